This is an optimization exercise on Yosys and OpenROAD, whose aim is a short achievable clock period and few clock cycles, not a production implementation.
RTL that was checked went through simulation tests only; none was proved equivalent to the original.
The runs stand in the order in which they began. Some may have run side by side, so a run need not build on the results above it, and the first need not be the original design.
The series may have gaps, and a smaller design here may also do less where the tests do not look.
Only the layout flow was run in runs 1 to 6 and 8; the RTL was not checked for function there.
Power and IR drop assume default switching activity.

`config.mk`:
```
export PLATFORM = sky130hd
export DESIGN_NAME = cache
export DESIGN_NICKNAME = cache
export VERILOG_FILES = /design/flow/design.v
export SDC_FILE = /design/flow/constraint.sdc
export NUM_CORES = 4
export LEC_CHECK = 0
export CAP_MARGIN = 20
export CORE_MARGIN = 2
export CORE_UTILIZATION = 40
export SLEW_MARGIN = 20
```
`run.sh`:
```
#!/bin/bash
# synth_recipe.tcl (not shown) runs the flow's synth.tcl, then flattens the netlist and writes it again
# the make line also repeats each setting of config.mk as NAME=value (left out here)
make -C /OpenROAD-flow-scripts/flow DESIGN_CONFIG=/design/flow/config.mk WORK_HOME=/design/flow/orfs CLKGATE_MAP_FILE= SYNTH_SCRIPT=/design/flow/synth_recipe.tcl finish
```
`constraint.sdc`:
```
create_clock -name core_clock -period 5.0 [get_ports {clk}]
set_input_delay 1.0000 -clock core_clock [delete_from_list [all_inputs] [get_ports {clk}]]
set_output_delay 1.0000 -clock core_clock [all_outputs]
set_load 0.01 [all_outputs]
```
`design.v`:
```
module cache(PRead_request, PWrite_request, PWrite_data, PAddress, clk, rst, MRead_data, MRead_ready, MWrite_done,
             MRead_request, MWrite_request, MWrite_data, MAddress, PRead_ready, PWrite_done, PRead_data);
input PRead_request;
input PWrite_request;
input [7:0] PWrite_data;
input [7:0] PAddress;
output PRead_ready;
output PWrite_done;
output [7:0] PRead_data;
output MRead_request;
output MWrite_request;
output [7:0] MWrite_data;
output [7:0] MAddress;
input MRead_ready;
input MWrite_done;
input [31:0] MRead_data;
input clk;
input rst;
reg [31:0] blocks [7:0];
reg [2:0]  cache_tags [7:0];
reg [7:0]  valid;
wire [2:0] p_tag           = PAddress[7:5];
wire [2:0] p_block_select  = PAddress[4:2];
wire [1:0] p_byte_in_block = PAddress[1:0];
wire cache_hit = valid[p_block_select] & (cache_tags[p_block_select] == p_tag);
wire fill = PRead_request & MRead_ready;
wire write_hit = PWrite_request & cache_hit;
always @(posedge clk) begin
    if (rst)
        valid <= 8'h00;
    else if (fill)
        valid[p_block_select] <= 1'b1;
end
always @(posedge clk) begin
    if (fill) begin
        blocks[p_block_select]     <= MRead_data;
        cache_tags[p_block_select] <= p_tag;
    end else if (write_hit) begin
        case (p_byte_in_block)
            2'd0: blocks[p_block_select][7:0]   <= PWrite_data;
            2'd1: blocks[p_block_select][15:8]  <= PWrite_data;
            2'd2: blocks[p_block_select][23:16] <= PWrite_data;
            2'd3: blocks[p_block_select][31:24] <= PWrite_data;
        endcase
    end
end
wire [31:0] line = blocks[p_block_select];
wire [7:0] cache_byte = (p_byte_in_block == 2'd0) ? line[7:0] :
                        (p_byte_in_block == 2'd1) ? line[15:8] :
                        (p_byte_in_block == 2'd2) ? line[23:16] : line[31:24];
wire [7:0] mem_byte   = (p_byte_in_block == 2'd0) ? MRead_data[7:0] :
                        (p_byte_in_block == 2'd1) ? MRead_data[15:8] :
                        (p_byte_in_block == 2'd2) ? MRead_data[23:16] : MRead_data[31:24];
assign PRead_ready    = PRead_request & (cache_hit | MRead_ready);
assign PRead_data     = MRead_ready ? mem_byte : cache_byte;
assign PWrite_done    = MWrite_done;
assign MRead_request  = PRead_request & ~cache_hit;
assign MWrite_request = PWrite_request;
assign MWrite_data    = PWrite_data;
assign MAddress       = {PAddress[7:2], PRead_request ? 2'b00 : p_byte_in_block};
endmodule
```
==> key figures, run 1 <==
Finish
  – Proportion of layout cells with a drive suffix above 1: 0.202
  – Diodes inserted: 0
  – Fin area: 14500 sq um
  – Post-layout nets: 931
  – Util after Layout: 0.489
  – Leading cell type in the layout, fill and taps excluded: edfxtp_1
  – Highest-count cells in the layout ignoring fill and taps: 280 x edfxtp_1, 76 x clkdlybuf4s50_1, 70 x nor2_1
  – Synth-to-layout area growth: 20.6%

Synthesis
  – Cell variety after synth: 51
  – #FFs+latches synth: 288
  – Post-synth EDFFs: 280
  – Top FF cell, synth: edfxtp_1
  – Share of the synthesized area in the top cell type: 0.700
  – Synth async-reset ratio: 0
  – Syn Area/Cell: 16.0 sq um
  – Syn_nets: 809
  – Ys Warns: 1
  – Synth Cell Area: 12000 sq um
  – Sequential-to-total area share from yosys stat: 0.713
  – Post-Syn Instances: 752
  – Synth top area cells: edfxtp_1 70%, a22oi_1 4.0%, mux4_2 3.0%
  – Yosys top cell by area: edfxtp_1

Route
  – DR vias: 7406
  – Drt drc: 0
  – WL final: 32.7 mm
  – Pre-antenna DRT Iters: 5
  – Iter 0 DRT Violations: 846
  – Routed Antenna Nets: 0
  – Vias per inst: 5.78
  – Routed WL per cell: 25.6 microns

Worst setup path
  – CP max FO: 8
  – CP bufs+invs: 3
  – CP peak stage delay: 0.78 ns
  – FF-to-FF setup slack: 2.16 ns
  – Worst path most repeated cell: clkdlybuf4s50_1
  – WP data arrival: 3.85 ns
  – Critical Path Slowest Stage Cell: clkdlybuf4s50_1
  – Critical path type: in -> out
  – Worst setup SP type: primary input
  – CP delay by family, top: buffers and inverters
  – Critical path cell sequence: clkdlybuf4s50_1, or2_2, a221oi_1, o21ai_0, nand2_1, o41ai_1, buf_4, clkdlybuf4s50_1
  – Critical Path Sink Type: primary output
  – Crit path required time: 4.00 ns

GRT
  – First-pass GRT wire length: 48.1 mm
  – GRT Total Usage: 0.211
  – Global route total overflow: 0
  – Vias in the first global route: 7434
  – Initial antenna violation count: 0
  – Largest net degree at the start of global routing: 27

CTS
  – Hold-fix buffers, CTS: 0
  – Cts repair resizes: 0
  – Setup Fix Bufs, Post-CTS: 0
  – CTS Root Cell: clkbuf_16
  – CTS tree: done
  – Cts bufs inserted: 30
  – H-tree levels: 1
  – Clock latency (worst-skew pair): 0.57 ns
  – Worst-path clk slew: 0.06 ns
  – Clock Sinks: 288
  – Clk buf depth: 3

Placement
  – DP HPWL: 22.1 mm
  – DP Worst Slack: 0.198 ns
  – IO buf count: 79
  – Placed inst area: 13600 sq um
  – Gpl congestion: 0.846

Timing
  – Tmin final: 4.85 ns
  – RSZ-0062 raised after global routing: false
  – Setup WS post-layout: 0.145 ns
  – Fin Clk Skew: 0.0118 ns
  – Slew Limit Headroom: 0.573
  – Final Cycle Share: 0.971
  – Min Hold Slack: 0.473 ns
  – Setup_tns: 0 ns
  – Max Slew Vio Count: 0
  – Achievable clock frequency: 206 MHz
  – Setup violators final: 0
  – Final Hold Violating Endpoints: 0
  – Least-Margin Pin Slew: 0.639 ns

Pwr
  – LEAKAGE: 4.76 nW
  – Power Density: 364 nW/um^2
  – Max VDD drop: 258 uV

Die
  – Initial core utilization: 0.405
  – Die width: 177 microns
  – Io pins: 82
  – Die Span Y: 177 microns
  – Row count: 63
  – Core Area: 29600 sq um
  – Die Area: 31400 sq um

Worst hold path
  – Worst min-delay path category: reg -> reg

Outcome
  – Status: timing/DRC/antenna clean

Run
  – Max-Cap Viols: 0
synthesized netlist by cell type (5+ instances only):
library cell and count:
edfxtp_1 280, a21oi_1 22, nand4_1 10, dfxtp_1 8, mux2_4 8, buf_4 18, a22oi_1 64, nor2_1 71
mux2_2 27, o21ai_0 14, nand2_1 23, nor2b_1 5, buf_2 13, mux2i_1 27, nand3_1 9, a22o_1 12
mux4_2 16, a31oi_1 15, clkbuf_1 25, a221oi_1 19
path summary, 6_finish.rpt:
path,depth (start not counted),end,startpoint
setup / recovery,8,PRead_data[6],PAddress[0]
hold / removal,2,valid[2],valid[2]
setup reg to reg,6,blocks[3][22],cache_tags[3][0]
hold reg to reg,2,valid[2],valid[2]
final cells by class:
type | count | area (sq um)
Clock buffer | 33 | 762
Clock inverter | 16 | 164
Fill cell | 2562 | 15200
Inverter | 4 | 15.0
Multi-Input combinational cell | 398 | 3110
Sequential cell | 288 | 8570
Tap cell | 390 | 488
Timing Repair Buffer | 152 | 1370
registers in the layout (all words and copies together) (netlist names):
signal,count
valid,8
blocks,256
cache_tags,24
cells by family (layout without fill, tap and decap cells):
logic type / after synthesis / in the layout / synth area share
flops: 288 / 288 / 0.713
xor+xnor: 4 / 4 / 0.00292
mux: 78 / 78 / 0.0878
simple gates: 145 / 145 / 0.0577
buf+inv: 66 / 205 / 0.0296
compound gates: 168 / 168 / 0.105
fa+ha+maj: 3 / 3 / 0.00313
through the flow:
| step | power (mW) | instances |
|---|---|---|
| final | 5.26 | 1281 |
| after global routing | 5.41 | 1281 |
| after CTS | 5.29 | 1281 |
| after detailed placement | 3.18 | 1232 |
| after global placement | 3.18 | 1232 |
| after floorplan | 2.98 | 752 |
power breakdown:
part	internal [mW]	switching, mW	leakage [nW]	total (mW)
clock	1.24	0.893	0.450	2.13
combinational	0.181	0.244	1.72	0.425
sequential	2.70	0.0115	2.59	2.71
total	4.12	1.15	4.76	5.26
per-layer routing:
metal,GRT usage,share of wire,vias to the layer above
met4,0.0707,0.037,0
met3,0.0286,0.077,77
li1,-,-,3249
met2,0.338,0.46,366
met5,0,0,-
met1,0.299,0.43,3714
worst min-delay path: stages (launching register included):
cell and delay (ns):
dfxtp_1 0.33, a31oi_1 0.04, nor2_1 0.07
==> run 2, diff against run 1 <==
==> design.v (replaced) <==
module cache(PRead_request, PWrite_request, PWrite_data, PAddress, clk, rst, MRead_data, MRead_ready, MWrite_done,
             MRead_request, MWrite_request, MWrite_data, MAddress, PRead_ready, PWrite_done, PRead_data);
input PRead_request;
input PWrite_request;
input [7:0] PWrite_data;
input [7:0] PAddress;
output PRead_ready;
output PWrite_done;
output [7:0] PRead_data;
output MRead_request;
output MWrite_request;
output [7:0] MWrite_data;
output [7:0] MAddress;
input MRead_ready;
input MWrite_done;
input [31:0] MRead_data;
input clk;
input rst;
reg [31:0] blocks [7:0];
reg [2:0]  cache_tags [7:0];
reg [7:0]  valid;
reg hit_state;
reg miss_state;
reg [7:0] hit_byte;      
reg [1:0] offset;        
reg write_hit;           
wire [2:0] p_tag           = PAddress[7:5];
wire [2:0] p_block_select  = PAddress[4:2];
wire [1:0] p_byte_in_block = PAddress[1:0];
wire cache_hit = valid[p_block_select] & (cache_tags[p_block_select] == p_tag);
wire lookup    = ~hit_state & ~miss_state;
wire fill      = miss_state & MRead_ready;
wire update    = write_hit & MWrite_done;
wire [31:0] line = blocks[p_block_select];
wire [7:0] cache_byte = (p_byte_in_block == 2'd0) ? line[7:0] :
                        (p_byte_in_block == 2'd1) ? line[15:8] :
                        (p_byte_in_block == 2'd2) ? line[23:16] : line[31:24];
always @(posedge clk) begin
    if (rst) begin
        valid      <= 8'h00;
        hit_state  <= 1'b0;
        miss_state <= 1'b0;
    end else begin
        if (fill)
            valid[p_block_select] <= 1'b1;
        hit_state  <= lookup & PRead_request & cache_hit;
        miss_state <= lookup ? (PRead_request & ~cache_hit) : (miss_state & ~MRead_ready);
    end
end
always @(posedge clk) begin
    hit_byte  <= cache_byte;
    offset    <= p_byte_in_block;
    write_hit <= PWrite_request & cache_hit;
end
always @(posedge clk) begin
    if (fill) begin
        blocks[p_block_select]     <= MRead_data;
        cache_tags[p_block_select] <= p_tag;
    end else if (update) begin
        case (p_byte_in_block)
            2'd0: blocks[p_block_select][7:0]   <= PWrite_data;
            2'd1: blocks[p_block_select][15:8]  <= PWrite_data;
            2'd2: blocks[p_block_select][23:16] <= PWrite_data;
            2'd3: blocks[p_block_select][31:24] <= PWrite_data;
        endcase
    end
end
wire [7:0] mem_byte = (offset == 2'd0) ? MRead_data[7:0] :
                      (offset == 2'd1) ? MRead_data[15:8] :
                      (offset == 2'd2) ? MRead_data[23:16] : MRead_data[31:24];
assign PRead_ready    = hit_state | fill;
assign PRead_data     = miss_state ? mem_byte : hit_byte;
assign PWrite_done    = MWrite_done;
assign MRead_request  = miss_state;
assign MWrite_request = PWrite_request;
assign MWrite_data    = PWrite_data;
assign MAddress       = {PAddress[7:2], miss_state ? 2'b00 : p_byte_in_block};
endmodule
--- a/config.mk
+++ b/config.mk
@@ -5,7 +5,9 @@
 export SDC_FILE = /design/flow/constraint.sdc
 export NUM_CORES = 4
 export LEC_CHECK = 0
+export ABC_CLOCK_PERIOD_IN_PS = 2200
 export CAP_MARGIN = 20
 export CORE_MARGIN = 2
 export CORE_UTILIZATION = 40
+export SETUP_SLACK_MARGIN = 2.7
 export SLEW_MARGIN = 20
==> key figures, run 2 <==
CTS
  – Clock latency (worst-skew pair): 0.58 ns (about the same)
  – Clock Sinks: 301 (+4.5%)
  – Hold-fix buffers, CTS: 0 (unchanged)
  – Clk buf depth: 3 (unchanged)
  – CTS Root Cell: clkbuf_16
  – CTS tree: done
  – Worst-path clk slew: 0.06 ns (about the same)
  – H-tree levels: 1 (unchanged)
  – Cts bufs inserted: 31 (+3.3%)

Worst setup path
  – CP bufs+invs: 1 (-2)
  – Critical path type: reg -> out
  – WP data arrival: 2.09 ns (-1.76 ns)
  – Crit path required time: 4.00 ns (about the same)
  – CP delay by family, top: multiplexers
  – Worst setup SP type: flop
  – CP peak stage delay: 0.58 ns (-0.20 ns)
  – CP max FO: 8 (unchanged)
  – Critical Path Slowest Stage Cell: mux4_2
  – Critical Path Sink Type: primary output
  – Critical path cell sequence: mux4_2, mux2_4, buf_6

Pwr
  – Max VDD drop: 280 uV (+8.2%)
  – P_sw: 1.30 mW (+13%)
  – Combinational power share: 0.099 (+0.018)
  – Sequential Power Share: 0.501 (-0.013)
  – Power, Total: 5.57 mW (+5.8%)
  – Power Density: 355 nW/um^2 (-2.4%)
  – LEAKAGE: 5.30 nW (+11%)
  – Cell-internal power: 4.27 mW (+3.8%)
  – Power share of the clock group: 0.400 (-0.005)
  – Sw frac: 0.233 (+0.0148)

Finish
  – Largest registers: blocks x256, cache_tags x24
  – Highest-count cells in the layout ignoring fill and taps: 280 x edfxtp_1, 45 x mux2i_1, 40 x nor2_4
  – Synth-to-layout area growth: 23.4%
  – Util after Layout: 0.499 (+0.0101)
  – Sequential cell area: 8840 sq um (+3.1%)
  – Flip-flop count of the largest register after layout: 256 (unchanged)
  – Fillers: 2611 (+1.9%)
  – Leading cell type in the layout, fill and taps excluded: edfxtp_1
  – Reg with most FFs: blocks
  – Diodes inserted: 0 (unchanged)
  – Post-layout nets: 958 (+2.9%)
  – Multi-input gate area: 4090 sq um (+32%)
  – Proportion of layout cells with a drive suffix above 1: 0.370 (+0.168)

Placement
  – IO buf count: 81 (+2.5%)
  – Gpl congestion: 0.844 (-0.26%)
  – DP Worst Slack: 1.21 ns (+1.01 ns)
  – DP HPWL: 24.7 mm (+12%)

Route
  – Iter 0 DRT Violations: 862 (+1.9%)
  – Vias per inst: 5.95 (+3.0%)
  – DR vias: 7905 (+6.7%)
  – Drt drc: 0 (unchanged)
  – WL final: 38.4 mm (+17%)
  – Pre-antenna DRT Iters: 5 (unchanged)
  – Routed WL per cell: 28.9 microns (+13%)
  – Routed Antenna Nets: 0 (unchanged)

Synthesis
  – Ys Warns: 1 (unchanged)
  – Top-count cell post-synth: edfxtp_1
  – Top FF cell, synth: edfxtp_1
  – Cell variety after synth: 59 (+16%)
  – Sequential-to-total area share from yosys stat: 0.694 (-0.0195)
  – Post-Syn Instances: 799 (+6.3%)
  – Syn Area/Cell: 15.9 sq um (-0.29%)
  – Synth top cells by count: 280 x edfxtp_1, 76 x nor2_1, 66 x mux2_2, 45 x mux2i_1, 29 x nand2_1
  – Post-synth EDFFs: 280 (unchanged)
  – Synth Cell Area: 12700 sq um (+5.9%)
  – Yosys top cell by area: edfxtp_1
  – Share of the synthesized area in the top cell type: 0.661 (-0.0392)
  – Synth async-reset ratio: 0 (unchanged)
  – Syn_nets: 856 (+5.8%)
  – #FFs+latches synth: 301 (+4.5%)
  – Synth top area cells: edfxtp_1 66%, mux2_2 5.8%, mux2i_1 3.5%

GRT
  – Largest net degree at the start of global routing: 26 (-3.7%)
  – First-pass GRT wire length: 55.0 mm (+14%)
  – Global route total overflow: 0 (unchanged)
  – Initial antenna violation count: 0 (unchanged)
  – Vias in the first global route: 7845 (+5.5%)
  – GRT Total Usage: 0.232 (+0.0205)

Timing
  – Max Slew Vio Count: 0 (unchanged)
  – Least-Margin Pin Slew: 0.689 ns (+0.0502 ns)
  – Final Hold Violating Endpoints: 0 (unchanged)
  – Setup WS post-layout: 1.91 ns (+1.77 ns)
  – Tmin final: 3.09 ns (-1.77 ns)
  – Slew Limit Headroom: 0.538 (-0.0342)
  – Setup violators final: 0 (unchanged)
  – Fin Clk Skew: 0.0157 ns (+0.00393 ns)
  – RSZ-0062 raised after global routing: true
  – Final Cycle Share: 0.618 (-0.353)
  – Setup_tns: 0 ns (unchanged)
  – Achievable clock frequency: 324 MHz (+57%)

Run
  – Max-Cap Viols: 0 (unchanged)

Die
  – Initial core utilization: 0.404 (-0.000970)
  – Die width: 182 microns (+2.9%)
  – Die Area: 33200 sq um (+5.8%)
  – Io pins: 82 (unchanged)
  – Die Span Y: 182 microns (+2.9%)
  – Row count: 65 (+3.2%)
  – Core Area: 31500 sq um (+6.2%)

Worst hold path
  – Worst min-delay path category: reg -> reg

Outcome
  – Status: timing/DRC/antenna clean
-- run 2: cell count changes in the layout (fill, tap and decap cells not counted), sizes merged, moves of 7 or more --
cell | before | now
clkdlybuf4s50 | 76 | 2
buf | 76 | 121
a22oi | 64 | 20
mux2 | 35 | 66
mux2i | 27 | 45
clkbuf | 33 | 48
dfxtp | 8 | 21
nand4 | 11 | 0
a31oi | 18 | 9
a221o | 3 | 11
o22ai | 1 | 9
a22o | 12 | 5
o221ai | 0 | 7
-- run 2: worst reg2reg max path: cells and delay by family (launching register included) --
kind                   cells  cell delay [ns]
buffers and inverters      5             0.81
flip-flops                 1             0.32
multiplexers               1             0.44
AND/OR/NAND/NOR            3             0.48
-- run 2: layer usage --
metal,up-vias,track usage,part of all wire
met5,-,0,0
met4,0,0.0842,0.038
li1,3385,-,-
met2,399,0.372,0.47
met1,4040,0.318,0.42
met3,81,0.0419,0.077
-- run 2: area by class of cell --
| type | count | area share |
|---|---|---|
| Clock buffer | 47 | 0.0558 |
| Multi-Input combinational cell | 432 | 0.261 |
| Sequential cell | 301 | 0.563 |
| Clock inverter | 11 | 0.00590 |
| Tap cell | 402 | 0.0320 |
| Inverter | 8 | 0.00438 |
| Timing Repair Buffer | 127 | 0.0782 |
-- run 2: power by group through the flow --
| stage | registers [mW] | logic (mW) | clock network, mW |
|---|---|---|---|
| 5_1_grt | 2.79 | 0.577 | 2.34 |
| 3_3_place_gp | 2.85 | 0.495 | 0 |
| 2_1_floorplan | 2.84 | 0.304 | 0 |
| 3_5_place_dp | 2.85 | 0.498 | 0 |
| 4_1_cts | 2.79 | 0.534 | 2.23 |
| 6_report | 2.79 | 0.552 | 2.23 |
-- run 2: logic make-up after synthesis --
group           synth area share
flops                      0.694
fa+ha+maj                0.00295
buf+inv                   0.0331
mux                        0.128
compound gates            0.0874
xor+xnor                0.000689
simple gates              0.0535
-- run 2: metrics by stage --
stage               cells  cell area (sq um)  hold slack (ns)
finish               1328              15700            0.471
global route         1328              15700            0.487
detailed placement   1243              14300            0.456
floorplan             799              13400            0.429
CTS                  1323              15600            0.471
global placement     1243              14300            0.444
-- run 2: repair_timing --
action                     CTS  global route
buffers inserted            19             5
pin swaps                    4             3
gates cloned                 3             0
setup endpoints to repair  583            61
resized for setup          385            25
-- run 2: path summary, 6_finish.rpt --
| kind | endpoint | depth (start not counted) | startpoint | slack, ns |
|---|---|---|---|---|
| max | PRead_data[2] | 3 | offset[0] | 1.91 |
| min | valid[2] | 2 | valid[2] | 0.47 |
| max reg2reg | blocks[3][23] | 9 | miss_state | 2.67 |
| min reg2reg | valid[2] | 2 | valid[2] | 0.47 |
==> run 3, diff against run 2 <==
==> design.v (replaced) <==
module cache(PRead_request, PWrite_request, PWrite_data, PAddress, clk, rst, MRead_data, MRead_ready, MWrite_done,
             MRead_request, MWrite_request, MWrite_data, MAddress, PRead_ready, PWrite_done, PRead_data);
input PRead_request;
input PWrite_request;
input [7:0] PWrite_data;
input [7:0] PAddress;
output PRead_ready;
output PWrite_done;
output [7:0] PRead_data;
output MRead_request;
output MWrite_request;
output [7:0] MWrite_data;
output [7:0] MAddress;
input MRead_ready;
input MWrite_done;
input [31:0] MRead_data;
input clk;
input rst;
reg [31:0] blocks [7:0];
reg [2:0]  cache_tags [7:0];
reg [7:0]  valid;
wire [2:0] p_tag           = PAddress[7:5];
wire [2:0] p_block_select  = PAddress[4:2];
wire [1:0] p_byte_in_block = PAddress[1:0];
wire cache_hit = valid[p_block_select] & (cache_tags[p_block_select] == p_tag);
wire fill = PRead_request & MRead_ready;
wire write_hit = PWrite_request & cache_hit;
always @(posedge clk) begin
    if (rst)
        valid <= 8'h00;
    else if (fill)
        valid[p_block_select] <= 1'b1;
end
always @(posedge clk) begin
    if (fill) begin
        blocks[p_block_select]     <= MRead_data;
        cache_tags[p_block_select] <= p_tag;
    end else if (write_hit) begin
        case (p_byte_in_block)
            2'd0: blocks[p_block_select][7:0]   <= PWrite_data;
            2'd1: blocks[p_block_select][15:8]  <= PWrite_data;
            2'd2: blocks[p_block_select][23:16] <= PWrite_data;
            2'd3: blocks[p_block_select][31:24] <= PWrite_data;
        endcase
    end
end
wire [31:0] line = blocks[p_block_select];
wire [7:0] cache_byte = (p_byte_in_block == 2'd0) ? line[7:0] :
                        (p_byte_in_block == 2'd1) ? line[15:8] :
                        (p_byte_in_block == 2'd2) ? line[23:16] : line[31:24];
wire [7:0] mem_byte   = (p_byte_in_block == 2'd0) ? MRead_data[7:0] :
                        (p_byte_in_block == 2'd1) ? MRead_data[15:8] :
                        (p_byte_in_block == 2'd2) ? MRead_data[23:16] : MRead_data[31:24];
assign PRead_ready    = PRead_request & (cache_hit | MRead_ready);
assign PRead_data     = MRead_ready ? mem_byte : cache_byte;
assign PWrite_done    = MWrite_done;
assign MRead_request  = PRead_request & ~cache_hit;
assign MWrite_request = PWrite_request;
assign MWrite_data    = PWrite_data;
assign MAddress       = {PAddress[7:2], PRead_request ? 2'b00 : p_byte_in_block};
endmodule
--- a/config.mk
+++ b/config.mk
@@ -5,9 +5,9 @@
 export SDC_FILE = /design/flow/constraint.sdc
 export NUM_CORES = 4
 export LEC_CHECK = 0
-export ABC_CLOCK_PERIOD_IN_PS = 2200
+export ABC_CLOCK_PERIOD_IN_PS = 3000
 export CAP_MARGIN = 20
 export CORE_MARGIN = 2
 export CORE_UTILIZATION = 40
-export SETUP_SLACK_MARGIN = 2.7
+export SETUP_SLACK_MARGIN = 1.8
 export SLEW_MARGIN = 20
==> key figures, run 3 <==
Worst setup path
  – CP delay by family, top: compound AO/OA/AOI/OAI gates
  – WP data arrival: 2.73 ns (+0.64 ns)
  – CP peak stage delay: 0.34 ns (-0.24 ns)
  – Crit path required time: 4.00 ns (about the same)
  – Worst setup SP type: primary input
  – Critical path type: in -> out
  – CP bufs+invs: 3 (+2)
  – CP max FO: 15 (+7)
  – Critical path cell sequence: buf_16, nor3b_4, buf_12, a22o_1, a221oi_4, a31oi_4, nor4_4, a21oi_1, buf_2
  – Critical Path Sink Type: primary output
  – Critical Path Slowest Stage Cell: nor4_4

CTS
  – CTS tree: done
  – Cts bufs inserted: 29 (-6.5%)
  – Hold-fix buffers, CTS: 0 (unchanged)
  – H-tree levels: 1 (unchanged)
  – Clock latency (worst-skew pair): 0.55 ns (-0.03 ns)
  – Worst-path clk slew: 0.06 ns (about the same)
  – Clk buf depth: 3 (unchanged)
  – CTS Root Cell: clkbuf_16
  – Clock Sinks: 288 (-4.3%)

Die
  – Row count: 63 (-3.1%)
  – Die width: 177 microns (-2.8%)
  – Die Span Y: 177 microns (-2.8%)
  – Initial core utilization: 0.405 (+0.000970)
  – Die Area: 31400 sq um (-5.5%)
  – Io pins: 82 (unchanged)
  – Core Area: 29600 sq um (-5.8%)

Timing
  – Setup violators final: 0 (unchanged)
  – Least-Margin Pin Slew: 0.697 ns (+0.00755 ns)
  – Final Hold Violating Endpoints: 0 (unchanged)
  – Max Slew Vio Count: 0 (unchanged)
  – Setup WS post-layout: 1.27 ns (-0.639 ns)
  – RSZ-0062 raised after global routing: true
  – Fin Clk Skew: 0.00717 ns (-0.00856 ns)
  – Setup_tns: 0 ns (unchanged)
  – Slew Limit Headroom: 0.534 (-0.00446)
  – Achievable clock frequency: 268 MHz (-17%)
  – Final Cycle Share: 0.746 (+0.128)
  – Tmin final: 3.73 ns (+0.639 ns)

Route
  – DR vias: 7555 (-4.4%)
  – Iter 0 DRT Violations: 641 (-26%)
  – Pre-antenna DRT Iters: 5 (unchanged)
  – Routed Antenna Nets: 0 (unchanged)
  – Drt drc: 0 (unchanged)
  – WL final: 35.7 mm (-7.0%)
  – Vias per inst: 5.85 (-1.7%)
  – Routed WL per cell: 27.6 microns (-4.3%)

GRT
  – Largest net degree at the start of global routing: 26 (unchanged)
  – Vias in the first global route: 7306 (-6.9%)
  – Initial antenna violation count: 0 (unchanged)
  – First-pass GRT wire length: 50.6 mm (-8.0%)
  – GRT Total Usage: 0.225 (-0.00678)
  – Global route total overflow: 0 (unchanged)

Synthesis
  – Synth Area in Simple Gates: 0.0577 (+0.00422)
  – Synth top area cells: edfxtp_1 70%, a22oi_1 4.0%, mux4_2 3.0%
  – Ys Warns: 1 (unchanged)
  – Mux cell area share after synthesis: 0.0878 (-0.0405)
  – Top-count cell post-synth: edfxtp_1
  – Syn Area/Cell: 16.0 sq um (+0.29%)
  – Synth Area in Compound Gates: 0.105 (+0.0179)
  – Synth Cell Area: 12000 sq um (-5.6%)
  – Share of the synthesized area in the top cell type: 0.700 (+0.0392)
  – Adder and majority gate portion of the synthesized area: 0.00313 (+0.000175)
  – Cell variety after synth: 51 (-14%)
  – Syn_nets: 809 (-5.5%)
  – Synth top cells by count: 280 x edfxtp_1, 71 x nor2_1, 64 x a22oi_1, 27 x mux2_2, 27 x mux2i_1
  – Post-Syn Instances: 752 (-5.9%)
  – Main combinational cell family by area after synthesis: compound AO/OA/AOI/OAI gates
  – Top FF cell, synth: edfxtp_1
  – Yosys top cell by area: edfxtp_1
  – Synth async-reset ratio: 0 (unchanged)
  – #FFs+latches synth: 288 (-4.3%)
  – Sequential-to-total area share from yosys stat: 0.713 (+0.0195)
  – Post-synth EDFFs: 280 (unchanged)
  – Post-synthesis xor/xnor area fraction: 0.00292 (+0.00223)

Pwr
  – LEAKAGE: 5.12 nW (-3.6%)
  – Power Density: 349 nW/um^2 (-1.7%)
  – Max VDD drop: 223 uV (-20%)

Finish
  – Reg with most FFs: blocks
  – Leading cell type in the layout, fill and taps excluded: edfxtp_1
  – Sequential cell area: 8570 sq um (-3.0%)
  – Post-layout nets: 937 (-2.2%)
  – Multi-input gate area: 3780 sq um (-7.7%)
  – Proportion of layout cells with a drive suffix above 1: 0.345 (-0.0252)
  – Diodes inserted: 0 (unchanged)
  – Fillers: 2386 (-8.6%)
  – Highest-count cells in the layout ignoring fill and taps: 280 x edfxtp_1, 54 x clkdlybuf4s50_1, 47 x a22oi_1
  – Flip-flop count of the largest register after layout: 256 (unchanged)
  – Largest registers: blocks x256, cache_tags x24, valid x8
  – Synth-to-layout area growth: 30.3%

Placement
  – Gpl congestion: 0.812 (-3.8%)
  – IO buf count: 79 (-2.5%)
  – DP HPWL: 22.5 mm (-9.0%)
  – DP Worst Slack: 0.335 ns (-0.871 ns)

Worst hold path
  – Worst min-delay path category: reg -> reg

Outcome
  – Status: timing/DRC/antenna clean

Run
  – Max-Cap Viols: 0 (unchanged)
==> run 3: path summary, 6_finish.rpt <==
| check | from | end | slack (ns) | cells past startpoint |
|---|---|---|---|---|
| setup / recovery | PAddress[4] | PRead_data[0] | 1.27 | 9 |
| hold / removal | valid[1] | valid[1] | 0.47 | 2 |
| setup reg to reg | cache_tags[5][0] | blocks[2][9] | 2.33 | 6 |
| hold reg to reg | valid[1] | valid[1] | 0.47 | 2 |
==> run 3: power breakdown <==
part | total (mW) | switching (mW) | leakage [nW] | internal [mW]
Combinational | 0.538 | 0.301 | 2.06 | 0.237
Clock | 2.21 | 0.894 | 0.466 | 1.31
Sequential | 2.71 | 0.0134 | 2.59 | 2.70
==> run 3: logic make-up after synthesis <==
| group | Yosys count |
|---|---|
| AND/OR/NAND/NOR | 145 |
| adder cells (fa/ha/maj) | 3 |
| multiplexers | 78 |
| XOR/XNOR | 4 |
| AO/OA/AOI/OAI | 168 |
| flip-flops | 288 |
| buffers and inverters | 66 |
==> run 3: layout make-up <==
| cell class | count | area share |
|---|---|---|
| flip-flops and latches | 288 | 0.548 |
| inverters | 4 | 0.000960 |
| clock inverters | 18 | 0.0137 |
| repair buffers | 159 | 0.117 |
| clock buffers | 34 | 0.0476 |
| well taps | 390 | 0.0312 |
| multi-input cells | 398 | 0.241 |
==> run 3: repair_timing <==
item	4_1_cts	5_1_grt
gates cloned	8	2
gates resized for setup	170	35
setup endpoints to repair	529	253
setup buffers	26	15
pin swaps	35	39
==> run 3: metal layers <==
layer	wire (microns)	vias to the layer above	track usage
met5	0	-	0
met2	17300	350	0.371
met1	14900	3881	0.310
met3	2620	52	0.0369
li1	-	3272	-
met4	868	0	0.0632
==> run 3: through the flow <==
| stage | power [mW] | hold WS [ns] | utilization | area [sq um] | instances |
|---|---|---|---|---|---|
| 2_1_floorplan | 3.00 | 0.431 | - | 12300 | 752 |
| 3_3_place_gp | 3.19 | 0.449 | 0.454 | 13500 | 1188 |
| 3_5_place_dp | 3.20 | 0.457 | 0.454 | 13500 | 1188 |
| 4_1_cts | 5.44 | 0.472 | 0.517 | 15300 | 1274 |
| 5_1_grt | 5.59 | 0.497 | 0.528 | 15600 | 1291 |
| 6_report | 5.46 | 0.472 | 0.528 | 15600 | 1291 |
==> run 3: worst register-to-register path, cell delays in order (launching register included) <==
cell and delay, ns:
edfxtp_1 0.33, mux2i_1 0.08, mux4_2 0.50, xor2_2 0.15
and4_2 0.44, a31oi_4 0.22, nor2_2 0.58
==> run 4, diff against run 3 <==
==> design.v (replaced) <==
module cache(PRead_request, PWrite_request, PWrite_data, PAddress, clk, rst, MRead_data, MRead_ready, MWrite_done,
             MRead_request, MWrite_request, MWrite_data, MAddress, PRead_ready, PWrite_done, PRead_data);
input PRead_request;
input PWrite_request;
input [7:0] PWrite_data;
input [7:0] PAddress;
output PRead_ready;
output PWrite_done;
output [7:0] PRead_data;
output MRead_request;
output MWrite_request;
output [7:0] MWrite_data;
output [7:0] MAddress;
input MRead_ready;
input MWrite_done;
input [31:0] MRead_data;
input clk;
input rst;
reg [31:0] blocks [7:0];
reg [2:0]  cache_tags [7:0];
reg [7:0]  valid;
reg       hit_state;     
reg       miss_state;    
reg [3:0] miss_sel;      
reg [7:0] hit_byte;      
reg       write_hit;     
wire [2:0] p_tag           = PAddress[7:5];
wire [2:0] p_block_select  = PAddress[4:2];
wire [1:0] p_byte_in_block = PAddress[1:0];
wire cache_hit = valid[p_block_select] & (cache_tags[p_block_select] == p_tag);
wire lookup    = ~hit_state & ~miss_state;
wire read_hit  = lookup & PRead_request & cache_hit;
wire read_miss = lookup & PRead_request & ~cache_hit;
wire fill      = miss_state & MRead_ready;
wire update    = write_hit & MWrite_done;
wire [31:0] line = blocks[p_block_select];
wire [7:0] cache_byte = (p_byte_in_block == 2'd0) ? line[7:0] :
                        (p_byte_in_block == 2'd1) ? line[15:8] :
                        (p_byte_in_block == 2'd2) ? line[23:16] : line[31:24];
always @(posedge clk) begin
    if (rst) begin
        valid      <= 8'h00;
        hit_state  <= 1'b0;
        miss_state <= 1'b0;
        miss_sel   <= 4'b0000;
    end else begin
        if (fill)
            valid[p_block_select] <= 1'b1;
        hit_state <= read_hit;
        if (lookup) begin
            miss_state <= read_miss;
            miss_sel   <= {4{read_miss}} & (4'b0001 << p_byte_in_block);
        end else if (MRead_ready) begin
            miss_state <= 1'b0;
            miss_sel   <= 4'b0000;
        end
    end
end
always @(posedge clk) begin
    hit_byte  <= read_hit ? cache_byte : 8'h00;
    write_hit <= PWrite_request & cache_hit;
end
always @(posedge clk) begin
    if (fill) begin
        blocks[p_block_select]     <= MRead_data;
        cache_tags[p_block_select] <= p_tag;
    end else if (update) begin
        case (p_byte_in_block)
            2'd0: blocks[p_block_select][7:0]   <= PWrite_data;
            2'd1: blocks[p_block_select][15:8]  <= PWrite_data;
            2'd2: blocks[p_block_select][23:16] <= PWrite_data;
            2'd3: blocks[p_block_select][31:24] <= PWrite_data;
        endcase
    end
end
assign PRead_ready    = hit_state | fill;
assign PRead_data     = hit_byte |
                        ({8{miss_sel[0]}} & MRead_data[7:0])   | ({8{miss_sel[1]}} & MRead_data[15:8]) |
                        ({8{miss_sel[2]}} & MRead_data[23:16]) | ({8{miss_sel[3]}} & MRead_data[31:24]);
assign PWrite_done    = MWrite_done;
assign MRead_request  = miss_state;
assign MWrite_request = PWrite_request;
assign MWrite_data    = PWrite_data;
assign MAddress       = {PAddress[7:2], miss_state ? 2'b00 : p_byte_in_block};
endmodule
--- a/config.mk
+++ b/config.mk
@@ -5,9 +5,9 @@
 export SDC_FILE = /design/flow/constraint.sdc
 export NUM_CORES = 4
 export LEC_CHECK = 0
-export ABC_CLOCK_PERIOD_IN_PS = 3000
+export ABC_CLOCK_PERIOD_IN_PS = 2200
 export CAP_MARGIN = 20
 export CORE_MARGIN = 2
 export CORE_UTILIZATION = 40
-export SETUP_SLACK_MARGIN = 1.8
+export SETUP_SLACK_MARGIN = 2.8
 export SLEW_MARGIN = 20
==> key figures, run 4 <==
Outcome
  – Status: timing/DRC/antenna clean

Die
  – Initial core utilization: 0.406 (+0.000534)
  – Die width: 180 microns (+1.6%)
  – Die Area: 32500 sq um (+3.3%)
  – Row count: 64 (+1.6%)
  – Core Area: 30600 sq um (+3.2%)
  – Die Span Y: 180 microns (+1.6%)
  – Io pins: 82 (unchanged)

Synthesis
  – Sequential-to-total area share from yosys stat: 0.715 (+0.00111)
  – Cell variety after synth: 70 (+37%)
  – Syn_nets: 845 (+4.4%)
  – Post-synthesis xor/xnor area fraction: 0.00212 (-0.000800)
  – Synth Area in Simple Gates: 0.0649 (+0.00721)
  – Syn Area/Cell: 15.7 sq um (-1.4%)
  – Top FF cell, synth: edfxtp_1
  – Yosys top cell by area: edfxtp_1
  – Post-Syn Instances: 788 (+4.8%)
  – Post-synth EDFFs: 280 (unchanged)
  – Synth top cells by count: 280 x edfxtp_1, 89 x a22oi_1, 66 x nor2_1, 41 x mux2_2, 24 x a21oi_1
  – Top-count cell post-synth: edfxtp_1
  – #FFs+latches synth: 303 (+5.2%)
  – Ys Warns: 1 (unchanged)
  – Mux cell area share after synthesis: 0.0578 (-0.0301)
  – Share of the synthesized area in the top cell type: 0.677 (-0.0227)
  – Synth Cell Area: 12400 sq um (+3.3%)
  – Synth top area cells: edfxtp_1 68%, a22oi_1 5.4%, mux2_2 3.7%
  – Main combinational cell family by area after synthesis: compound AO/OA/AOI/OAI gates
  – Synth Area in Compound Gates: 0.123 (+0.0174)
  – Synth async-reset ratio: 0 (unchanged)
  – Adder and majority gate portion of the synthesized area: 0.00302 (-0.000101)

Worst setup path
  – Crit path required time: 4.00 ns (about the same)
  – Worst setup SP type: primary input
  – Critical Path Sink Type: primary output
  – WP data arrival: 1.74 ns (-0.99 ns)
  – CP max FO: 2 (-13)
  – Critical path type: in -> out

Route
  – Routed Antenna Nets: 0 (unchanged)
  – Drt drc: 0 (unchanged)
  – WL final: 37.2 mm (+4.3%)
  – Iter 0 DRT Violations: 915 (+43%)
  – Pre-antenna DRT Iters: 5 (unchanged)
  – Vias per inst: 5.88 (+0.55%)
  – DR vias: 8032 (+6.3%)
  – Routed WL per cell: 27.3 microns (-1.4%)

Finish
  – Flip-flop count of the largest register after layout: 256 (unchanged)
  – Post-layout nets: 1002 (+6.9%)
  – Diodes inserted: 0 (unchanged)
  – Final std cells w/o fill: 1365 (+5.7%)
  – Proportion of layout cells with a drive suffix above 1: 0.410 (+0.0645)
  – Synth-to-layout area growth: 33.7%
  – Fin area: 16600 sq um (+6.1%)
  – Reg with most FFs: blocks
  – Largest registers: blocks x256, cache_tags x24
  – Leading cell type in the layout, fill and taps excluded: edfxtp_1
  – Fillers: 2430 (+1.8%)
  – Highest-count cells in the layout ignoring fill and taps: 280 x edfxtp_1, 81 x a22oi_1, 67 x buf_4

CTS
  – Hold-fix buffers, CTS: 0 (unchanged)
  – Clock Sinks: 303 (+5.2%)
  – Clock latency (worst-skew pair): 0.58 ns (+0.03 ns)
  – CTS tree: done
  – Clk buf depth: 3 (unchanged)
  – Worst-path clk slew: 0.06 ns (about the same)
  – CTS Root Cell: clkbuf_16
  – Cts bufs inserted: 31 (+6.9%)
  – H-tree levels: 1 (unchanged)

Placement
  – Post-placement cell count: 1217 (+2.4%)
  – DP HPWL: 23.3 mm (+3.7%)
  – Placed inst area: 13900 sq um (+3.4%)
  – Gpl congestion: 0.875 (+7.8%)
  – DP Worst Slack: 1.13 ns (+0.796 ns)
  – IO buf count: 81 (+2.5%)

GRT
  – Largest net degree at the start of global routing: 27 (+3.8%)
  – First-pass GRT wire length: 54.4 mm (+7.5%)
  – GRT Total Usage: 0.224 (-0.000947)
  – Global route total overflow: 0 (unchanged)
  – Vias in the first global route: 7977 (+9.2%)
  – Initial antenna violation count: 0 (unchanged)

Pwr
  – Power Density: 339 nW/um^2 (-2.7%)
  – Sequential Power Share: 0.498 (about the same)
  – Combinational power share: 0.100 (about the same)
  – LEAKAGE: 5.47 nW (+6.9%)
  – P_sw: 1.28 mW (+6.1%)
  – Power share of the clock group: 0.402 (-0.003)
  – Sw frac: 0.228 (+0.00622)
  – Cell-internal power: 4.35 mW (+2.4%)
  – Max VDD drop: 277 uV (+24%)

Timing
  – Achievable clock frequency: 364 MHz (+36%)
  – Final Cycle Share: 0.549 (-0.197)
  – Setup_tns: 0 ns (unchanged)
  – Min Hold Slack: 0.473 ns (+0.00152 ns)
  – Tmin final: 2.74 ns (-0.983 ns)
  – RSZ-0062 raised after global routing: true
  – Setup WS post-layout: 2.26 ns (+0.983 ns)
  – Final Hold Violating Endpoints: 0 (unchanged)
  – Least-Margin Pin Slew: 0.679 ns (-0.0178 ns)
  – Max Slew Vio Count: 0 (unchanged)
  – Slew Limit Headroom: 0.547 (+0.0134)
  – Setup violators final: 0 (unchanged)
  – Fin Clk Skew: 0.0177 ns (+0.0106 ns)

Run
  – Max-Cap Viols: 0 (unchanged)

Worst hold path
  – Worst min-delay path category: reg -> reg
run 4: cell types whose count changed in the layout (fill, tap and decap cells not counted), sizes merged, moves of 10 or more:
cell / previous run / this run
o21ai: 14 / 4
a221oi: 19 / 9
a22oi: 64 / 89
dfxtp: 8 / 23
buf: 91 / 168
a31oi: 18 / 8
clkdlybuf4s50: 54 / 2
mux4: 16 / 4
mux2i: 27 / 15
run 4: cell type report:
cell class | count | area, sq um | share of cell area
clock buffers | 38 | 812 | 0.0489
clock inverters | 19 | 181 | 0.0109
inverters | 7 | 36.3 | 0.00219
multi-input cells | 415 | 4010 | 0.241
flip-flops and latches | 303 | 8870 | 0.535
well taps | 396 | 495 | 0.0299
repair buffers | 187 | 2190 | 0.132
run 4: power groups by stage:
stage	logic, mW	registers (mW)	clock network (mW)
floorplan	0.253	2.85	0
global placement	0.410	2.86	0
detailed placement	0.411	2.86	0
CTS	0.517	2.80	2.27
global route	0.587	2.80	2.38
finish	0.561	2.80	2.27
run 4: repair_timing:
action	4_1_cts	5_1_grt
cloned	8	0
pin swaps	55	39
gates resized for setup	436	58
setup buffers	53	30
endpoints found under the setup margin	574	147
run 4: kinds of logic after synthesis:
| logic type | Yosys count |
|---|---|
| DFF | 303 |
| muxes | 61 |
| AOI/OAI and AO/OA | 194 |
| xor gates and xnor gates | 3 |
| adders and majority gates | 3 |
| buffers and inverters | 71 |
| and+or+nand+nor | 153 |
run 4: per-layer routing:
metal / GRT usage / up-vias / routed length (microns)
met5: 0 / - / 0
met4: 0.0452 / 0 / 840
met3: 0.0293 / 59 / 2140
met2: 0.381 / 311 / 18500
met1: 0.311 / 4167 / 15700
li1: - / 3495 / -
run 4: worst max-delay path: stages:
cell	delay, ns
buf_8	0.10
a222oi_1	0.35
nand2_2	0.14
buf_6	0.14
run 4: path summary, 6_finish.rpt:
check,from,endpoint,slack (ns),depth (start not counted)
setup reg to reg,miss_state,blocks[1][25],2.91,7
setup / recovery,MRead_data[10],PRead_data[2],2.26,4
hold / removal,valid[6],valid[6],0.47,2
hold reg to reg,valid[6],valid[6],0.47,2
run 4: through the flow:
| stage | total power [mW] | util |
|---|---|---|
| after floorplan | 3.11 | - |
| after global placement | 3.27 | 0.455 |
| after detailed placement | 3.27 | 0.455 |
| after CTS | 5.59 | 0.528 |
| after global routing | 5.78 | 0.543 |
| final | 5.63 | 0.543 |
==> run 5, diff against run 4 <==
==> design.v (replaced) <==
module cache(PRead_request, PWrite_request, PWrite_data, PAddress, clk, rst, MRead_data, MRead_ready, MWrite_done,
             MRead_request, MWrite_request, MWrite_data, MAddress, PRead_ready, PWrite_done, PRead_data);
input PRead_request;
input PWrite_request;
input [7:0] PWrite_data;
input [7:0] PAddress;
output PRead_ready;
output PWrite_done;
output [7:0] PRead_data;
output MRead_request;
output MWrite_request;
output [7:0] MWrite_data;
output [7:0] MAddress;
input MRead_ready;
input MWrite_done;
input [31:0] MRead_data;
input clk;
input rst;
reg [31:0] blocks [7:0];
reg [2:0]  cache_tags [7:0];
reg [7:0]  valid;
reg       answer;        
reg       miss_state;    
reg [7:0] read_byte;     
reg       write_hit;     
wire [2:0] p_tag           = PAddress[7:5];
wire [2:0] p_block_select  = PAddress[4:2];
wire [1:0] p_byte_in_block = PAddress[1:0];
wire cache_hit = valid[p_block_select] & (cache_tags[p_block_select] == p_tag);
wire lookup    = ~answer & ~miss_state;
wire read_hit  = lookup & PRead_request & cache_hit;
wire read_miss = lookup & PRead_request & ~cache_hit;
wire fill      = miss_state & MRead_ready;
wire update    = write_hit & MWrite_done;
wire [31:0] line = fill ? MRead_data : blocks[p_block_select];
wire [7:0] line_byte = (p_byte_in_block == 2'd0) ? line[7:0] :
                       (p_byte_in_block == 2'd1) ? line[15:8] :
                       (p_byte_in_block == 2'd2) ? line[23:16] : line[31:24];
always @(posedge clk) begin
    if (rst) begin
        valid      <= 8'h00;
        answer     <= 1'b0;
        miss_state <= 1'b0;
    end else begin
        if (fill)
            valid[p_block_select] <= 1'b1;
        answer <= read_hit | fill;
        if (lookup)
            miss_state <= read_miss;
        else if (MRead_ready)
            miss_state <= 1'b0;
    end
end
always @(posedge clk) begin
    read_byte <= line_byte;
    write_hit <= PWrite_request & cache_hit;
end
always @(posedge clk) begin
    if (fill) begin
        blocks[p_block_select]     <= MRead_data;
        cache_tags[p_block_select] <= p_tag;
    end else if (update) begin
        case (p_byte_in_block)
            2'd0: blocks[p_block_select][7:0]   <= PWrite_data;
            2'd1: blocks[p_block_select][15:8]  <= PWrite_data;
            2'd2: blocks[p_block_select][23:16] <= PWrite_data;
            2'd3: blocks[p_block_select][31:24] <= PWrite_data;
        endcase
    end
end
assign PRead_ready    = answer;
assign PRead_data     = read_byte;
assign PWrite_done    = MWrite_done;
assign MRead_request  = miss_state;
assign MWrite_request = PWrite_request;
assign MWrite_data    = PWrite_data;
assign MAddress       = {PAddress[7:2], miss_state ? 2'b00 : p_byte_in_block};
endmodule
==> key figures, run 5 <==
Outcome
  – Status: timing/DRC/antenna clean

Route
  – Routed WL per cell: 29.3 microns (+7.6%)
  – Pre-antenna DRT Iters: 5 (unchanged)
  – Routed Antenna Nets: 0 (unchanged)
  – Vias per inst: 6.02 (+2.3%)
  – Drt drc: 0 (unchanged)
  – Iter 0 DRT Violations: 975 (+6.6%)
  – WL final: 42.7 mm (+15%)
  – DR vias: 8758 (+9.0%)

Synthesis
  – Post-Syn Instances: 830 (+5.3%)
  – Synth top cells by count: 280 x edfxtp_1, 102 x nor2_1, 59 x mux2_2, 45 x a21oi_1, 44 x mux2i_1
  – Top-count cell post-synth: edfxtp_1
  – Synth async-reset ratio: 0 (unchanged)
  – Post-synth EDFFs: 280 (unchanged)
  – #FFs+latches synth: 299 (-1.3%)
  – Yosys top cell by area: edfxtp_1
  – Synth top area cells: edfxtp_1 66%, mux2_2 5.2%, mux2i_1 3.5%
  – Syn Area/Cell: 15.3 sq um (-2.9%)
  – Syn_nets: 887 (+5.0%)
  – Cell variety after synth: 56 (-20%)
  – Sequential-to-total area share from yosys stat: 0.693 (-0.0220)
  – Synth Cell Area: 12700 sq um (+2.2%)
  – Share of the synthesized area in the top cell type: 0.663 (-0.0148)
  – Ys Warns: 1 (unchanged)
  – Top FF cell, synth: edfxtp_1

GRT
  – Initial antenna violation count: 2 (+2)
  – GRT Total Usage: 0.250 (+0.0255)
  – GRT met1 Usage: 0.327 (+0.0157)
  – First-pass GRT wire length: 58.5 mm (+7.6%)
  – Largest net degree at the start of global routing: 30 (+11%)
  – Global route total overflow: 0 (unchanged)
  – Met2 usage: 0.376 (-0.00573)
  – GRT Max-Usage Layer: met2
  – Met3 Use GR: 0.0848 (+0.0555)
  – Vias in the first global route: 8380 (+5.1%)

Worst setup path
  – Critical Path Slowest Stage Cell: buf_12
  – Critical path cell sequence: buf_6, buf_12, nor2b_4, buf_6
  – Critical Path Sink Type: primary output
  – Worst setup SP type: primary input
  – Crit path required time: 4.00 ns (about the same)
  – Worst path most repeated cell: buf_6
  – CP peak stage delay: 0.11 ns (-0.24 ns)
  – Critical path type: in -> out
  – R2R depth: 4 (-3)
  – CP max FO: 2 (unchanged)
  – WP data arrival: 1.43 ns (-0.31 ns)

Timing
  – Final Hold Violating Endpoints: 0 (unchanged)
  – Final Cycle Share: 0.486 (-0.0633)
  – Achievable clock frequency: 412 MHz (+13%)
  – RSZ-0062 raised after global routing: true
  – Setup violators final: 0 (unchanged)
  – Fin Clk Skew: 0.0163 ns (-0.00141 ns)
  – Tmin final: 2.43 ns (-0.316 ns)
  – Max Slew Vio Count: 0 (unchanged)
  – Least-Margin Pin Slew: 0.644 ns (-0.0353 ns)
  – Setup_tns: 0 ns (unchanged)
  – Slew Limit Headroom: 0.571 (+0.0236)
  – Min Hold Slack: 0.472 ns (-0.000690 ns)

CTS
  – Worst-path clk slew: 0.06 ns (about the same)
  – CTS Root Cell: clkbuf_16
  – Cts bufs inserted: 34 (+9.7%)
  – Clock latency (worst-skew pair): 0.51 ns (-0.07 ns)
  – Clk buf depth: 3 (unchanged)
  – CTS tree: done
  – Clock Sinks: 299 (-1.3%)
  – H-tree levels: 2 (+1)

Placement
  – Gpl congestion: 0.953 (+8.9%)
  – Placed inst area: 14200 sq um (+2.1%)
  – DP HPWL: 25.8 mm (+11%)
  – IO buf count: 81 (unchanged)

Run
  – Max-Cap Viols: 0 (unchanged)

Pwr
  – LEAKAGE: 6.00 nW (+9.7%)
  – Power, Total: 6.08 mW (+8.0%)
  – Max VDD drop: 224 uV (-19%)
  – Power Density: 350 nW/um^2 (+3.3%)

Die
  – Die Area: 33200 sq um (+2.2%)
  – Io pins: 82 (unchanged)
  – Die width: 182 microns (+1.1%)
  – Initial core utilization: 0.404 (-0.00153)
  – Row count: 65 (+1.6%)
  – Core Area: 31400 sq um (+2.6%)
  – Die Span Y: 182 microns (+1.1%)

Worst hold path
  – Hold depth: 2 (unchanged)
  – Worst min-delay path category: reg -> reg

Finish
  – Fin area: 17400 sq um (+4.6%)
  – Reg with most FFs: blocks
  – Proportion of layout cells with a drive suffix above 1: 0.401 (-0.00913)
  – Multi-input gate area: 4260 sq um (+6.3%)
  – Largest registers: blocks x256, cache_tags x24
  – Post-layout nets: 1083 (+8.1%)
  – Synth-to-layout area growth: 36.8%
  – Highest-count cells in the layout ignoring fill and taps: 280 x edfxtp_1, 90 x buf_4, 54 x nor2_1
  – Fillers: 2430 (unchanged)
  – Sequential cell area: 8790 sq um (-0.90%)
  – Flip-flop count of the largest register after layout: 256 (unchanged)
  – Leading cell type in the layout, fill and taps excluded: edfxtp_1
-- run 5: cell types whose count changed in the layout (fill, tap and decap cells not counted), sizes merged, moves of 10 or more --
cell	delta
mux2i	+29
a21oi	+21
a22oi	-72
a41oi	-12
clkdlybuf4s50	+32
a221oi	+13
mux2	+18
o21ai	+20
nor2	+39
mux4	+10
-- run 5: through the flow --
stage	instances	setup WS, ns	util
finish	1455	2.57	0.553
global route	1453	2.56	0.553
CTS	1408	2.57	0.529
detailed placement	1271	1.40	0.453
global placement	1271	1.42	0.453
floorplan	830	2.65	-
-- run 5: path summary, 6_finish.rpt --
check                            startpoint  slack, ns             to
worst min register to register     valid[0]       0.47       valid[0]
worst max-delay path            PAddress[1]       2.57    MAddress[1]
worst min-delay path               valid[0]       0.47       valid[0]
worst max register to register    write_hit       3.00  blocks[5][11]
-- run 5: where the power goes --
group | switching [mW] | internal, mW | total (mW)
registers | 0.0200 | 2.79 | 2.81
logic | 0.412 | 0.329 | 0.741
clock network | 0.985 | 1.55 | 2.53
-- run 5: area by class of cell --
| type | count | area share |
|---|---|---|
| antenna | 2 | 0.000288 |
| tap | 402 | 0.0290 |
| timing repair buffer | 220 | 0.153 |
| clock inverter | 16 | 0.0101 |
| sequential | 299 | 0.507 |
| inverter | 3 | 0.00108 |
| clock buffer | 45 | 0.0551 |
| multi-input combinational | 468 | 0.245 |
-- run 5: worst max-delay path: cells and delay by family --
kind                   cells  cell delay [ns]
buffers and inverters      3             0.32
AND/OR/NAND/NOR            1             0.11
-- run 5: logic make-up after synthesis --
family	Yosys count	synth area share
AOI/OAI and AO/OA	171	0.0942
xor gates and xnor gates	4	0.00276
adders and majority gates	3	0.00296
buffers and inverters	65	0.0352
DFF	299	0.693
muxes	118	0.114
and+or+nand+nor	170	0.0586
-- run 5: what timing repair did --
item / 4_1_cts / 5_1_grt
cloned: 7 / 3
resized for setup: 285 / 54
setup endpoints to repair: 577 / 435
setup buffers: 69 / 42
pin swaps: 23 / 26
hold buffers: 0 / 0
-- run 5: routing by layer --
metal / wire length [microns] / part of all wire / up-vias
met5: 0 / 0 / -
met4: 1900 / 0.045 / 0
met3: 4910 / 0.12 / 122
met2: 19300 / 0.45 / 594
met1: 16600 / 0.39 / 4374
li1: - / - / 3668
==> run 6, diff against run 5 <==
==> design.v (replaced) <==
module cache(PRead_request, PWrite_request, PWrite_data, PAddress, clk, rst, MRead_data, MRead_ready, MWrite_done,
             MRead_request, MWrite_request, MWrite_data, MAddress, PRead_ready, PWrite_done, PRead_data);
input PRead_request;
input PWrite_request;
input [7:0] PWrite_data;
input [7:0] PAddress;
output PRead_ready;
output PWrite_done;
output [7:0] PRead_data;
output MRead_request;
output MWrite_request;
output [7:0] MWrite_data;
output [7:0] MAddress;
input MRead_ready;
input MWrite_done;
input [31:0] MRead_data;
input clk;
input rst;
reg [31:0] blocks [7:0];
reg [2:0]  cache_tags [7:0];
reg [7:0]  valid;
reg       hit_state;     
reg       miss_state;    
reg [3:0] miss_sel;      
reg [7:0] hit_byte;      
reg       write_hit;     
reg [7:0] addr_q;        
reg [7:0] wdata_q;       
wire [2:0] p_tag           = PAddress[7:5];
wire [2:0] p_block_select  = PAddress[4:2];
wire [1:0] p_byte_in_block = PAddress[1:0];
wire [2:0] q_tag           = addr_q[7:5];
wire [2:0] q_block_select  = addr_q[4:2];
wire [1:0] q_byte_in_block = addr_q[1:0];
wire cache_hit = valid[p_block_select] & (cache_tags[p_block_select] == p_tag);
wire lookup    = ~hit_state & ~miss_state;
wire read_hit  = lookup & PRead_request & cache_hit;
wire read_miss = lookup & PRead_request & ~cache_hit;
wire fill      = miss_state & MRead_ready;
wire [31:0] line = blocks[p_block_select];
wire [7:0] cache_byte = (p_byte_in_block == 2'd0) ? line[7:0] :
                        (p_byte_in_block == 2'd1) ? line[15:8] :
                        (p_byte_in_block == 2'd2) ? line[23:16] : line[31:24];
always @(posedge clk) begin
    if (rst) begin
        valid      <= 8'h00;
        hit_state  <= 1'b0;
        miss_state <= 1'b0;
        miss_sel   <= 4'b0000;
        write_hit  <= 1'b0;
    end else begin
        if (fill)
            valid[q_block_select] <= 1'b1;
        hit_state <= read_hit;
        if (lookup) begin
            miss_state <= read_miss;
            miss_sel   <= {4{read_miss}} & (4'b0001 << p_byte_in_block);
        end else if (MRead_ready) begin
            miss_state <= 1'b0;
            miss_sel   <= 4'b0000;
        end
        write_hit <= PWrite_request & cache_hit;
    end
end
always @(posedge clk) begin
    hit_byte  <= read_hit ? cache_byte : 8'h00;
    addr_q    <= PAddress;
    wdata_q   <= PWrite_data;
end
always @(posedge clk) begin
    if (fill) begin
        blocks[q_block_select]     <= MRead_data;
        cache_tags[q_block_select] <= q_tag;
    end else if (write_hit) begin
        case (q_byte_in_block)
            2'd0: blocks[q_block_select][7:0]   <= wdata_q;
            2'd1: blocks[q_block_select][15:8]  <= wdata_q;
            2'd2: blocks[q_block_select][23:16] <= wdata_q;
            2'd3: blocks[q_block_select][31:24] <= wdata_q;
        endcase
    end
end
assign PRead_ready    = hit_state | fill;
assign PRead_data     = hit_byte |
                        ({8{miss_sel[0]}} & MRead_data[7:0])   | ({8{miss_sel[1]}} & MRead_data[15:8]) |
                        ({8{miss_sel[2]}} & MRead_data[23:16]) | ({8{miss_sel[3]}} & MRead_data[31:24]);
assign PWrite_done    = MWrite_done;
assign MRead_request  = miss_state;
assign MWrite_request = PWrite_request;
assign MWrite_data    = PWrite_data;
assign MAddress       = {PAddress[7:2], miss_state ? 2'b00 : p_byte_in_block};
endmodule
==> key figures, run 6 <==
Worst setup path
  – WP data arrival: 1.76 ns (+0.33 ns)
  – Worst setup SP type: primary input
  – FF-to-FF End: blocks[0][23]
  – Critical R2R Launch: write_hit
  – Critical path type: in -> out
  – CP max FO: 2 (unchanged)
  – FF-to-FF setup slack: 2.72 ns (-0.28 ns)
  – R2R depth: 3 (-1)
  – Crit path required time: 4.00 ns (about the same)
  – Critical Path Sink Type: primary output

CTS
  – CTS tree: done
  – Clk buf depth: 3 (unchanged)
  – CTS Root Cell: clkbuf_16
  – Clock Sinks: 319 (+6.7%)
  – Worst-path clk slew: 0.06 ns (about the same)
  – H-tree levels: 2 (unchanged)
  – Clock latency (worst-skew pair): 0.51 ns (about the same)
  – Cts bufs inserted: 34 (unchanged)
  – Hold-fix buffers, CTS: 0 (unchanged)

Finish
  – Reg with most FFs: blocks
  – Highest-count cells in the layout ignoring fill and taps: 280 x edfxtp_1, 69 x mux4_2, 56 x buf_4
  – Proportion of layout cells with a drive suffix above 1: 0.412 (+0.0113)
  – Flip-flop count of the largest register after layout: 256 (unchanged)
  – Largest registers: blocks x256, cache_tags x24
  – Diodes inserted: 0 (-2)
  – Post-layout nets: 876 (-19%)
  – Leading cell type in the layout, fill and taps excluded: edfxtp_1
  – Synth-to-layout area growth: 24.4%

GRT
  – Initial antenna violation count: 0 (-2)
  – Global route total overflow: 0 (unchanged)
  – GRT Total Usage: 0.196 (-0.0541)
  – Vias in the first global route: 7326 (-13%)
  – Largest net degree at the start of global routing: 43 (+43%)
  – First-pass GRT wire length: 47.2 mm (-19%)

Die
  – Io pins: 82 (unchanged)
  – Die Area: 33200 sq um (+0.26%)
  – Die width: 182 microns (+0.13%)
  – Initial core utilization: 0.404 (about the same)
  – Core Area: 31500 sq um (+0.26%)
  – Row count: 65 (unchanged)
  – Die Span Y: 182 microns (+0.13%)

Synthesis
  – Yosys top cell by area: edfxtp_1
  – Cell variety after synth: 33 (-41%)
  – Synth Area in Simple Gates: 0.0387 (-0.0199)
  – Synth top cells by count: 280 x edfxtp_1, 69 x mux4_2, 54 x nor2_1, 39 x dfxtp_1, 33 x mux2_2
  – Syn Area/Cell: 18.4 sq um (+21%)
  – Synth top area cells: edfxtp_1 66%, mux4_2 12%, dfxtp_1 6.1%
  – Synth Cell Area: 12700 sq um (+0.27%)
  – Top FF cell, synth: edfxtp_1
  – Mux cell area share after synthesis: 0.161 (+0.0471)
  – Syn_nets: 748 (-16%)
  – Post-synth EDFFs: 280 (unchanged)
  – Ys Warns: 1 (unchanged)
  – Main combinational cell family by area after synthesis: multiplexers
  – Adder and majority gate portion of the synthesized area: 0.00393 (+0.000976)
  – Top-count cell post-synth: edfxtp_1
  – Share of the synthesized area in the top cell type: 0.661 (-0.00176)
  – Synth Area in Compound Gates: 0.0437 (-0.0505)
  – Post-synthesis xor/xnor area fraction: 0.00344 (+0.000681)
  – #FFs+latches synth: 319 (+6.7%)
  – Synth async-reset ratio: 0 (unchanged)
  – Post-Syn Instances: 690 (-17%)
  – Sequential-to-total area share from yosys stat: 0.722 (+0.0296)

Timing
  – Slew Limit Headroom: 0.334 (-0.237)
  – Final Hold Violating Endpoints: 0 (unchanged)
  – Tmin final: 2.76 ns (+0.330 ns)
  – Setup_tns: 0 ns (unchanged)
  – Achievable clock frequency: 363 MHz (-12%)
  – Max Slew Vio Count: 0 (unchanged)
  – Setup WS post-layout: 2.24 ns (-0.330 ns)
  – Setup violators final: 0 (unchanged)
  – Least-Margin Pin Slew: 0.999 ns (+0.355 ns)
  – RSZ-0062 raised after global routing: true
  – Fin Clk Skew: 0.0147 ns (-0.00162 ns)
  – Final Cycle Share: 0.552 (+0.0661)

Route
  – Vias per inst: 5.76 (-4.4%)
  – Iter 0 DRT Violations: 597 (-39%)
  – Drt drc: 0 (unchanged)
  – DR vias: 7149 (-18%)
  – Routed Antenna Nets: 0 (unchanged)
  – WL final: 32.3 mm (-24%)
  – Routed WL per cell: 26.0 microns (-11%)
  – Pre-antenna DRT Iters: 5 (unchanged)

Worst hold path
  – Worst min-delay path category: reg -> reg
  – Hold worst-path end: valid[7]
  – Hold wc startpoint: valid[7]
  – Hold depth: 2 (unchanged)

Outcome
  – Status: timing/DRC/antenna clean

Placement
  – Gpl congestion: 0.812 (-15%)
  – DP Worst Slack: 1.33 ns (-0.0709 ns)
  – DP HPWL: 20.5 mm (-20%)
  – IO buf count: 79 (-2.5%)

Pwr
  – Power Density: 364 nW/um^2 (+3.8%)
  – Max VDD drop: 203 uV (-9.4%)
  – Power, Total: 5.75 mW (-5.4%)
  – LEAKAGE: 5.34 nW (-11%)

Run
  – Max-Cap Viols: 0 (unchanged)
==> run 6: changes by cell type after synthesis, sizes merged, moves of 10 or more <==
cell	before	now
a21oi	45	28
a221oi	22	0
a22oi	17	32
mux2	60	33
mux2i	44	12
nand2	31	21
mux4	14	69
nor2	105	54
o21ai	24	0
dfxtp	19	39
==> run 6: cell families (layout without fill, tap and decap cells) <==
kind of cell | count (synthesis) | in the layout
mux | 114 | 114
fa+ha+maj | 4 | 4
simple gates | 110 | 110
compound gates | 81 | 81
xor+xnor | 5 | 5
flops | 319 | 319
buf+inv | 57 | 207
==> run 6: routing by layer <==
metal / vias to the layer above / share of wire / track usage
met5: - / 0 / 0
met4: 0 / 0.019 / 0.0503
met1: 3739 / 0.45 / 0.284
met2: 309 / 0.46 / 0.299
li1: 3053 / - / -
met3: 48 / 0.074 / 0.0469
==> run 6: area by class of cell <==
type	count	area (sq um)
Fill cell	2543	15700
Sequential cell	319	9200
Multi-Input combinational cell	314	3530
Timing Repair Buffer	146	1540
Clock buffer	43	916
Tap cell	402	503
Clock inverter	15	125
Inverter	3	11.3
==> run 6: worst max path at each step <==
stage | start | endpoint | slack [ns] | cells after the start
floorplan | PAddress[2] | hit_byte[0] | 2.55 | 8
global placement | PAddress[3] | miss_sel[3] | 1.38 | 6
detailed placement | PAddress[3] | miss_sel[3] | 1.33 | 6
CTS | MRead_data[14] | PRead_data[6] | 2.22 | 4
global route | MRead_data[14] | PRead_data[6] | 2.19 | 4
finish | MRead_data[6] | PRead_data[6] | 2.24 | 4
==> run 6: power by group <==
group | switching (mW) | internal [mW] | leakage, nW
clock network | 0.981 | 1.40 | 0.503
registers | 0.0243 | 2.92 | 2.84
logic | 0.220 | 0.208 | 1.99
==> run 6: through the flow <==
| step | hold slack, ns | instance area (sq um) | util | instances |
|---|---|---|---|---|
| 3_3_place_gp | 0.446 | 13900 | 0.441 | 1122 |
| 6_report | 0.478 | 15800 | 0.503 | 1242 |
| 3_5_place_dp | 0.465 | 13900 | 0.441 | 1122 |
| 2_1_floorplan | 0.432 | 13000 | - | 690 |
| 4_1_cts | 0.482 | 15500 | 0.491 | 1212 |
| 5_1_grt | 0.505 | 15800 | 0.503 | 1242 |
==> run 6: what timing repair did <==
item | in CTS | in global routing
hold endpoints to repair | 0 | 0
gates resized for setup | 371 | 36
setup endpoints to repair | 554 | 190
buffers inserted | 26 | 30
pin swaps | 22 | 17
gates cloned | 6 | 0
==> run 6: worst max-delay path, stage by stage <==
cell and delay (ns):
dlygate4sd2_1 0.28, a21oi_2 0.17, nand2_1 0.13, buf_2 0.18
==> run 7, diff against run 6 <==
--- a/design.v
+++ b/design.v
@@ -19,10 +19,9 @@
 reg [31:0] blocks [7:0];
 reg [2:0]  cache_tags [7:0];
 reg [7:0]  valid;
-reg       hit_state;     
+reg       answer;        
 reg       miss_state;    
-reg [3:0] miss_sel;      
-reg [7:0] hit_byte;      
+reg [7:0] read_byte;     
 reg       write_hit;     
 reg [7:0] addr_q;        
 reg [7:0] wdata_q;       
@@ -33,37 +32,36 @@
 wire [2:0] q_block_select  = addr_q[4:2];
 wire [1:0] q_byte_in_block = addr_q[1:0];
 wire cache_hit = valid[p_block_select] & (cache_tags[p_block_select] == p_tag);
-wire lookup    = ~hit_state & ~miss_state;
+wire lookup    = ~answer & ~miss_state;
 wire read_hit  = lookup & PRead_request & cache_hit;
 wire read_miss = lookup & PRead_request & ~cache_hit;
 wire fill      = miss_state & MRead_ready;
 wire [31:0] line = blocks[p_block_select];
-wire [7:0] cache_byte = (p_byte_in_block == 2'd0) ? line[7:0] :
-                        (p_byte_in_block == 2'd1) ? line[15:8] :
-                        (p_byte_in_block == 2'd2) ? line[23:16] : line[31:24];
+wire [7:0] hit_byte  = (p_byte_in_block == 2'd0) ? line[7:0] :
+                       (p_byte_in_block == 2'd1) ? line[15:8] :
+                       (p_byte_in_block == 2'd2) ? line[23:16] : line[31:24];
+wire [7:0] fill_byte = (q_byte_in_block == 2'd0) ? MRead_data[7:0] :
+                       (q_byte_in_block == 2'd1) ? MRead_data[15:8] :
+                       (q_byte_in_block == 2'd2) ? MRead_data[23:16] : MRead_data[31:24];
 always @(posedge clk) begin
     if (rst) begin
         valid      <= 8'h00;
-        hit_state  <= 1'b0;
+        answer     <= 1'b0;
         miss_state <= 1'b0;
-        miss_sel   <= 4'b0000;
         write_hit  <= 1'b0;
     end else begin
         if (fill)
             valid[q_block_select] <= 1'b1;
-        hit_state <= read_hit;
-        if (lookup) begin
+        answer <= read_hit | fill;
+        if (lookup)
             miss_state <= read_miss;
-            miss_sel   <= {4{read_miss}} & (4'b0001 << p_byte_in_block);
-        end else if (MRead_ready) begin
+        else if (MRead_ready)
             miss_state <= 1'b0;
-            miss_sel   <= 4'b0000;
-        end
         write_hit <= PWrite_request & cache_hit;
     end
 end
 always @(posedge clk) begin
-    hit_byte  <= read_hit ? cache_byte : 8'h00;
+    read_byte <= fill ? fill_byte : hit_byte;
     addr_q    <= PAddress;
     wdata_q   <= PWrite_data;
 end
@@ -80,10 +78,8 @@
         endcase
     end
 end
-assign PRead_ready    = hit_state | fill;
-assign PRead_data     = hit_byte |
-                        ({8{miss_sel[0]}} & MRead_data[7:0])   | ({8{miss_sel[1]}} & MRead_data[15:8]) |
-                        ({8{miss_sel[2]}} & MRead_data[23:16]) | ({8{miss_sel[3]}} & MRead_data[31:24]);
+assign PRead_ready    = answer;
+assign PRead_data     = read_byte;
 assign PWrite_done    = MWrite_done;
 assign MRead_request  = miss_state;
 assign MWrite_request = PWrite_request;
==> key figures, run 7 <==
CTS
  – Worst-path clk slew: 0.06 ns (about the same)
  – CTS tree: done
  – Clock latency (worst-skew pair): 0.53 ns (+0.02 ns)
  – H-tree levels: 2 (unchanged)
  – Clock Sinks: 315 (-1.3%)
  – Cts bufs inserted: 35 (+2.9%)
  – CTS Root Cell: clkbuf_16
  – Clk buf depth: 3 (unchanged)

Synthesis
  – Yosys top cell by area: edfxtp_1
  – Sequential-to-total area share from yosys stat: 0.711 (-0.0117)
  – Post-synth EDFFs: 280 (unchanged)
  – Top-count cell post-synth: edfxtp_1
  – Synth async-reset ratio: 0 (unchanged)
  – Cell variety after synth: 38 (+15%)
  – Synth top area cells: edfxtp_1 66%, mux4_2 7.6%, mux2i_1 5.9%
  – Post-Syn Instances: 731 (+5.9%)
  – Syn Area/Cell: 17.5 sq um (-4.9%)
  – Ys Warns: 1 (unchanged)
  – #FFs+latches synth: 315 (-1.3%)
  – Share of the synthesized area in the top cell type: 0.656 (-0.00503)
  – Synth top cells by count: 280 x edfxtp_1, 76 x mux2i_1, 69 x nor2_1, 43 x mux4_2, 35 x dfxtp_1
  – Syn_nets: 788 (+5.3%)
  – Synth Cell Area: 12800 sq um (+0.77%)
  – Top FF cell, synth: edfxtp_1

Timing
  – Final Hold Violating Endpoints: 0 (unchanged)
  – Least-Margin Pin Slew: 0.789 ns (-0.210 ns)
  – Slew Limit Headroom: 0.472 (+0.138)
  – Setup violators final: 0 (unchanged)
  – Tmin final: 2.45 ns (-0.306 ns)
  – Max Slew Vio Count: 0 (unchanged)
  – Setup_tns: 0 ns (unchanged)
  – Final Cycle Share: 0.490 (-0.0612)
  – Fin Clk Skew: 0.0293 ns (+0.0146 ns)
  – Min Hold Slack: 0.465 ns (-0.0132 ns)
  – Achievable clock frequency: 408 MHz (+12%)
  – RSZ-0062 raised after global routing: true

Worst setup path
  – Critical path cell sequence: buf_6, buf_6, nor2b_4, buf_6
  – CP max FO: 2 (unchanged)
  – Critical path type: in -> out
  – Crit path required time: 4.00 ns (about the same)
  – Critical Path Sink Type: primary output
  – WP data arrival: 1.45 ns (-0.31 ns)
  – CP peak stage delay: 0.13 ns (-0.15 ns)
  – Worst setup SP type: primary input
  – Worst path most repeated cell: buf_6
  – Critical Path Slowest Stage Cell: buf_6

Pwr
  – Combinational power share: 0.072 (-0.003)
  – Sw frac: 0.214 (+0.00111)
  – LEAKAGE: 5.34 nW (+0.13%)
  – Power share of the clock group: 0.433 (+0.020)
  – Sequential Power Share: 0.495 (-0.017)
  – Power Density: 378 nW/um^2 (+4.0%)
  – Max VDD drop: 202 uV (-0.39%)
  – Cell-internal power: 4.65 mW (+2.7%)
  – Power, Total: 5.91 mW (+2.8%)
  – P_sw: 1.27 mW (+3.3%)

Outcome
  – Status: timing/DRC/antenna clean

Finish
  – Flip-flop count of the largest register after layout: 256 (unchanged)
  – Fillers: 2611 (+2.7%)
  – Leading cell type in the layout, fill and taps excluded: edfxtp_1
  – Post-layout nets: 885 (+1.0%)
  – Highest-count cells in the layout ignoring fill and taps: 280 x edfxtp_1, 76 x mux2i_1, 45 x mux4_2
  – Synth-to-layout area growth: 22.0%
  – Reg with most FFs: blocks
  – Diodes inserted: 0 (unchanged)
  – Final std cells w/o fill: 1256 (+1.1%)
  – Proportion of layout cells with a drive suffix above 1: 0.290 (-0.122)
  – Largest registers: blocks x256, cache_tags x24

Run
  – Max-Cap Viols: 0 (unchanged)

Placement
  – Post-placement cell count: 1165 (+3.8%)
  – Gpl congestion: 0.800 (-1.5%)
  – IO buf count: 79 (unchanged)
  – DP HPWL: 21.0 mm (+2.2%)

Die
  – Core Area: 31600 sq um (+0.26%)
  – Die Span Y: 183 microns (+0.38%)
  – Row count: 65 (unchanged)
  – Die width: 183 microns (+0.38%)
  – Die Area: 33500 sq um (+0.75%)
  – Io pins: 82 (unchanged)
  – Initial core utilization: 0.406 (+0.00205)

GRT
  – Largest net degree at the start of global routing: 67 (+56%)
  – Initial antenna violation count: 0 (unchanged)
  – Global route total overflow: 0 (unchanged)
  – First-pass GRT wire length: 46.2 mm (-2.1%)
  – GRT Total Usage: 0.193 (-0.00257)
  – Vias in the first global route: 7075 (-3.4%)

Route
  – Highest routed layer: met4
  – Vias per inst: 5.58 (-3.1%)
  – WL final: 32.3 mm (+0.13%)
  – Met1 wire length: 13.1 mm (-9.8%)
  – DR vias: 7004 (-2.0%)
  – Iter 0 DRT Violations: 574 (-3.9%)
  – Routed WL per cell: 25.8 microns (-0.98%)
  – Met3 wire length: 1.90 mm (-20%)
  – Metal2 WL: 16.0 mm (+7.8%)
  – Routed Antenna Nets: 0 (unchanged)
  – Pre-antenna DRT Iters: 5 (unchanged)
  – Drt drc: 0 (unchanged)

Worst hold path
  – Worst min-delay path category: reg -> reg
run 7: cell types whose count changed after synthesis, sizes merged, moves of 8 or more:
cell    previous run  this run
a21oi             28        14
a222oi             8         0
a22o               4        16
a22oi             32        24
a41oi              0         9
mux2i             12        76
mux4              69        45
nand3              6        20
nor2              54        69
nor3              11         3
o21ai              0         8
run 7: cell type report:
cell class | count | area, sq um | area share
clock buffers | 44 | 941 | 0.0602
well taps | 402 | 503 | 0.0322
inverters | 2 | 7.51 | 0.000480
clock inverters | 19 | 209 | 0.0134
multi-input cells | 361 | 3590 | 0.230
flip-flops and latches | 315 | 9110 | 0.583
repair buffers | 113 | 1270 | 0.0811
run 7: worst paths after layout:
path / start / to / slack, ns / cells after the start
setup / recovery: PAddress[1] / MAddress[1] / 2.55 / 4
hold / removal: valid[6] / valid[6] / 0.46 / 2
setup reg to reg: addr_q[2] / blocks[4][19] / 2.89 / 3
hold reg to reg: valid[6] / valid[6] / 0.46 / 2
run 7: worst max-delay path: cells and delay by family:
family | cells | cell delay [ns]
buf+inv | 3 | 0.33
simple gates | 1 | 0.12
run 7: cells by family after synthesis:
kind of cell,Yosys count,share of synthesized area
xor gates and xnor gates,4,0.00273
AOI/OAI and AO/OA,76,0.0423
DFF,315,0.711
adders and majority gates,3,0.00293
muxes,154,0.168
buffers and inverters,55,0.0298
and+or+nand+nor,124,0.0438
run 7: repair_timing:
action,in CTS,in global routing
gates resized for setup,198,11
buffers inserted,17,8
endpoints found under the hold margin,0,0
endpoints found under the setup margin,550,101
hold buffers,0,0
gates cloned,2,1
pin swaps,2,2
run 7: power by group through the flow:
stage	registers (mW)	logic, mW	clock network [mW]
2_1_floorplan	2.97	0.240	0
3_3_place_gp	2.98	0.392	0
4_1_cts	2.93	0.415	2.60
5_1_grt	2.93	0.448	2.72
3_5_place_dp	2.99	0.393	0
6_report	2.93	0.423	2.56
run 7: metrics by stage:
stage / setup slack (ns) / utilization / cell area [sq um]
6_report: 2.55 / 0.495 / 15600
5_1_grt: 2.55 / 0.495 / 15600
4_1_cts: 2.54 / 0.491 / 15500
3_5_place_dp: 1.43 / 0.444 / 14000
3_3_place_gp: 1.44 / 0.444 / 14000
2_1_floorplan: 2.58 / - / 13100
run 7: per-layer routing:
metal | vias up | GRT usage
li1 | 3086 | -
met1 | 3606 | 0.247
met2 | 241 | 0.324
met3 | 71 | 0.0373
met4 | 0 | 0.0803
met5 | - | 0
Testbench counts for the RTL of run 7, summed over its fixed seeds: cycles 85,828.
==> run 8, diff against run 7 <==
==> design.v: back to that of run 6 <==
--- a/config.mk
+++ b/config.mk
@@ -5,9 +5,9 @@
 export SDC_FILE = /design/flow/constraint.sdc
 export NUM_CORES = 4
 export LEC_CHECK = 0
-export ABC_CLOCK_PERIOD_IN_PS = 2200
+export ABC_CLOCK_PERIOD_IN_PS = 2300
 export CAP_MARGIN = 20
 export CORE_MARGIN = 2
 export CORE_UTILIZATION = 40
-export SETUP_SLACK_MARGIN = 2.8
+export SETUP_SLACK_MARGIN = 2.6
 export SLEW_MARGIN = 20
==> key figures, run 8 <==
Outcome
  – Status: timing/DRC/antenna clean

CTS
  – Clock Sinks: 319 (+1.3%)
  – Clock latency (worst-skew pair): 0.56 ns (+0.03 ns)
  – Cts bufs inserted: 31 (-11%)
  – Hold-fix buffers, CTS: 0 (unchanged)
  – Worst-path clk slew: 0.06 ns (about the same)
  – CTS Root Cell: clkbuf_16
  – Clk buf depth: 3 (unchanged)
  – CTS tree: done
  – H-tree levels: 1 (-1)

Finish
  – Reg with most FFs: blocks
  – Flip-flop count of the largest register after layout: 256 (unchanged)
  – Diodes inserted: 0 (unchanged)
  – Synth-to-layout area growth: 18.3%
  – Util after Layout: 0.478 (-0.0174)
  – Highest-count cells in the layout ignoring fill and taps: 280 x edfxtp_1, 69 x mux4_2, 36 x dfxtp_1
  – Fillers: 2599 (-0.46%)
  – Fin area: 15000 sq um (-3.8%)
  – Leading cell type in the layout, fill and taps excluded: edfxtp_1
  – Sequential cell area: 9200 sq um (+0.88%)
  – Proportion of layout cells with a drive suffix above 1: 0.342 (+0.0514)
  – Post-layout nets: 819 (-7.5%)
  – Largest registers: blocks x256, cache_tags x24
  – Multi-input gate area: 3340 sq um (-7.1%)

Route
  – Metal2 WL: 15.0 mm (-5.7%)
  – Met3 wire length: 2.63 mm (+38%)
  – Routed WL per cell: 26.9 microns (+4.3%)
  – Iter 0 DRT Violations: 723 (+26%)
  – Highest routed layer: met4
  – WL final: 31.9 mm (-1.5%)
  – Met1 wire length: 13.5 mm (+3.4%)
  – Drt drc: 0 (unchanged)
  – Vias per inst: 5.84 (+4.6%)
  – DR vias: 6921 (-1.2%)
  – Routed Antenna Nets: 0 (unchanged)
  – Pre-antenna DRT Iters: 5 (unchanged)

Worst setup path
  – Critical Path Sink Type: primary output
  – Critical Path Slowest Stage Cell: a222oi_1
  – WP data arrival: 1.80 ns (+0.35 ns)
  – Critical path type: in -> out
  – Worst setup SP type: primary input
  – Crit path required time: 4.00 ns (about the same)
  – CP peak stage delay: 0.35 ns (+0.22 ns)
  – CP bufs+invs: 2 (-1)
  – CP max FO: 2 (unchanged)
  – CP delay by family, top: compound AO/OA/AOI/OAI gates
  – Critical path cell sequence: buf_8, a222oi_1, nand2_1, buf_2

Synthesis
  – Top FF cell, synth: edfxtp_1
  – Syn Area/Cell: 18.4 sq um (+5.1%)
  – Synth Cell Area: 12700 sq um (-0.76%)
  – Post-Syn Instances: 690 (-5.6%)
  – Syn_nets: 748 (-5.1%)
  – Synth top cells by count: 280 x edfxtp_1, 69 x mux4_2, 54 x nor2_1, 39 x dfxtp_1, 33 x mux2_2
  – Cell variety after synth: 33 (-13%)
  – Synth async-reset ratio: 0 (unchanged)
  – Post-synth EDFFs: 280 (unchanged)
  – Top-count cell post-synth: edfxtp_1
  – Synth top area cells: edfxtp_1 66%, mux4_2 12%, dfxtp_1 6.1%
  – Share of the synthesized area in the top cell type: 0.661 (+0.00503)
  – Yosys top cell by area: edfxtp_1
  – Sequential-to-total area share from yosys stat: 0.722 (+0.0117)
  – #FFs+latches synth: 319 (+1.3%)
  – Ys Warns: 1 (unchanged)

Timing
  – Setup_tns: 0 ns (unchanged)
  – Achievable clock frequency: 358 MHz (-12%)
  – Slew Limit Headroom: 0.252 (-0.220)
  – Final Hold Violating Endpoints: 0 (unchanged)
  – Least-Margin Pin Slew: 1.12 ns (+0.328 ns)
  – Final Cycle Share: 0.559 (+0.0689)
  – RSZ-0062 raised after global routing: true
  – Setup violators final: 0 (unchanged)
  – Tmin final: 2.80 ns (+0.345 ns)
  – Fin Clk Skew: 0.0139 ns (-0.0154 ns)
  – Max Slew Vio Count: 0 (unchanged)

Placement
  – IO buf count: 79 (unchanged)
  – Gpl congestion: 0.796 (-0.51%)
  – DP HPWL: 20.9 mm (-0.43%)
  – Placed inst area: 13700 sq um (-2.0%)

Die
  – Row count: 65 (unchanged)
  – Die Span Y: 182 microns (-0.37%)
  – Core Area: 31500 sq um (-0.26%)
  – Initial core utilization: 0.404 (-0.00205)
  – Die width: 182 microns (-0.37%)
  – Io pins: 82 (unchanged)
  – Die Area: 33200 sq um (-0.75%)

GRT
  – Initial antenna violation count: 0 (unchanged)
  – Largest net degree at the start of global routing: 62 (-7.5%)
  – Vias in the first global route: 7019 (-0.79%)
  – First-pass GRT wire length: 45.9 mm (-0.67%)
  – GRT Total Usage: 0.190 (-0.00270)
  – Global route total overflow: 0 (unchanged)

Pwr
  – Power, Total: 5.85 mW (-1.0%)
  – Max VDD drop: 260 uV (+28%)
  – Power Density: 389 nW/um^2 (+2.8%)
  – LEAKAGE: 4.99 nW (-6.7%)

Run
  – Max-Cap Viols: 0 (unchanged)

Worst hold path
  – Worst min-delay path category: reg -> reg
## run 8: cell types whose count changed after synthesis, sizes merged, moves of 9 or more
cell,delta
a21oi,+14
a22o,-12
a41oi,-9
mux2i,-64
mux4,+24
nand3,-14
nor2,-15
## run 8: cells by family after synthesis
group	after synthesis	share of synthesized area
muxes	114	0.161
and+or+nand+nor	110	0.0387
buffers and inverters	57	0.0272
AOI/OAI and AO/OA	81	0.0437
adders and majority gates	4	0.00393
DFF	319	0.722
xor gates and xnor gates	5	0.00344
## run 8: worst register-to-register path: stages (launching register included)
cell     delay (ns)
dfxtp_1        0.46
inv_1          0.16
or3_1          0.54
nor2_1         0.71
## run 8: path summary, 6_finish.rpt
path                            slack [ns]  cells after the start             to           start
worst min-delay path                  0.48                      2       valid[4]        valid[4]
worst max register to register        2.74                      3   blocks[3][6]       addr_q[2]
worst min register to register        0.48                      2       valid[4]        valid[4]
worst max-delay path                  2.20                      4  PRead_data[5]  MRead_data[13]
## run 8: stage by stage
step | setup WS (ns) | std cells | hold WS [ns]
after global routing | 2.16 | 1186 | 0.514
after global placement | 1.44 | 1120 | 0.446
after detailed placement | 1.43 | 1120 | 0.469
after CTS | 2.16 | 1184 | 0.486
final | 2.20 | 1186 | 0.482
after floorplan | 2.55 | 690 | 0.432
## run 8: metal layers
layer	vias up	GRT usage
met1	3622	0.268
li1	2925	-
met2	328	0.304
met3	46	0.0447
met4	0	0.0426
met5	-	0
## run 8: area by class of cell
cell class	count	share of cell area
Clock inverter	17	0.0194
Inverter	3	0.000748
Tap cell	402	0.0334
Clock buffer	39	0.0549
Timing Repair Buffer	92	0.0588
Multi-Input combinational cell	314	0.222
Sequential cell	319	0.611
## run 8: what timing repair did
| item | in CTS | in global routing |
|---|---|---|
| setup buffers | 6 | 1 |
| endpoints found under the setup margin | 554 | 335 |
| pin swaps | 16 | 14 |
| resized for setup | 317 | 20 |
| gates cloned | 2 | 1 |
## run 8: where the power goes
part	switching (mW)	internal, mW
clock	0.973	1.58
combinational	0.203	0.155
sequential	0.0226	2.92
total	1.20	4.65
==> run 9, diff against run 8 <==
==> design.v: back to that of run 7 <==
==> key figures, run 9 <==
Timing
  – Final Cycle Share: 0.482 (-0.0771)
  – Least-Margin Pin Slew: 0.983 ns (-0.135 ns)
  – Setup violators final: 0 (unchanged)
  – Fin Clk Skew: 0.00800 ns (-0.00588 ns)
  – Slew Limit Headroom: 0.344 (+0.0925)
  – Final Hold Violating Endpoints: 0 (unchanged)
  – Setup WS post-layout: 2.59 ns (+0.385 ns)
  – Setup_tns: 0 ns (unchanged)
  – RSZ-0062 raised after global routing: true
  – Max Slew Vio Count: 0 (unchanged)
  – Tmin final: 2.41 ns (-0.385 ns)
  – Achievable clock frequency: 415 MHz (+16%)

CTS
  – H-tree levels: 1 (unchanged)
  – Cts bufs inserted: 31 (unchanged)
  – Hold-fix buffers, CTS: 0 (unchanged)
  – CTS Root Cell: clkbuf_16
  – CTS tree: done
  – Clk buf depth: 3 (unchanged)
  – Worst-path clk slew: 0.06 ns (about the same)
  – Clock latency (worst-skew pair): 0.56 ns (about the same)
  – Clock Sinks: 315 (-1.3%)

Synthesis
  – Cell variety after synth: 38 (+15%)
  – Share of the synthesized area in the top cell type: 0.656 (-0.00503)
  – Synth top area cells: edfxtp_1 66%, mux4_2 7.6%, mux2i_1 5.9%
  – Synth async-reset ratio: 0 (unchanged)
  – Top FF cell, synth: edfxtp_1
  – Yosys top cell by area: edfxtp_1
  – #FFs+latches synth: 315 (-1.3%)
  – Syn_nets: 788 (+5.3%)
  – Synth top cells by count: 280 x edfxtp_1, 76 x mux2i_1, 69 x nor2_1, 43 x mux4_2, 35 x dfxtp_1
  – Post-synth EDFFs: 280 (unchanged)
  – Synth Cell Area: 12800 sq um (+0.77%)
  – Syn Area/Cell: 17.5 sq um (-4.9%)
  – Top-count cell post-synth: edfxtp_1
  – Post-Syn Instances: 731 (+5.9%)
  – Sequential-to-total area share from yosys stat: 0.711 (-0.0117)
  – Ys Warns: 1 (unchanged)

GRT
  – GRT Max-Usage Layer: met2
  – Met2 usage: 0.309 (+0.00558)
  – Vias in the first global route: 6870 (-2.1%)
  – First-pass GRT wire length: 45.7 mm (-0.50%)
  – GRT met1 Usage: 0.257 (-0.0114)
  – Initial antenna violation count: 1 (+1)
  – Largest net degree at the start of global routing: 67 (+8.1%)
  – Global route total overflow: 0 (unchanged)
  – GRT Total Usage: 0.188 (-0.00216)
  – Met3 Use GR: 0.0417 (-0.00300)

Pwr
  – Power Density: 361 nW/um^2 (-7.3%)
  – Max VDD drop: 283 uV (+9.1%)
  – LEAKAGE: 5.02 nW (+0.64%)

Die
  – Die Span Y: 183 microns (+0.38%)
  – Row count: 65 (unchanged)
  – Die width: 183 microns (+0.38%)
  – Die Area: 33500 sq um (+0.75%)
  – Initial core utilization: 0.406 (+0.00205)
  – Core Area: 31600 sq um (+0.26%)
  – Io pins: 82 (unchanged)

Worst setup path
  – Critical Path Sink Type: primary output
  – WP data arrival: 1.41 ns (-0.39 ns)
  – Crit path from: PAddress[1]
  – Critical path type: in -> out
  – Critical R2R Launch: addr_q[2]
  – CP max FO: 12 (+10)
  – Crit path required time: 4.00 ns (about the same)
  – Worst setup SP type: primary input

Route
  – Vias per inst: 5.59 (-4.3%)
  – Routed WL per cell: 25.5 microns (-4.9%)
  – Pre-antenna DRT Iters: 5 (unchanged)
  – Iter 0 DRT Violations: 514 (-29%)
  – Routed Antenna Nets: 0 (unchanged)
  – DR vias: 6888 (-0.48%)
  – Drt drc: 0 (unchanged)
  – WL final: 31.5 mm (-1.1%)

Placement
  – Gpl congestion: 0.806 (+1.2%)
  – DP HPWL: 20.2 mm (-3.4%)
  – IO buf count: 79 (unchanged)
  – DP Worst Slack: 1.48 ns (+0.0462 ns)

Worst hold path
  – Hold wc startpoint: valid[7]
  – Worst min-delay path category: reg -> reg

Finish
  – Largest registers: blocks x256, cache_tags x24
  – Reg with most FFs: blocks
  – Highest-count cells in the layout ignoring fill and taps: 280 x edfxtp_1, 76 x mux2i_1, 45 x mux4_2
  – Diodes inserted: 0 (unchanged)
  – Sequential cell area: 9110 sq um (-0.90%)
  – Leading cell type in the layout, fill and taps excluded: edfxtp_1
  – Post-layout nets: 864 (+5.5%)
  – Synth-to-layout area growth: 18.2%
  – Flip-flop count of the largest register after layout: 256 (unchanged)
  – Proportion of layout cells with a drive suffix above 1: 0.252 (-0.0903)
  – Multi-input gate area: 3610 sq um (+8.3%)
  – Fillers: 2636 (+1.4%)

Run
  – Max-Cap Viols: 0 (unchanged)

Outcome
  – Status: timing/DRC/antenna clean
-- run 9: where the power goes --
group	switching [mW]	leakage (nW)	internal [mW]
clock	0.958	0.455	1.18
sequential	0.0283	2.81	2.90
combinational	0.221	1.75	0.172
total	1.21	5.02	4.25
-- run 9: logic make-up after synthesis --
| kind of cell | Yosys count | synth area share |
|---|---|---|
| flip-flops | 315 | 0.711 |
| multiplexers | 154 | 0.168 |
| AND/OR/NAND/NOR | 124 | 0.0438 |
| AO/OA/AOI/OAI | 76 | 0.0423 |
| buffers and inverters | 55 | 0.0298 |
| XOR/XNOR | 4 | 0.00273 |
| adder cells (fa/ha/maj) | 3 | 0.00293 |
-- run 9: final timing paths --
check | to | slack, ns | depth (start not counted)
max | MAddress[1] | 2.59 | 3
min | valid[7] | 0.47 | 2
max reg2reg | blocks[6][20] | 2.83 | 3
min reg2reg | valid[7] | 0.47 | 2
-- run 9: metrics by stage --
step / power [mW] / utilization / area, sq um / hold slack, ns / instances
floorplan: 3.20 / - / 12800 / 0.432 / 731
global placement: 3.36 / 0.437 / 13800 / 0.449 / 1165
detailed placement: 3.36 / 0.437 / 13800 / 0.456 / 1165
CTS: 5.49 / 0.479 / 15100 / 0.471 / 1233
global route: 5.63 / 0.480 / 15100 / 0.513 / 1233
finish: 5.46 / 0.480 / 15100 / 0.471 / 1233
-- run 9: layer usage --
metal | share of wire | vias to the layer above
met2 | 0.48 | 255
li1 | - | 3042
met3 | 0.076 | 58
met4 | 0.022 | 0
met5 | 0 | -
met1 | 0.42 | 3533
-- run 9: area by class of cell --
cell class,instances,area share
multi-input cells,361,0.239
clock buffers,36,0.0525
well taps,402,0.0332
repair buffers,96,0.0651
clock inverters,21,0.00851
flip-flops and latches,315,0.602
inverters,2,0.000496
-- run 9: worst max-delay path, stage by stage --
cell,delay [ns]
buf_6,0.13
nor2b_2,0.14
clkbuf_2,0.13
-- run 9: repair_timing --
| action | 4_1_cts | 5_1_grt |
|---|---|---|
| cloned | 2 | 0 |
| setup buffers | 9 | 0 |
| resized for setup | 188 | 11 |
| endpoints found under the setup margin | 486 | 124 |
| pin swaps | 3 | 0 |
Testbench counts for the RTL of run 9, summed over its fixed seeds: cycles 85,828.

-- separate check: timing with driven ports --
Ports are ideal in the flow. The routed layouts listed here were re-timed in OpenROAD. Step 1 sets driving cells, clkbuf_16 on the clock port and buf_2 on the other inputs (assumed; they add their load-dependent delay and slew). Step 2 adds t to the input delays and takes it off the output delays; t is the mean of the earliest and latest rising clock arrival at the registers after step 1. Input paths then give back, and output paths get back, about the clock's delay inside the block. a / b / c = ideal / step 1 / step 2; a / b = the first two.
run | t, ns | setup WS [ns] | worst setup path at the end
run 1 | 0.609 | 0.145 / 0.122 / 0.122 | input to output
run 2 | 0.622 | 1.912 / 1.865 / 1.888 | input to output
run 3 | 0.596 | 1.272 / 1.131 / 1.131 | input to output
run 4 | 0.619 | 2.255 / 2.217 / 1.935 | input to register
run 5 | 0.554 | 2.572 / 2.540 / 2.008 | input to register
run 6 | 0.554 | 2.241 / 2.200 / 2.092 | input to register
run 7 | 0.556 | 2.548 / 2.517 / 2.121 | input to register
run 8 | 0.597 | 2.203 / 2.163 / 2.084 | input to register
run 9 | 0.604 | 2.588 / 2.543 / 2.015 | input to register
After both steps setup and hold are still met in every run listed. The setup slack of run 9, which loses most, moves by -0.045 ns with the drivers and by -0.573 ns with both steps.
